Background: an optimization exercise with open tools, aiming at small area and a short achievable clock period. Do not read the settings as production practice.
Function was checked by simulation only, so behaviour that the tests miss may differ from the original.
Order is by start time. A run may have started before the one above it ended, and the first run may already hold edits.
The series may have gaps, and a smaller design here may also do less where the tests do not look.
No activity file was given, so power comes from the tool's default toggle rates.

File: flow/design.v
module Register32bit(
    input wire [31:0] I,
    input wire E,
    input wire [2:0] FunSel,
    input wire Clock,
    output reg [31:0] Q
    );
    always @(posedge Clock) begin
        if(E) begin
            case(FunSel)
                3'b000: Q <= Q - 1;
                3'b001: Q <= Q + 1;
                3'b010: Q <= I;
                3'b011: Q <= 32'b0;
                3'b100: begin 
                    Q[31:8] <= 24'b0;
                    Q[7:0] <= I[7:0];
                end
                3'b101: begin
                    Q[31:16] <= 16'b0;
                    Q[15:0] <= I[15:0];
                end
                3'b110: begin
                    Q[31:8] <= Q[23:0];
                    Q[7:0] <= I[7:0];
                end
                3'b111: begin
                    Q <= {{16{I[15]}} , I[15:0]};
                end
            endcase
        end    
    end
endmodule
module Register16bit(
    input wire [15:0] I,
    input wire E,
    input wire [1:0] FunSel,
    input wire Clock,
    output reg [15:0] Q
);
always @(posedge Clock) begin
    if(E) begin
        case(FunSel)
            2'b00 : Q <= Q - 1;
            2'b01 : Q <= Q + 1;
            2'b10 : Q <= I;
            2'b11 : Q <= 16'b0;
        endcase
    end
    else begin 
        Q <= Q;
    end
end
endmodule
module DataRegister(
    input wire [7:0] I,
    input wire E,
    input wire [1:0] FunSel,
    input wire Clock,
    output reg [31:0] DROut
    );
    always @(posedge Clock) begin
        if(E) begin
            case(FunSel)
                2'b00: DROut <= {{24{I[7]}},I[7:0]};
                2'b01: DROut <= {24'b0,I[7:0]};
                2'b10: DROut <= {DROut[23:0],I[7:0]};
                2'b11: DROut <= {I[7:0],DROut[31:8]};
            endcase
        end
        else DROut <= DROut;
    end
endmodule
module InstructionRegister(
    input wire [7:0] I,
    input wire Write,
    input wire LH,
    input wire Clock,
    output reg [15:0] IROut
    );
    always @(posedge Clock) begin
        if(Write) begin
            if(LH) begin
               IROut[15:8] <= I[7:0]; 
            end
            else begin
                IROut[7:0] <= I[7:0];
            end
        end
    end
endmodule
module RegisterFile(
    input wire [31:0] I,
    input wire Clock,
    input wire [2:0] FunSel,
    input wire [2:0] OutASel,
    input wire [2:0] OutBSel,
    input wire [3:0] RegSel,
    input wire [3:0] ScrSel,
    output reg [31:0] OutA, OutB
    );
    wire [31:0] R1Q, R2Q, R3Q, R4Q, S1Q, S2Q, S3Q, S4Q;
    Register32bit R1(.I(I), .FunSel(FunSel), .Clock(Clock), .E(RegSel[3]), .Q(R1Q));
    Register32bit R2(.I(I), .FunSel(FunSel), .Clock(Clock), .E(RegSel[2]), .Q(R2Q));
    Register32bit R3(.I(I), .FunSel(FunSel), .Clock(Clock), .E(RegSel[1]), .Q(R3Q));
    Register32bit R4(.I(I), .FunSel(FunSel), .Clock(Clock), .E(RegSel[0]), .Q(R4Q));
    Register32bit S1(.I(I), .FunSel(FunSel), .Clock(Clock), .E(ScrSel[3]), .Q(S1Q));
    Register32bit S2(.I(I), .FunSel(FunSel), .Clock(Clock), .E(ScrSel[2]), .Q(S2Q));
    Register32bit S3(.I(I), .FunSel(FunSel), .Clock(Clock), .E(ScrSel[1]), .Q(S3Q));
    Register32bit S4(.I(I), .FunSel(FunSel), .Clock(Clock), .E(ScrSel[0]), .Q(S4Q));
    always @* begin
        case(OutASel)
            3'b000: OutA = R1Q;
            3'b001: OutA = R2Q;
            3'b010: OutA = R3Q;
            3'b011: OutA = R4Q;
            3'b100: OutA = S1Q;
            3'b101: OutA = S2Q;
            3'b110: OutA = S3Q;
            3'b111: OutA = S4Q;
        endcase
        case(OutBSel)
            3'b000: OutB = R1Q;
            3'b001: OutB = R2Q;
            3'b010: OutB = R3Q;
            3'b011: OutB = R4Q;
            3'b100: OutB = S1Q;
            3'b101: OutB = S2Q;
            3'b110: OutB = S3Q;
            3'b111: OutB = S4Q;
        endcase
    end
endmodule
module AddressRegisterFile(
    input wire [31:0] I,
    input wire [2:0] RegSel,
    input wire [1:0] FunSel, OutCSel, OutDSel,
    output reg [15:0] OutC, OutD,
    input wire Clock
    );
    wire [15:0] PCQ, SPQ, ARQ;
    Register16bit PC(.I(I[15:0]), .E(RegSel[2]), .FunSel(FunSel), .Clock(Clock), .Q(PCQ));
    Register16bit SP(.I(I[15:0]), .E(RegSel[1]), .FunSel(FunSel), .Clock(Clock), .Q(SPQ));
    Register16bit AR(.I(I[15:0]), .E(RegSel[0]), .FunSel(FunSel), .Clock(Clock), .Q(ARQ));
    always @* begin
        case(OutCSel)
            2'b00: OutC = PCQ;
            2'b01: OutC = SPQ;
            2'b10: OutC = ARQ;
            2'b11: OutC = ARQ;
        endcase
        case(OutDSel)
            2'b00: OutD = PCQ;
            2'b01: OutD = SPQ;
            2'b10: OutD = ARQ;
            2'b11: OutD = ARQ;
        endcase
    end
endmodule
module ArithmeticLogicUnit(
    input wire [31:0] A, B,
    input wire [4:0] FunSel,
    input wire WF,
    output wire [31:0] ALUOut,
    output reg [3:0] FlagsOut,
    input wire Clock
    );
    wire [16:0] sum16 = {1'b0, A[15:0]} + {1'b0, B[15:0]};
    wire [16:0] sum16carry = {1'b0, A[15:0]} + {1'b0, B[15:0]} + FlagsOut[2];
    wire [16:0] subs16 = {1'b0, A[15:0]} - {1'b0, B[15:0]};
    wire [32:0] sum32 = {1'b0, A} + {1'b0, B};
    wire [32:0] sum32carry = {1'b0, A} + {1'b0, B} + FlagsOut[2];
    wire [32:0] subs32 = {1'b0, A} - {1'b0, B};
    wire [15:0] and16 = A[15:0] & B[15:0];
    wire [15:0] or16 = A[15:0] | B[15:0];
    wire [15:0] xor16 = A[15:0] ^ B[15:0];
    wire [15:0] nand16 = ~(A[15:0] & B[15:0]);
    wire [31:0] and32 = A & B;
    wire [31:0] or32 = A | B;
    wire [31:0] xor32 = A ^ B;
    wire [31:0] nand32 = ~(A & B);
    wire [31:0] lsl16 = {16'b0, A[15:0] << 1};
    wire [31:0] lsr16 = {16'b0, A[15:0] >> 1};
    wire [31:0] asr16 = {16'b0, $signed(A[15:0]) >>> 1};
    wire [31:0] csl16 = {16'b0, A[14:0], FlagsOut[2]};
    wire [31:0] csr16 = {16'b0, FlagsOut[2], A[15:1]};
    wire [31:0] lsl32 = A << 1;
    wire [31:0] lsr32 = A >> 1;
    wire [31:0] asr32 = $signed(A) >>> 1;
    wire [31:0] csl32 = {A[30:0], FlagsOut[2]};
    wire [31:0] csr32 = {FlagsOut[2], A[31:1]};
    assign ALUOut = (FunSel == 5'b00000) ? {16'b0, A[15:0]} :
                (FunSel == 5'b00001) ? {16'b0, B[15:0]} :
                (FunSel == 5'b10000) ? A :
                (FunSel == 5'b10001) ? B :
                (FunSel == 5'b00010) ? {16'b0, ~A[15:0]} :
                (FunSel == 5'b00011) ? {16'b0, ~B[15:0]} :
                (FunSel == 5'b10010) ? ~A :
                (FunSel == 5'b10011) ? ~B :
                (FunSel == 5'b00100) ? {16'b0, sum16[15:0]} :
                (FunSel == 5'b00101) ? {16'b0, sum16carry[15:0]} :
                (FunSel == 5'b00110) ? {16'b0, subs16[15:0]} :
                (FunSel == 5'b10100) ? sum32 :
                (FunSel == 5'b10101) ? sum32carry :
                (FunSel == 5'b10110) ? subs32 :
                (FunSel == 5'b00111) ? {16'b0, and16} :
                (FunSel == 5'b01000) ? {16'b0, or16} :
                (FunSel == 5'b01001) ? {16'b0, xor16} :
                (FunSel == 5'b01010) ? {16'b0, nand16} :
                (FunSel == 5'b10111) ? and32 :
                (FunSel == 5'b11000) ? or32 :
                (FunSel == 5'b11001) ? xor32 :
                (FunSel == 5'b11010) ? nand32 :
                (FunSel == 5'b01011) ? lsl16 :
                (FunSel == 5'b01100) ? lsr16 :
                (FunSel == 5'b01101) ? asr16 :
                (FunSel == 5'b01110) ? csl16 :
                (FunSel == 5'b01111) ? csr16 :
                (FunSel == 5'b11011) ? lsl32 :
                (FunSel == 5'b11100) ? lsr32 :
                (FunSel == 5'b11101) ? asr32 :
                (FunSel == 5'b11110) ? csl32 :
                (FunSel == 5'b11111) ? csr32 :
                32'b0;
    always @(posedge Clock) begin
        case(FunSel)
            5'b00000: begin
                if(WF) begin
                    FlagsOut[3] <= A[15:0]==16'b0;
                    FlagsOut[1] <= A[15];
                end
            end
            5'b00001: begin
                if(WF) begin
                    FlagsOut[3] <= B[15:0]==16'b0;
                    FlagsOut[1] <= B[15];
                end
            end
            5'b10000: begin
                if(WF) begin
                    FlagsOut[3] <= A == 32'b0;
                    FlagsOut[1] <= A[31];
                end
            end
            5'b10001: begin
                if(WF) begin
                    FlagsOut[3] <= B == 32'b0;
                    FlagsOut[1] <= B[31];
                end
            end
            5'b00010: begin
                if(WF) begin
                    FlagsOut[3] <= ~A[15:0]==16'b0;
                    FlagsOut[1] <= ~A[15];
                end
            end
            5'b00011: begin
                if(WF) begin
                    FlagsOut[3] <= ~B[15:0]==16'b0;
                    FlagsOut[1] <= ~B[15];
                end
            end
            5'b10010: begin
                if(WF) begin
                    FlagsOut[3] <= ~A == 32'b0;
                    FlagsOut[1] <= ~A[31];
                end
            end
            5'b10011: begin
                if(WF) begin
                    FlagsOut[3] <= ~B == 32'b0;
                    FlagsOut[1] <= ~B[31];
                end
            end
            5'b00100: begin
                if(WF) begin
                    FlagsOut[3] <= sum16[15:0] == 16'b0;
                    FlagsOut[2] <= sum16[16];
                    FlagsOut[1] <= sum16[15];
                    FlagsOut[0] <= (A[15] == B[15]) && (sum16[15] != A[15]);
                end
            end
            5'b00101: begin
                if(WF) begin
                    FlagsOut[3] <= sum16carry[15:0] == 16'b0;
                    FlagsOut[2] <= sum16carry[16];
                    FlagsOut[1] <= sum16carry[15];
                    FlagsOut[0] <= (A[15] == B[15]) && (sum16carry[15] != A[15]);
                end
            end
            5'b00110: begin
                if(WF) begin
                    FlagsOut[3] <= subs16[15:0] == 16'b0;
                    FlagsOut[2] <= subs16[16];
                    FlagsOut[1] <= subs16[15];
                    FlagsOut[0] <= (A[15] != B[15]) && (subs16[15] != A[15]);
                end
            end
            5'b10100: begin
                if(WF) begin
                    FlagsOut[3] <= sum32[31:0] == 32'b0;
                    FlagsOut[2] <= sum32[32];
                    FlagsOut[1] <= sum32[31];
                    FlagsOut[0] <= (A[31] == B[31]) && (sum32[31] != A[31]);
                end
            end
            5'b10101: begin
                if(WF) begin
                    FlagsOut[3] <= sum32carry[31:0] == 32'b0;
                    FlagsOut[2] <= sum32carry[32];
                    FlagsOut[1] <= sum32carry[31];
                    FlagsOut[0] <= (A[31] == B[31]) && (sum32carry[31] != A[31]);
                end
            end
            5'b10110: begin
                if(WF) begin
                    FlagsOut[3] <= subs32[31:0] == 32'b0;
                    FlagsOut[2] <= subs32[32];
                    FlagsOut[1] <= subs32[31];
                    FlagsOut[0] <= (A[31] != B[31]) && (subs32[31] != A[31]);
                end
            end
            5'b00111: begin
                if(WF) begin 
                    FlagsOut[3] <= and16 == 0;
                    FlagsOut[1] <= and16[15];
                end
            end
            5'b01000: begin
                if(WF) begin 
                    FlagsOut[3] <= or16 == 0;
                    FlagsOut[1] <= or16[15];
                end
            end
            5'b01001: begin
                if(WF) begin 
                    FlagsOut[3] <= xor16 == 0;
                    FlagsOut[1] <= xor16[15];
                end
            end
            5'b01010: begin
                if(WF) begin 
                    FlagsOut[3] <= nand16 == 0;
                    FlagsOut[1] <= nand16[15];
                end
            end
            5'b10111: begin
                if(WF) begin 
                    FlagsOut[3] <= and32 == 0;
                    FlagsOut[1] <= and32[31];
                end
            end
            5'b11000: begin
                if(WF) begin 
                    FlagsOut[3] <= or32 == 0;
                    FlagsOut[1] <= or32[31];
                end
            end
            5'b11001: begin
                if(WF) begin 
                    FlagsOut[3] <= xor32 == 0;
                    FlagsOut[1] <= xor32[31];
                end
            end
            5'b11010: begin
                if(WF) begin 
                    FlagsOut[3] <= nand32 == 0;
                    FlagsOut[1] <= nand32[31];
                end
            end
            5'b01011: begin
                if(WF) begin
                    FlagsOut[3] <= lsl16 == 32'b0;
                    FlagsOut[2] <= A[15];
                    FlagsOut[1] <= lsl16[15];
                end
            end
            5'b01100: begin
                if(WF) begin
                    FlagsOut[3] <= lsr16 == 32'b0;
                    FlagsOut[2] <= A[0];
                    FlagsOut[1] <= lsr16[15];
                end
            end
            5'b01101: begin
                if(WF) begin
                    FlagsOut[3] <= asr16 == 32'b0;
                end
            end
            5'b01110: begin
                if(WF) begin
                    FlagsOut[3] <= csl16 == 32'b0;
                    FlagsOut[2] <= A[15];
                    FlagsOut[1] <= csl16[15];
                end
            end
            5'b01111: begin
                if(WF) begin
                    FlagsOut[3] <= csr16 == 32'b0;
                    FlagsOut[2] <= A[0];
                    FlagsOut[1] <= csr16[15];
                end
            end
            5'b11011: begin
                if(WF) begin
                    FlagsOut[3] <= lsl32 == 32'b0;
                    FlagsOut[2] <= A[31];
                    FlagsOut[1] <= lsl32[31];
                end
            end
            5'b11100: begin
                if(WF) begin
                    FlagsOut[3] <= lsr32 == 32'b0;
                    FlagsOut[2] <= A[0];
                    FlagsOut[1] <= lsr32[31];
                end
            end
            5'b11101: begin
                if(WF) begin
                    FlagsOut[3] <= asr32 == 32'b0;
                end
            end
            5'b11110: begin
                if(WF) begin
                    FlagsOut[3] <= csl32 == 32'b0;
                    FlagsOut[2] <= A[31];
                    FlagsOut[1] <= csl32[31];
                end
            end
            5'b11111: begin
                if(WF) begin
                    FlagsOut[3] <= csr32 == 32'b0;
                    FlagsOut[2] <= A[0];
                    FlagsOut[1] <= csr32[31];
                end
            end
        endcase
    end
endmodule
module MUX4_1_32bit (
    input  wire [31:0] in1, in2, in3, in4,
    input  wire [1:0] sel,
    output reg  [31:0] out
);
  always @(*) begin
    case (sel)
      2'b00: out = in1;
      2'b01: out = in2;
      2'b10: out = in3;
      2'b11: out = in4;
    endcase
  end
endmodule
module MUX4_1_8bit (
    input  wire [7:0] in1, in2, in3, in4,
    input  wire [1:0] sel,
    output reg  [7:0] out
);
  always @(*) begin
    case (sel)
      2'b00: out = in1;
      2'b01: out = in2;
      2'b10: out = in3;
      2'b11: out = in4;
    endcase
  end
endmodule
module MUX2_1_32bit (
    input wire [31:0] in1, in2,
    input wire sel,
    output reg [31:0] out
);
  always @(*) begin
    case (sel)
      1'b0: out = in1;
      1'b1: out = in2;
    endcase
  end
endmodule
module ArithmeticLogicUnitSystem(
    input wire MuxDSel, IR_Write, IR_LH, 
               DR_E, ALU_WF,
               Clock,
    input wire [1:0] MuxASel, MuxBSel, MuxCSel, DR_FunSel, 
                     ARF_OutCSel, ARF_OutDSel, ARF_FunSel,
    input wire [2:0] RF_FunSel, RF_OutASel, RF_OutBSel, 
                     ARF_RegSel,
    input wire [3:0] RF_RegSel, RF_ScrSel, 
    input wire [4:0] ALU_FunSel,
    input wire [7:0] MemOut,
    output wire [15:0] Address,
    output wire [7:0] MemData,
    output wire [31:0] ALUOut,
    output wire Z, C, N, O
);
    wire [31:0] ALU_A, RF_I, ARF_I, MuxAOut, MuxBOut, MuxDOut;
    wire [7:0]  MEM_I, MuxCOut;
    wire [31:0] OutA, OutB, DROut;
    wire [15:0] IROut, OutD, OutC;
    wire [3:0]  FlagsOut;
    ArithmeticLogicUnit ALU(.WF(ALU_WF),.FunSel(ALU_FunSel),
                        .A(ALU_A),.B(OutB),.Clock(Clock),
                        .ALUOut(ALUOut),.FlagsOut(FlagsOut));
    RegisterFile RF(.I(RF_I),.Clock(Clock),.RegSel(RF_RegSel),
                .ScrSel(RF_ScrSel),.FunSel(RF_FunSel),
                .OutASel(RF_OutASel),.OutBSel(RF_OutBSel),.OutA(OutA),.OutB(OutB));
    AddressRegisterFile ARF(.I(ARF_I),.Clock(Clock),.RegSel(ARF_RegSel),
                      .FunSel(ARF_FunSel),.OutDSel(ARF_OutDSel),
                      .OutCSel(ARF_OutCSel),.OutD(OutD),.OutC(OutC));
    DataRegister DR(.I(MemOut),.Clock(Clock),.E(DR_E),.FunSel(DR_FunSel),.DROut(DROut));
    InstructionRegister IR(.I(MemOut),.Clock(Clock),.Write(IR_Write),.LH(IR_LH),.IROut(IROut));
    assign Address = OutD;
    assign RF_I = MuxAOut;
    assign ARF_I = MuxBOut;
    assign MEM_I = MuxCOut;
    assign ALU_A = MuxDOut;
    assign MemData = MEM_I;
    assign {Z, C, N, O} = FlagsOut;
    MUX4_1_32bit MuxA (
        .in1(ALUOut),
        .in2({16'b0, OutC}),
        .in3(DROut),
        .in4({24'b0, IROut[7:0]}),
        .sel(MuxASel),
        .out(MuxAOut)
    );
    MUX4_1_32bit MuxB (
        .in1(ALUOut),
        .in2({16'b0, OutC}),
        .in3(DROut),
        .in4({24'b0, IROut[7:0]}),
        .sel(MuxBSel),
        .out(MuxBOut)
    );
    MUX4_1_8bit MuxC (
        .in1(ALUOut[7:0]),
        .in2(ALUOut[15:8]),
        .in3(ALUOut[23:16]),
        .in4(ALUOut[31:24]),
        .sel(MuxCSel),
        .out(MuxCOut)
    );
    MUX2_1_32bit MuxD (
        .in1(OutA),
        .in2({16'b0, OutC}),
        .sel(MuxDSel),
        .out(MuxDOut)
    );
endmodule
File: flow/run.sh
#!/bin/bash
# synth_recipe.tcl (not shown) runs the flow's synth.tcl, then flattens the netlist and writes it again
# the make line also repeats each setting of config.mk as NAME=value (left out here)
make -C /OpenROAD-flow-scripts/flow DESIGN_CONFIG=/design/flow/config.mk WORK_HOME=/design/flow/orfs CLKGATE_MAP_FILE= SYNTH_SCRIPT=/design/flow/synth_recipe.tcl finish
File: flow/config.mk
export PLATFORM = sky130hd
export DESIGN_NAME = ArithmeticLogicUnitSystem
export DESIGN_NICKNAME = ArithmeticLogicUnitSystem
export VERILOG_FILES = /design/flow/design.v
export SDC_FILE = /design/flow/constraint.sdc
export NUM_CORES = 4
export LEC_CHECK = 0
export CAP_MARGIN = 20
export CORE_MARGIN = 2
export CORE_UTILIZATION = 30
export PLACE_DENSITY = 0.5
export SETUP_SLACK_MARGIN = 0.3
export SLEW_MARGIN = 20
File: flow/constraint.sdc
create_clock -name core_clock -period 12.0 [get_ports {Clock}]
set_input_delay 2.4000 -clock core_clock [delete_from_list [all_inputs] [get_ports {Clock}]]
set_output_delay 2.4000 -clock core_clock [all_outputs]
set_load 0.01 [all_outputs]
==> results of run 1 <==
==> placed cells by master, fill, tap and decap left out, types with 118 or more instances in the layout <==
cell | Yosys | final
o21ai_0 | 322 | 317
edfxtp_1 | 348 | 348
nand2_1 | 489 | 488
a22oi_1 | 239 | 239
nor2_1 | 428 | 420
xnor2_1 | 370 | 369
nor3_1 | 194 | 192
ha_1 | 156 | 153
nand3_1 | 178 | 178
a21oi_1 | 244 | 243
a221oi_1 | 120 | 118
xor2_1 | 182 | 180
buf_4 | 6 | 291
inv_1 | 192 | 192
==> final cells by class <==
type / count / share of cell area
diodes: 5 / 0.000249
clock buffers: 56 / 0.0245
clock inverters: 32 / 0.00552
inverters: 201 / 0.0150
multi-input cells: 4585 / 0.632
flip-flops and latches: 348 / 0.208
well taps: 2016 / 0.0502
repair buffers: 402 / 0.0648
==> state kept, by name, indices dropped and copies added (netlist names) <==
name	cells
RF.S1.Q	32
ARF.AR.Q	16
RF.S2.Q	32
RF.R2.Q	32
RF.S3.Q	32
RF.R3.Q	32
RF.R1.Q	32
ALU.FlagsOut	4
ARF.PC.Q	16
IR.IROut	8
DR.DROut	32
RF.R4.Q	32
RF.S4.Q	32
ARF.SP.Q	16
==> cell usage after synthesis, types with 36 or more instances <==
cell type and instances:
a2bb2oi_1 49, o21ai_0 322, or4_1 41, o22ai_1 59, o21bai_1 36, xor2_1 182, xnor2_1 370, nand3_1 178
nor4_1 92, nand4_1 98, a21oi_1 244, o211ai_1 37, nor2_1 428, ha_1 156, clkbuf_1 482, nor3_1 194
nor2b_1 53, or3_1 58, buf_1 37, and3_1 90, edfxtp_1 348, mux4_2 47, and2_1 47, mux2i_1 95
a221oi_1 120, a211oi_1 55, mux2_2 83, a22oi_1 239, a31oi_1 61, a21o_1 80, buf_2 39, o221ai_1 46
inv_1 192, nand2_1 489, nand2b_1 66
==> through the flow <==
step,instances,setup slack (ps),instance area [um^2],util,total power [uW]
after floorplan,5714,1630,45200,-,3610
after global placement,7550,82.6,48600,0.325,4960
after detailed placement,7550,76.4,48600,0.325,4950
after CTS,7638,327,50200,0.335,6440
after global routing,7641,313,50300,0.336,6790
final,7645,436,50300,0.336,6590
==> metal layers <==
metal | vias to the layer above | wire, um
met5 | - | 101
met4 | 16 | 14000
met3 | 654 | 27400
met1 | 24500 | 102000
li1 | 21200 | -
met2 | 3365 | 108000
==> logic make-up after synthesis <==
| group | synth area share |
|---|---|
| AOI/OAI and AO/OA | 0.264 |
| DFF | 0.231 |
| xor gates and xnor gates | 0.108 |
| muxes | 0.0654 |
| adders and majority gates | 0.0454 |
| buffers and inverters | 0.0688 |
| and+or+nand+nor | 0.217 |
==> worst max-delay path by stage <==
stage | from | to | depth (start not counted)
2_1_floorplan | RF_OutASel[0] | MemData[1] | 19
3_3_place_gp | ARF_OutCSel[0] | MemData[6] | 23
3_5_place_dp | ARF_OutCSel[0] | MemData[3] | 19
4_1_cts | ARF_OutCSel[0] | MemData[6] | 24
5_1_grt | ARF_OutCSel[1] | MemData[7] | 23
6_report | RF_OutBSel[0] | MemData[3] | 22
==> critical path, stage by stage <==
cell             delay [ps]
buf_4                   390
nor2b_1                 300
buf_4                   270
nand2_1                  70
o21ai_0                 130
a221oi_1                170
nor2_1                  600
inv_1                   200
ha_1                    400
buf_4                   200
a21oi_1                 310
and3_1                  360
o21ai_0                 240
a21oi_1                 290
o211ai_1                190
or3_1                   510
o21a_1                  240
nor3_1                  510
a221oi_1                110
a2bb2oi_1               250
mux4_2                  530
clkdlybuf4s50_1         490
==> report_power, final <==
part,switching (uW),internal (uW)
logic,2020,1170
clock network,686,803
registers,380,1530
total,3090,3500
==> timing repair <==
action | 4_1_cts | 5_1_grt
resized for setup | 6 | 24
setup endpoints to repair | 11 | 12
pin swaps | 0 | 2
hold buffers | 0 | 0
cloned | 0 | 0
setup buffers | 0 | 2
==> results.cfg, run 1 <==
[status]
status = no timing/DRC/antenna violations

[sta]
setup_viol = 0
rsz0062_at_grt = false
min_period_over_period = 0.964
hold_viol = 0
tns_ps = 0
slew-limit-headroom = 0.158
clock_skew_ps = 64.4
min_period_ps = 11560
drv_slew = 0
holdWs_ps = 690
max_freq_ghz = 0.0865
worst_slew_pin_slew_ps = 1260

[floorplanning]
io_pins = 113
die_width_um = 392
row_count = 142
die_height_um = 392
die_area_um2 = 154000
initial_core_util = 0.302
core_area_um2 = 150000

[critical_path]
worst-setup-path-type = input port to output port
cp-end-kind = output port
required_ps = 9600
arrival_ps = 9160
r2r_cells = 21
crit_path_max_fanout = 36
regToRegStartpoint = RF.S4.Q[1]$_DFFE_PP_
reg2reg_to = RF.R2.Q[19]$_DFFE_PP_
worst_setup_path_start_kind = input port
reg2reg_slack_ps = 4030

[hold_path]
holdPathStages = 1
min_to = DR.DROut[4]$_DFFE_PP_
min_path_type = flip-flop to flip-flop
min-delay-start = DR.DROut[12]$_DFFE_PP_

[synthesis]
synth-seq-cells = 348
yosysTopAreaCellShare = 0.231
synth_top_area_cell = edfxtp_1
syn_inst = 5714
synth_edf_count = 348
yosysSeqAreaShare = 0.231
netlist_area_um2 = 45200
ys.flop_type = edfxtp_1
yosys.cell_types.count = 116
synthArstFlopShare = 0
ys_top_cells_by_area = edfxtp_1, xnor2_1, ha_1
yosysWarningCount = 10
syn_avg_cell_area_um2 = 7.90

[place]
gp_congestion = 1.05
io_buffers = 112
hpwl_um = 191000

[global_routing]
met1_usage = 0.421
gr-usage-met3 = 0.0674
grt_most_used_layer = met2
grtUsageMet2 = 0.477
grt_pass1_vias = 45700
antenna_found_initial = 15
gr-usage-all-layers = 0.314
gr-total-overflow = 0
grt_max_degree = 193
grt_pass1_wl_um = 350000

[clock_network]
cts_buffers = 48
clk_latency_ps = 700
cts_tree = yes
cts-root-buf = clkbuf_16
clk_path_buf_depth = 3
cts.sinks = 348
htree_num_levels = 2
clk_pin_slew_ps = 60

[drt]
drcViolationCount = 0
drtAntennaViolNets = 0
initialDrtViolationCount = 7355
routedWlPerCell_um = 32.9
wirelength_um = 251000
dr.pass1.iters = 8
via_count = 49700
vias_per_cell = 6.50

[finish]
layout-drive-gt1-share = 0.117
syn2layout_area_growth_pct = 11.4
nFillCells = 15900
register_area_um2 = 10500
multiInputGateArea_um2 = 31800
finalNetCount = 5800

[pwr]
p_leak_uw = 0.0179
power_density_nw_per_um2 = 131
vdd_drop_max_v = 0.000120

[job]
max_cap_viol_count = 0
==> run 2, diff against run 1 <==
==> flow/design.v (replaced) <==
module DataRegister(
    input wire [7:0] I,
    input wire E,
    input wire [1:0] FunSel,
    input wire Clock,
    output reg [31:0] DROut
    );
    always @(posedge Clock) begin
        if(E) begin
            case(FunSel)
                2'b00: DROut <= {{24{I[7]}},I[7:0]};
                2'b01: DROut <= {24'b0,I[7:0]};
                2'b10: DROut <= {DROut[23:0],I[7:0]};
                2'b11: DROut <= {I[7:0],DROut[31:8]};
            endcase
        end
    end
endmodule
module InstructionRegister(
    input wire [7:0] I,
    input wire Write,
    input wire LH,
    input wire Clock,
    output reg [7:0] IROut
    );
    always @(posedge Clock) begin
        if(Write && !LH)
            IROut <= I;
    end
endmodule
module RegisterFile(
    input wire [31:0] I,
    input wire Clock,
    input wire [2:0] FunSel,
    input wire [2:0] OutASel,
    input wire [2:0] OutBSel,
    input wire [3:0] RegSel,
    input wire [3:0] ScrSel,
    output reg [31:0] OutA, OutB
    );
    wire [7:0] en = {ScrSel[0], ScrSel[1], ScrSel[2], ScrSel[3],
                     RegSel[0], RegSel[1], RegSel[2], RegSel[3]};
    wire incdec = (FunSel[2:1] == 2'b00);
    wire dec    = ~FunSel[0];
    wire shl8   = (FunSel == 3'b110);
    reg [31:0] X;
    always @* begin
        case (FunSel)
            3'b010:  X = I;
            3'b100:  X = {24'b0, I[7:0]};
            3'b101:  X = {16'b0, I[15:0]};
            3'b110:  X = {24'b0, I[7:0]};
            3'b111:  X = {{16{I[15]}}, I[15:0]};
            default: X = 32'b0;
        endcase
    end
    genvar k, i;
    generate
        for (k = 0; k < 8; k = k + 1) begin : R
            reg [31:0] q;
            wire a  = en[k] & incdec;
            wire sh = en[k] & shl8;
            wire ld = en[k] & ~incdec;
            wire [32:0] c;
            wire [31:0] m;
            assign c[0] = a;
            for (i = 0; i < 32; i = i + 1) begin : b
                assign c[i+1] = c[i] & (q[i] ^ dec);
                if (i >= 8) begin : hi
                    assign m[i] = sh ? q[i-8] : ld ? X[i] : q[i];
                end else begin : lo
                    assign m[i] = ld ? X[i] : q[i];
                end
            end
            always @(posedge Clock)
                q <= m ^ c[31:0];
        end
    endgenerate
    always @* begin
        case (OutASel)
            3'b000: OutA = R[0].q;
            3'b001: OutA = R[1].q;
            3'b010: OutA = R[2].q;
            3'b011: OutA = R[3].q;
            3'b100: OutA = R[4].q;
            3'b101: OutA = R[5].q;
            3'b110: OutA = R[6].q;
            3'b111: OutA = R[7].q;
        endcase
        case (OutBSel)
            3'b000: OutB = R[0].q;
            3'b001: OutB = R[1].q;
            3'b010: OutB = R[2].q;
            3'b011: OutB = R[3].q;
            3'b100: OutB = R[4].q;
            3'b101: OutB = R[5].q;
            3'b110: OutB = R[6].q;
            3'b111: OutB = R[7].q;
        endcase
    end
endmodule
module AddressRegisterFile(
    input wire [31:0] I,
    input wire [2:0] RegSel,
    input wire [1:0] FunSel, OutCSel, OutDSel,
    output reg [15:0] OutC, OutD,
    input wire Clock
    );
    wire [2:0] en = {RegSel[0], RegSel[1], RegSel[2]};    
    wire incdec = ~FunSel[1];
    wire dec    = ~FunSel[0];
    wire [15:0] X = FunSel[0] ? 16'b0 : I[15:0];           
    genvar k, i;
    generate
        for (k = 0; k < 3; k = k + 1) begin : A
            reg [15:0] q;
            wire a  = en[k] & incdec;
            wire ld = en[k] & ~incdec;
            wire [16:0] c;
            assign c[0] = a;
            for (i = 0; i < 16; i = i + 1) begin : b
                assign c[i+1] = c[i] & (q[i] ^ dec);
            end
            always @(posedge Clock)
                q <= (ld ? X : q) ^ c[15:0];
        end
    endgenerate
    always @* begin
        case (OutCSel)
            2'b00:   OutC = A[0].q;
            2'b01:   OutC = A[1].q;
            default: OutC = A[2].q;
        endcase
        case (OutDSel)
            2'b00:   OutD = A[0].q;
            2'b01:   OutD = A[1].q;
            default: OutD = A[2].q;
        endcase
    end
endmodule
module ArithmeticLogicUnit(
    input wire [31:0] A, B,
    input wire [4:0] FunSel,
    input wire WF,
    output wire [31:0] ALUOut,
    output reg [3:0] FlagsOut,
    input wire Clock
    );
    wire w32 = FunSel[4];
    wire [3:0] f = FunSel[3:0];
    wire cf = FlagsOut[2];
    reg [3:0] T;
    always @* begin
        case (f)
            4'b0000: T = 4'b1100;    
            4'b0001: T = 4'b1010;    
            4'b0010: T = 4'b0011;    
            4'b0011: T = 4'b0101;    
            4'b0100: T = 4'b0110;    
            4'b0101: T = 4'b0110;    
            4'b0110: T = 4'b1001;    
            4'b0111: T = 4'b1000;    
            4'b1000: T = 4'b1110;    
            4'b1001: T = 4'b0110;    
            4'b1010: T = 4'b0111;    
            default: T = 4'b0000;    
        endcase
    end
    wire arith = (f == 4'b0100) | (f == 4'b0101) | (f == 4'b0110);
    wire sub   = (f == 4'b0110);
    wire cin   = (f == 4'b0110) | ((f == 4'b0101) & cf);
    wire left  = (f == 4'b1011) | (f == 4'b1110);
    wire right = (f == 4'b1100) | (f == 4'b1101) | (f == 4'b1111);
    wire asr   = (f == 4'b1101);
    wire shift = left | right;
    wire [3:0] Thi = w32 ? T : 4'b0000;
    wire arith_hi = arith & w32;
    wire left_hi  = left & w32;
    wire right_hi = right & w32;
    wire lin0   = (f == 4'b1110) & cf;                    
    wire rin31  = (asr & A[31]) | ((f == 4'b1111) & cf);  
    wire rin15  = w32 ? A[16] : ((asr & A[15]) | ((f == 4'b1111) & cf));
    wire [31:0] L, g;
    genvar i;
    generate
        for (i = 0; i < 32; i = i + 1) begin : bitl
            wire [3:0] t = (i < 16) ? T : Thi;
            wire ar = (i < 16) ? arith : arith_hi;
            assign L[i] = A[i] ? (B[i] ? t[3] : t[2]) : (B[i] ? t[1] : t[0]);
            assign g[i] = ar & A[i] & ~L[i];
        end
    endgenerate
    wire [31:0] Gl [0:5];
    wire [31:0] Pl [0:5];
    assign Gl[0] = {g[31:1], g[0] | (L[0] & cin)};
    assign Pl[0] = L;
    genvar l;
    generate
        for (l = 0; l < 5; l = l + 1) begin : lvl
            for (i = 0; i < 32; i = i + 1) begin : b
                if (i & (1 << l)) begin : op
                    localparam integer j = ((i >> l) << l) - 1;
                    assign Gl[l+1][i] = Gl[l][i] | (Pl[l][i] & Gl[l][j]);
                    assign Pl[l+1][i] = Pl[l][i] & Pl[l][j];
                end else begin : pass
                    assign Gl[l+1][i] = Gl[l][i];
                    assign Pl[l+1][i] = Pl[l][i];
                end
            end
        end
    endgenerate
    wire [32:0] c = {Gl[5], cin};
    wire [31:0] res;
    generate
        for (i = 0; i < 32; i = i + 1) begin : outb
            wire lf = (i < 16) ? left : left_hi;
            wire rt = (i < 16) ? right : right_hi;
            wire ci = (i == 16) ? (c[16] & w32) : c[i];
            wire sl = (i == 0) ? lin0 : A[i-1];
            wire sr = (i == 31) ? rin31 : (i == 15) ? rin15 : A[i+1];
            assign res[i] = (L[i] ^ ci) | (lf & sl) | (rt & sr);
        end
    endgenerate
    assign ALUOut = res;
    wire zero = ~|res;
    wire neg  = w32 ? res[31] : res[15];
    wire cout = w32 ? c[32] : c[16];
    wire ovf  = w32 ? (c[31] ^ c[32]) : (c[15] ^ c[16]);
    wire atop = w32 ? A[31] : A[15];
    always @(posedge Clock) begin
        if (WF) begin
            FlagsOut[3] <= zero;
            if (!asr)
                FlagsOut[1] <= neg;
            if (arith)
                FlagsOut[2] <= cout ^ sub;
            else if (left)
                FlagsOut[2] <= atop;
            else if (right & !asr)
                FlagsOut[2] <= A[0];
            if (arith)
                FlagsOut[0] <= ovf;
        end
    end
endmodule
module ArithmeticLogicUnitSystem(
    input wire MuxDSel, IR_Write, IR_LH,
               DR_E, ALU_WF,
               Clock,
    input wire [1:0] MuxASel, MuxBSel, MuxCSel, DR_FunSel,
                     ARF_OutCSel, ARF_OutDSel, ARF_FunSel,
    input wire [2:0] RF_FunSel, RF_OutASel, RF_OutBSel,
                     ARF_RegSel,
    input wire [3:0] RF_RegSel, RF_ScrSel,
    input wire [4:0] ALU_FunSel,
    input wire [7:0] MemOut,
    output wire [15:0] Address,
    output wire [7:0] MemData,
    output wire [31:0] ALUOut,
    output wire Z, C, N, O
);
    wire [31:0] OutA, OutB, DROut;
    wire [15:0] OutC, OutD;
    wire [7:0]  IROut;
    wire [3:0]  FlagsOut;
    reg  [31:0] MuxAOut;
    reg  [15:0] MuxBOut;
    reg  [7:0]  MuxCOut;
    wire [31:0] ALU_A = MuxDSel ? {16'b0, OutC} : OutA;
    ArithmeticLogicUnit ALU(.WF(ALU_WF), .FunSel(ALU_FunSel),
                        .A(ALU_A), .B(OutB), .Clock(Clock),
                        .ALUOut(ALUOut), .FlagsOut(FlagsOut));
    RegisterFile RF(.I(MuxAOut), .Clock(Clock), .RegSel(RF_RegSel),
                .ScrSel(RF_ScrSel), .FunSel(RF_FunSel),
                .OutASel(RF_OutASel), .OutBSel(RF_OutBSel), .OutA(OutA), .OutB(OutB));
    AddressRegisterFile ARF(.I({16'b0, MuxBOut}), .Clock(Clock), .RegSel(ARF_RegSel),
                      .FunSel(ARF_FunSel), .OutDSel(ARF_OutDSel),
                      .OutCSel(ARF_OutCSel), .OutD(OutD), .OutC(OutC));
    DataRegister DR(.I(MemOut), .Clock(Clock), .E(DR_E), .FunSel(DR_FunSel), .DROut(DROut));
    InstructionRegister IR(.I(MemOut), .Clock(Clock), .Write(IR_Write), .LH(IR_LH), .IROut(IROut));
    always @* begin
        case (MuxASel)
            2'b00: MuxAOut = ALUOut;
            2'b01: MuxAOut = {16'b0, OutC};
            2'b10: MuxAOut = DROut;
            2'b11: MuxAOut = {24'b0, IROut};
        endcase
        case (MuxBSel)
            2'b00: MuxBOut = ALUOut[15:0];
            2'b01: MuxBOut = OutC;
            2'b10: MuxBOut = DROut[15:0];
            2'b11: MuxBOut = {8'b0, IROut};
        endcase
        case (MuxCSel)
            2'b00: MuxCOut = ALUOut[7:0];
            2'b01: MuxCOut = ALUOut[15:8];
            2'b10: MuxCOut = ALUOut[23:16];
            2'b11: MuxCOut = ALUOut[31:24];
        endcase
    end
    assign Address = OutD;
    assign MemData = MuxCOut;
    assign {Z, C, N, O} = FlagsOut;
endmodule
==> results.cfg, run 2 <==
[global_routing]
gr-total-overflow = 0
grt_pass1_wl_um = 212000
antenna_found_initial = 6
grt_max_degree = 137
gr-usage-all-layers = 0.269
grt_pass1_vias = 29000

[synthesis]
ys_top_cells_by_area = dfxtp_1, mux2i_1, xnor2_1
synth_most_common_cell = nand2_1
synth-seq-cells = 348
synthArstFlopShare = 0
syn_avg_cell_area_um2 = 7.80
synth_top_area_cell = dfxtp_1
yosysSeqAreaShare = 0.241
yosysTopAreaCellShare = 0.198
syn_inst = 3948
synth_edf_count = 44
yosys.cell_types.count = 100
yosysWarningCount = 6
ys.flop_type = dfxtp_1
netlist_area_um2 = 30800
synth_common_cells = nand2_1, dfxtp_1, a21oi_1

[critical_path]
critical_path.slowest_cell = o21ai_0
arrival_ps = 8440
worst-path-buf-inv = 3
cp_common_cell = a21oi_1
cpLargestDelayFamily = compound AO/OA/AOI/OAI gates
cp_slowest_stage_delay_ps = 820
worstPathCellList = buf_2 -> buf_4 -> and2_1 -> a222oi_1 -> o21ai_1 -> a21oi_1 -> or4b_1 -> a22o_1 -> o211ai_4 -> a2bb2oi_1 -> a21oi_1 -> o21ai_2 -> and3_1 -> o21ai_0 -> mux4_2 -> clkdlybuf4s50_1
worst_setup_path_start_kind = input port
worst-setup-path-type = input port to output port
cp-end-kind = output port
required_ps = 9600
crit_path_max_fanout = 39

[finish]
regMostFlops = RF.R.q
final_area_um2 = 34300
finalNetCount = 3900
layout_commonest_cell = nand2_1
layout-drive-gt1-share = 0.0908
post-route-util = 0.338
syn2layout_area_growth_pct = 11.5
reg_top3 = RF.R.q x256, ARF.A.q x48, DR.DROut x32
largest_reg_flops = 256
nFillCells = 10800
register_area_um2 = 7410
multiInputGateArea_um2 = 21700
final_cell_mix = nand2_1, dfxtp_1, a21oi_1

[clock_network]
postCtsSetupRepairBufs = 0
htree_num_levels = 2
clk_pin_slew_ps = 60
cts_tree = yes
clk_latency_ps = 630
postCtsResizedCells = 0
clk_path_buf_depth = 3
cts.sinks = 348
cts-root-buf = clkbuf_16
cts_buffers = 47
cts_hold_buffers = 0

[hold_path]
min_path_type = flip-flop to flip-flop

[drt]
dr.pass1.iters = 6
initialDrtViolationCount = 4046
drtAntennaViolNets = 0
via_count = 31900
drcViolationCount = 0
vias_per_cell = 6.08
wirelength_um = 148000
routedWlPerCell_um = 28.3

[floorplanning]
die_height_um = 324
die_area_um2 = 105000
core_area_um2 = 102000
io_pins = 113
initial_core_util = 0.303
die_width_um = 324
row_count = 117

[pwr]
seq_power_share = 0.371
vdd_drop_max_v = 0.000113
power_density_nw_per_um2 = 149
p_sw_uw = 2130
swShare = 0.417
p_leak_uw = 0.0124
pwr-share-clk = 0.292
power_frac_comb = 0.337
internal_power_uw = 2970

[sta]
worst_slew_pin_slew_ps = 1170
min_period_ps = 10840
slew-limit-headroom = 0.219
min_period_over_period = 0.904
clock_skew_ps = 25.1
drv_slew = 0
hold_viol = 0
setup_viol = 0
tns_ps = 0
rsz0062_at_grt = false
max_freq_ghz = 0.0922

[status]
status = no timing/DRC/antenna violations

[place]
io_buffers = 112
gp_congestion = 0.999
hpwl_um = 114000
post_dp_cell_area_um2 = 32800

[job]
max_cap_viol_count = 0
[run 2: cell type report]
type,instances,area share
diodes,3,0.000219
clock buffers,59,0.0383
well taps,1368,0.0498
flip-flops and latches,348,0.216
repair buffers,188,0.0488
clock inverters,24,0.00740
inverters,64,0.00700
multi-input cells,3194,0.633
[run 2: cells by family after synthesis]
group                    Yosys count  share of synthesized area
XOR/XNOR                         347                     0.0987
flip-flops                       348                      0.241
buffers and inverters            406                     0.0556
adder cells (fa/ha/maj)            4                    0.00163
multiplexers                     365                      0.143
AO/OA/AOI/OAI                   1223                      0.262
AND/OR/NAND/NOR                 1255                      0.199
[run 2: worst reg2reg max path, stage by stage, from the launching register on]
cell	delay, ps
dfxtp_1	350
inv_1	260
a221oi_1	140
a211oi_1	950
or2_1	300
mux4_2	580
nor4_4	300
nand3_1	210
a21oi_1	330
o21ai_2	200
and3_1	210
nor3_1	780
a21oi_1	590
o21ai_0	450
xor2_1	170
[run 2: final timing paths]
kind	start	endpoint	slack (ps)	cells after the start
max	RF_OutBSel[0]	MemData[4]	1160	16
min	ARF.A[0].q[0]$_DFF_P_	ARF.A[0].q[0]$_DFF_P_	570	1
max reg2reg	RF.R[2].q[7]$_DFF_P_	RF.R[7].q[30]$_DFF_P_	6100	14
min reg2reg	ARF.A[0].q[0]$_DFF_P_	ARF.A[0].q[0]$_DFF_P_	570	1
[run 2: power by group through the flow]
| stage | combinational (uW) | clock, uW | sequential, uW |
|---|---|---|---|
| global route | 1850 | 1550 | 1910 |
| detailed placement | 1690 | 0 | 1900 |
| finish | 1720 | 1490 | 1890 |
| floorplan | 1240 | 0 | 1570 |
| CTS | 1700 | 1510 | 1870 |
| global placement | 1680 | 0 | 1900 |
[run 2: metal layers]
layer  track usage  vias to the layer above  part of all wire
li1              -                    14400                 -
met1         0.362                    15500              0.43
met2         0.407                     1681              0.43
met3        0.0482                      364             0.082
met4         0.146                        4             0.059
met5             0                        -           0.00016
[run 2: stage by stage]
step,setup WS (ps),instances,hold WS (ps),total power [uW]
5_1_grt,814,5248,592,5310
3_3_place_gp,1320,5161,539,3580
6_report,1160,5248,568,5100
3_5_place_dp,1330,5162,554,3590
4_1_cts,1330,5245,563,5080
2_1_floorplan,3360,3948,493,2810
==> run 3, diff against run 2 <==
--- a/flow/config.mk
+++ b/flow/config.mk
@@ -9,5 +9,5 @@
 export CORE_MARGIN = 2
 export CORE_UTILIZATION = 30
 export PLACE_DENSITY = 0.5
-export SETUP_SLACK_MARGIN = 0.3
+export SETUP_SLACK_MARGIN = 3
 export SLEW_MARGIN = 20
==> results.cfg, run 3 <==
[status]
status = no timing/DRC/antenna violations

[synthesis]
yosysSeqAreaShare = 0.241
yosysWarningCount = 6
netlist_area_um2 = 30800
ys_top_cells_by_area = dfxtp_1, mux2i_1, xnor2_1
synth_common_cells = nand2_1, dfxtp_1, a21oi_1
synth_top_area_cell = dfxtp_1
synth_edf_count = 44
synth-seq-cells = 348
ys.flop_type = dfxtp_1
syn_inst = 3948
yosysTopAreaCellShare = 0.198
synth_most_common_cell = nand2_1
yosys.cell_types.count = 100
syn_avg_cell_area_um2 = 7.80
synthArstFlopShare = 0

[drt]
drtAntennaViolNets = 0
initialDrtViolationCount = 4380
vias_per_cell = 6.14
via_count = 32800
wirelength_um = 153000
routedWlPerCell_um = 28.6
dr.pass1.iters = 8
drcViolationCount = 0

[global_routing]
gr-usage-all-layers = 0.277
antenna_found_initial = 3
gr-total-overflow = 0
grt_pass1_wl_um = 218000
grt_max_degree = 137
grt_pass1_vias = 29700

[place]
pre_cts_ws_ps = 1330
io_buffers = 112
place_inst = 5162
hpwl_um = 114000
gp_congestion = 0.999

[clock_network]
clk_path_buf_depth = 3
htree_num_levels = 2
clk_latency_ps = 640
cts_hold_buffers = 0
clk_pin_slew_ps = 60
cts.sinks = 348
cts_tree = yes
cts-root-buf = clkbuf_16
cts_buffers = 47

[critical_path]
r2r_cells = 16
critPathLaunch = RF_OutASel[0]
reg2reg_slack_ps = 6490
worst-setup-path-type = input port to output port
worst_setup_path_start_kind = input port
arrival_ps = 6570
crit_path_max_fanout = 28
regToRegStartpoint = RF.R[7].q[5]$_DFF_P_
reg2reg_to = RF.R[7].q[30]$_DFF_P_
cp-end-kind = output port
required_ps = 9600

[finish]
nFillCells = 10600
largest_reg_flops = 256
reg_top3 = RF.R.q x256, ARF.A.q x48, DR.DROut x32
layout-drive-gt1-share = 0.150
layout_commonest_cell = nand2_1
layoutNonFillerInstCount = 5342
finalNetCount = 3996
final_cell_mix = nand2_1, dfxtp_1, nor2_1
regMostFlops = RF.R.q
syn2layout_area_growth_pct = 18.3

[floorplanning]
die_area_um2 = 105000
row_count = 117
die_width_um = 324
initial_core_util = 0.303
core_area_um2 = 102000
die_height_um = 324
io_pins = 113

[job]
max_cap_viol_count = 0

[sta]
hold_viol = 0
slew-limit-headroom = 0.223
min_period_over_period = 0.747
setup_viol = 0
clock_skew_ps = 29.4
rsz0062_at_grt = true
worst_slew_pin_slew_ps = 1160
drv_slew = 0
min_period_ps = 8970
max_freq_ghz = 0.111
tns_ps = 0
fin_ws_ps = 3030

[hold_path]
min_to = ARF.A[1].q[2]$_DFF_P_
min-delay-start = ARF.A[1].q[2]$_DFF_P_
min_path_type = flip-flop to flip-flop
holdPathStages = 2

[pwr]
vdd_drop_max_v = 0.000115
p_leak_uw = 0.0132
power_density_nw_per_um2 = 144
==> run 3: critical path, stage by stage <==
cell,delay (ps)
buf_16,160
nor2b_4,190
buf_4,170
a21oi_1,120
o21ai_1,210
o31ai_2,390
or4b_1,500
a22o_1,300
o211ai_4,300
o2bb2ai_4,170
o211ai_1,150
a211oi_2,300
buf_4,170
nor2_1,40
mux2_4,360
mux4_2,460
buf_2,160
==> run 3: metal layers <==
metal | up-vias | GRT usage | share of wire
met5 | - | 0 | 0.00014
met4 | 4 | 0.158 | 0.064
met3 | 445 | 0.0524 | 0.088
met2 | 1811 | 0.413 | 0.43
met1 | 16000 | 0.372 | 0.42
li1 | 14600 | - | -
==> run 3: cells by family (layout without fill, tap and decap cells) <==
kind of cell             count (synthesis)  in the layout  share of synthesized area
AND/OR/NAND/NOR                       1255           1255                      0.199
adder cells (fa/ha/maj)                  4              4                    0.00163
AO/OA/AOI/OAI                         1223           1224                      0.262
multiplexers                           365            365                      0.143
buffers and inverters                  406            430                     0.0556
flip-flops                             348            348                      0.241
XOR/XNOR                               347            347                     0.0987
other                                    0              1                          0
==> run 3: worst max path at each step <==
stage	endpoint	slack (ps)	depth (start not counted)
2_1_floorplan	MemData[7]	3360	18
3_3_place_gp	MemData[4]	1320	13
3_5_place_dp	MemData[4]	1330	16
4_1_cts	MemData[7]	3020	16
5_1_grt	MemData[1]	2950	18
6_report	MemData[6]	3030	17
==> run 3: stage by stage <==
step	total power [uW]	util	area (um^2)	hold slack [ps]
6_report	5260	0.358	36400	569
5_1_grt	5460	0.358	36400	592
4_1_cts	5180	0.354	36000	563
3_5_place_dp	3590	0.322	32800	554
3_3_place_gp	3580	0.322	32800	539
2_1_floorplan	2810	-	30800	493
==> run 3: power by group <==
group,leakage (uW),switching (uW),internal (uW)
logic,0.00953,1060,814
clock network,0.000762,629,863
registers,0.00296,514,1380
total,0.0132,2200,3060
==> run 3: timing repair <==
| action | in CTS | in global routing |
|---|---|---|
| setup buffers | 63 | 20 |
| pin swaps | 39 | 31 |
| gates cloned | 11 | 2 |
| endpoints found under the setup margin | 37 | 22 |
| gates resized for setup | 236 | 62 |
==> run 3: layout make-up <==
type                            instances  area [um^2]  area share
Antenna cell                            1         2.50   0.0000687
Sequential cell                       348         7410       0.203
Multi-Input combinational cell       3195        22600       0.621
Clock inverter                         24          254     0.00697
Inverter                               64          262     0.00718
Tap cell                             1368         1710      0.0470
Clock buffer                           59         1310      0.0361
Timing Repair inverter                  1         5.00    0.000137
Timing Repair Buffer                  282         2860      0.0784
==> run 4, diff against run 3 <==
--- a/flow/design.v
+++ b/flow/design.v
@@ -58,46 +58,73 @@
     generate
         for (k = 0; k < 8; k = k + 1) begin : R
             reg [31:0] q;
-            wire a  = en[k] & incdec;
-            wire sh = en[k] & shl8;
-            wire ld = en[k] & ~incdec;
-            wire [32:0] c;
-            wire [31:0] m;
+            wire [31:0] d;
+            wire a   = en[k] & incdec;
+            wire sh  = en[k] & shl8;
+            wire ldl = en[k] & ~incdec;           
+            wire ldh = en[k] & ~incdec & ~shl8;   
+            wire hd  = ~(en[k] & ~incdec);        
+            wire [16:0] c;
             assign c[0] = a;
-            for (i = 0; i < 32; i = i + 1) begin : b
-                assign c[i+1] = c[i] & (q[i] ^ dec);
-                if (i >= 8) begin : hi
-                    assign m[i] = sh ? q[i-8] : ld ? X[i] : q[i];
-                end else begin : lo
-                    assign m[i] = ld ? X[i] : q[i];
+            for (i = 0; i < 16; i = i + 1) begin : s
+                if (i < 4) begin : lo
+                    RegSlice #(.SH(0)) sl(.q(q[2*i+1:2*i]), .qm8(2'b00), .x(X[2*i+1:2*i]),
+                        .c(c[i]), .dec(dec), .sh(1'b0), .ld(ldl), .hd(hd),
+                        .d(d[2*i+1:2*i]), .cn(c[i+1]));
+                end else begin : hi
+                    RegSlice #(.SH(1)) sl(.q(q[2*i+1:2*i]), .qm8(q[2*i-7:2*i-8]), .x(X[2*i+1:2*i]),
+                        .c(c[i]), .dec(dec), .sh(sh), .ld(ldh), .hd(hd),
+                        .d(d[2*i+1:2*i]), .cn(c[i+1]));
                 end
             end
             always @(posedge Clock)
-                q <= m ^ c[31:0];
+                q <= d;
+        end
+    endgenerate
+    wire [7:0] sa = 8'b1 << OutASel;
+    wire [7:0] sb = 8'b1 << OutBSel;
+    generate
+        for (i = 0; i < 32; i = i + 1) begin : rd
+            wire [7:0] col = {R[7].q[i], R[6].q[i], R[5].q[i], R[4].q[i],
+                              R[3].q[i], R[2].q[i], R[1].q[i], R[0].q[i]};
+            wire ya, yb;
+            ReadBit8 ra(.d(col), .s(sa), .y(ya));
+            ReadBit8 rb(.d(col), .s(sb), .y(yb));
+            always @* begin
+                OutA[i] = ya;
+                OutB[i] = yb;
+            end
+        end
+    endgenerate
+endmodule
+module RegSlice #(parameter SH = 1) (
+    input wire [1:0] q, qm8, x,
+    input wire c, dec, sh, ld, hd,
+    output wire [1:0] d,
+    output wire cn
+    );
+    wire c1 = c & (q[0] ^ dec);
+    assign cn = c1 & (q[1] ^ dec);
+    wire [1:0] m;
+    genvar j;
+    generate
+        for (j = 0; j < 2; j = j + 1) begin : b
+            if (SH) begin : s
+                assign m[j] = (sh & qm8[j]) | (ld & x[j]) | (hd & q[j]);
+            end else begin : n
+                assign m[j] = (ld & x[j]) | (hd & q[j]);
+            end
         end
     endgenerate
-    always @* begin
-        case (OutASel)
-            3'b000: OutA = R[0].q;
-            3'b001: OutA = R[1].q;
-            3'b010: OutA = R[2].q;
-            3'b011: OutA = R[3].q;
-            3'b100: OutA = R[4].q;
-            3'b101: OutA = R[5].q;
-            3'b110: OutA = R[6].q;
-            3'b111: OutA = R[7].q;
-        endcase
-        case (OutBSel)
-            3'b000: OutB = R[0].q;
-            3'b001: OutB = R[1].q;
-            3'b010: OutB = R[2].q;
-            3'b011: OutB = R[3].q;
-            3'b100: OutB = R[4].q;
-            3'b101: OutB = R[5].q;
-            3'b110: OutB = R[6].q;
-            3'b111: OutB = R[7].q;
-        endcase
-    end
+    assign d[0] = c  ? ~q[0] : m[0];
+    assign d[1] = c1 ? ~q[1] : m[1];
+endmodule
+module ReadBit8(
+    input wire [7:0] d,
+    input wire [7:0] s,
+    output wire y
+    );
+    assign y = |(d & s);
 endmodule
 module AddressRegisterFile(
     input wire [31:0] I,
@@ -114,29 +141,41 @@
     generate
         for (k = 0; k < 3; k = k + 1) begin : A
             reg [15:0] q;
+            wire [15:0] d;
             wire a  = en[k] & incdec;
             wire ld = en[k] & ~incdec;
-            wire [16:0] c;
+            wire [8:0] c;
             assign c[0] = a;
-            for (i = 0; i < 16; i = i + 1) begin : b
-                assign c[i+1] = c[i] & (q[i] ^ dec);
+            for (i = 0; i < 8; i = i + 1) begin : s
+                RegSlice #(.SH(0)) sl(.q(q[2*i+1:2*i]), .qm8(2'b00), .x(X[2*i+1:2*i]),
+                    .c(c[i]), .dec(dec), .sh(1'b0), .ld(ld), .hd(~ld),
+                    .d(d[2*i+1:2*i]), .cn(c[i+1]));
             end
             always @(posedge Clock)
-                q <= (ld ? X : q) ^ c[15:0];
+                q <= d;
         end
     endgenerate
-    always @* begin
-        case (OutCSel)
-            2'b00:   OutC = A[0].q;
-            2'b01:   OutC = A[1].q;
-            default: OutC = A[2].q;
-        endcase
-        case (OutDSel)
-            2'b00:   OutD = A[0].q;
-            2'b01:   OutD = A[1].q;
-            default: OutD = A[2].q;
-        endcase
-    end
+    wire [2:0] sc = {OutCSel[1], OutCSel == 2'b01, OutCSel == 2'b00};
+    wire [2:0] sd = {OutDSel[1], OutDSel == 2'b01, OutDSel == 2'b00};
+    generate
+        for (i = 0; i < 16; i = i + 1) begin : rd
+            wire [2:0] col = {A[2].q[i], A[1].q[i], A[0].q[i]};
+            wire yc, yd;
+            ReadBit3 rc(.d(col), .s(sc), .y(yc));
+            ReadBit3 rd(.d(col), .s(sd), .y(yd));
+            always @* begin
+                OutC[i] = yc;
+                OutD[i] = yd;
+            end
+        end
+    endgenerate
+endmodule
+module ReadBit3(
+    input wire [2:0] d,
+    input wire [2:0] s,
+    output wire y
+    );
+    assign y = |(d & s);
 endmodule
 module ArithmeticLogicUnit(
     input wire [31:0] A, B,
--- a/flow/config.mk
+++ b/flow/config.mk
@@ -11,3 +11,5 @@
 export PLACE_DENSITY = 0.5
 export SETUP_SLACK_MARGIN = 3
 export SLEW_MARGIN = 20
+export SYNTH_HIERARCHICAL = 1
+export SYNTH_MINIMUM_KEEP_SIZE = 0
==> results.cfg, run 4 <==
[critical_path]
arrival_ps = 6770
worst-setup-path-type = input port to output port
cp-end-kind = output port
r2r_cells = 20
worst_setup_path_start_kind = input port
required_ps = 9600
reg2reg_to = RF.R[4].q[28]$_DFF_P_
crit_path_max_fanout = 16
reg2reg_slack_ps = 6230
regToRegStartpoint = ARF.A[0].q[1]$_DFF_P_

[drt]
wl_met3_um = 11800
dr.pass1.iters = 13
drtAntennaViolNets = 0
initialDrtViolationCount = 4741
top_layer = met5
wl_met1_um = 50600
dr_wl_met2_um = 55300
wirelength_um = 122000
via_count = 28900
drcViolationCount = 0
vias_per_cell = 6.45
routedWlPerCell_um = 27.2

[synthesis]
syn_avg_cell_area_um2 = 9.04
syn_inst = 3049
netlist_area_um2 = 27600
yosysWarningCount = 12

[finish]
regMostFlops = RF.R.q
syn2layout_area_growth_pct = 23.4
layout-drive-gt1-share = 0.214
layout_commonest_cell = dfxtp_1
layoutNonFillerInstCount = 4487
largest_reg_flops = 256
nFillCells = 9222
final_cell_mix = dfxtp_1, a222oi_1, mux2i_1
finalNetCount = 3323
final_area_um2 = 34000
reg_top3 = RF.R.q x256, ARF.A.q x48, DR.DROut x32
diodes = 0

[place]
io_buffers = 112
gp_congestion = 0.965
post_dp_cell_area_um2 = 30200
place_inst = 4259
hpwl_um = 87600

[clock_network]
htree_num_levels = 2
cts_hold_buffers = 0
cts-root-buf = clkbuf_16
clk_latency_ps = 610
cts_tree = yes
clk_pin_slew_ps = 60
cts.sinks = 348
clk_path_buf_depth = 3
cts_buffers = 45

[sta]
holdWs_ps = 497
rsz0062_at_grt = true
min_period_ps = 9170
tns_ps = 0
worst_slew_pin_slew_ps = 1200
hold_viol = 0
drv_slew = 0
slew-limit-headroom = 0.199
max_freq_ghz = 0.109
setup_viol = 0
min_period_over_period = 0.764
clock_skew_ps = 46.2

[floorplanning]
core_area_um2 = 91400
initial_core_util = 0.302
row_count = 111
io_pins = 113
die_area_um2 = 94400
die_width_um = 307
die_height_um = 307

[pwr]
power_uw = 4580
power_density_nw_per_um2 = 135
vdd_drop_max_v = 0.0000985
p_leak_uw = 0.0130

[job]
max_cap_viol_count = 0

[global_routing]
grt_pass1_wl_um = 176000
grt_max_degree = 194
grt_pass1_vias = 25900
antenna_found_initial = 3
gr-usage-all-layers = 0.244
gr-total-overflow = 0

[hold_path]
min-delay-start = ARF.A[0].q[15]$_DFF_P_
min_to = ARF.A[0].q[15]$_DFF_P_
min_path_type = flip-flop to flip-flop
holdPathStages = 1

[status]
status = no timing/DRC/antenna violations
## run 4: metrics by stage
| step | utilization | worst slack, ps |
|---|---|---|
| after floorplan | - | 1790 |
| after global placement | 0.330 | 1140 |
| after detailed placement | 0.330 | 994 |
| after CTS | 0.363 | 2880 |
| after global routing | 0.372 | 2750 |
| final | 0.372 | 2830 |
## run 4: worst max-delay path, cell delays in order
cell	delay, ps
buf_12	110
nor3b_4	150
buf_12	140
buf_12	140
a22oi_2	210
nand4_1	260
mux2_4	380
nand2b_4	150
o32ai_2	230
or2_4	190
nor4_4	60
and3_4	190
a221o_1	430
buf_4	170
o211ai_1	160
buf_4	160
a21oi_4	60
o21ai_2	120
or3b_4	420
mux4_2	490
buf_6	140
## run 4: power by group
part           switching, uW  internal, uW  leakage [uW]
clock network            590           822      0.000735
logic                    809           656       0.00930
registers                367          1340       0.00293
total                   1770          2820        0.0130
## run 4: worst max path at each step
stage / startpoint / end / slack (ps)
after global placement: ARF_OutCSel[1] / MemData[3] / 1140
final: RF_OutASel[0] / MemData[5] / 2830
after CTS: RF_OutASel[1] / MemData[3] / 2880
after global routing: ALU_FunSel[1] / MemData[5] / 2750
after floorplan: RF_FunSel[0] / RF.R[0].q[31]$_DFF_P_ / 1790
after detailed placement: ARF_OutCSel[1] / MemData[3] / 990
## run 4: area by class of cell
class,count,area [um^2],share of cell area
Timing Repair Buffer,335,3290,0.0965
Clock buffer,65,1300,0.0382
Clock inverter,17,195,0.00573
Tap cell,1186,1480,0.0436
Sequential cell,348,7410,0.218
Inverter,61,235,0.00691
Multi-Input combinational cell,2475,20100,0.591
## run 4: per-layer routing
metal,vias to the layer above,GRT usage
met5,-,0
met4,4,0.0690
met3,257,0.0491
met2,1672,0.396
met1,14100,0.327
li1,12900,-
## run 4: repair_timing
action	CTS	global route
endpoints found under the setup margin	39	29
gates resized for setup	237	86
gates cloned	8	5
hold endpoints to repair	0	0
buffers inserted	88	44
pin swaps	56	57
==> run 5, diff against run 4 <==
==> flow/design.v (replaced) <==
module DataRegister(
    input wire [7:0] I,
    input wire E,
    input wire [1:0] FunSel,
    input wire Clock,
    output reg [31:0] DROut
    );
    wire hd  = ~E;
    wire s00 = E & (FunSel == 2'b00);    
    wire s01 = E & (FunSel == 2'b01);    
    wire s10 = E & (FunSel == 2'b10);    
    wire s11 = E & (FunSel == 2'b11);    
    wire slo = s00 | s01 | s10;          
    wire [31:0] d;
    genvar i;
    generate
        for (i = 0; i < 32; i = i + 1) begin : b
            if (i < 8) begin : lo
                DataRegBit u(.q(DROut[i]), .hd(hd), .a(I[i]), .sa(slo), .b(DROut[i+8]), .sb(s11),
                             .c(1'b0), .sc(1'b0), .y(d[i]));
            end else if (i < 24) begin : mid
                DataRegBit u(.q(DROut[i]), .hd(hd), .a(I[7]), .sa(s00), .b(DROut[i+8]), .sb(s11),
                             .c(DROut[i-8]), .sc(s10), .y(d[i]));
            end else begin : hi
                DataRegBit u(.q(DROut[i]), .hd(hd), .a(I[7]), .sa(s00), .b(I[i-24]), .sb(s11),
                             .c(DROut[i-8]), .sc(s10), .y(d[i]));
            end
        end
    endgenerate
    always @(posedge Clock)
        DROut <= d;
endmodule
module DataRegBit(input wire q, hd, a, sa, b, sb, c, sc, output wire y);
    assign y = (hd & q) | (sa & a) | (sb & b) | (sc & c);
endmodule
module InstructionRegister(
    input wire [7:0] I,
    input wire Write,
    input wire LH,
    input wire Clock,
    output reg [7:0] IROut
    );
    always @(posedge Clock) begin
        if(Write && !LH)
            IROut <= I;
    end
endmodule
module RegisterFile(
    input wire [31:0] I,
    input wire Clock,
    input wire [2:0] FunSel,
    input wire [3:0] RegSel,
    input wire [3:0] ScrSel,
    output wire [255:0] Q
    );
    wire [7:0] en = {ScrSel[0], ScrSel[1], ScrSel[2], ScrSel[3],
                     RegSel[0], RegSel[1], RegSel[2], RegSel[3]};
    wire incdec = (FunSel[2:1] == 2'b00);
    wire dec    = ~FunSel[0];
    wire shl8   = (FunSel == 3'b110);
    reg [31:0] X;
    always @* begin
        case (FunSel)
            3'b010:  X = I;
            3'b100:  X = {24'b0, I[7:0]};
            3'b101:  X = {16'b0, I[15:0]};
            3'b110:  X = {24'b0, I[7:0]};
            3'b111:  X = {{16{I[15]}}, I[15:0]};
            default: X = 32'b0;
        endcase
    end
    genvar k, i;
    generate
        for (k = 0; k < 8; k = k + 1) begin : R
            reg [31:0] q;
            wire [31:0] d;
            wire a   = en[k] & incdec;
            wire sh  = en[k] & shl8;
            wire ldl = en[k] & ~incdec;           
            wire ldh = en[k] & ~incdec & ~shl8;   
            wire hd  = ~(en[k] & ~incdec);        
            wire [4:0] cl;           
            wire [32:8] c;           
            assign cl[0] = a;
            assign c[8] = cl[4];
            for (i = 0; i < 4; i = i + 1) begin : s
                RegSlice sl(.q(q[2*i+1:2*i]), .x(X[2*i+1:2*i]),
                    .c(cl[i]), .dec(dec), .ld(ldl), .hd(hd),
                    .d(d[2*i+1:2*i]), .cn(cl[i+1]));
            end
            for (i = 8; i < 32; i = i + 1) begin : t
                if (i % 2 == 0) begin : e
                    RegBitShT sl(.q(q[i]), .qm8(q[i-8]), .x(X[i]),
                        .c(c[i]), .dec(dec), .sh(sh), .ld(ldh), .hd(hd),
                        .d(d[i]), .ncn(c[i+1]));
                end else begin : o
                    RegBitShN sl(.q(q[i]), .qm8(q[i-8]), .x(X[i]),
                        .nc(c[i]), .dec(dec), .sh(sh), .ld(ldh), .hd(hd),
                        .d(d[i]), .cn(c[i+1]));
                end
            end
            always @(posedge Clock)
                q <= d;
            assign Q[32*k+31:32*k] = q;
        end
    endgenerate
endmodule
module RegSlice(
    input wire [1:0] q, x,
    input wire c, dec, ld, hd,
    output wire [1:0] d,
    output wire cn
    );
    wire c1 = c & (q[0] ^ dec);
    assign cn = c1 & (q[1] ^ dec);
    wire [1:0] m = ({2{ld}} & x) | ({2{hd}} & q);
    assign d[0] = c  ? ~q[0] : m[0];
    assign d[1] = c1 ? ~q[1] : m[1];
endmodule
module RegBitShT(
    input wire q, qm8, x,
    input wire c, dec, sh, ld, hd,
    output wire d,
    output wire ncn
    );
    wire nm, p;
    Aoi222 um(.a(sh), .b(qm8), .c(ld), .d(x), .e(hd), .f(q), .y(nm));
    Xor2 ux(.a(q), .b(dec), .y(p));
    Nand2 uc(.a(c), .b(p), .y(ncn));
    Mux2i ud(.a0(nm), .a1(q), .s(c), .y(d));         
endmodule
module RegBitShN(
    input wire q, qm8, x,
    input wire nc, dec, sh, ld, hd,
    output wire d,
    output wire cn
    );
    wire nm, np;
    Aoi222 um(.a(sh), .b(qm8), .c(ld), .d(x), .e(hd), .f(q), .y(nm));
    Xnor2 ux(.a(q), .b(dec), .y(np));
    Nor2 uc(.a(nc), .b(np), .y(cn));
    Mux2i ud(.a0(q), .a1(nm), .s(nc), .y(d));        
endmodule
module Xor2(input wire a, b, output wire y);
    assign y = a ^ b;
endmodule
module Xnor2(input wire a, b, output wire y);
    assign y = ~(a ^ b);
endmodule
module Nand2(input wire a, b, output wire y);
    assign y = ~(a & b);
endmodule
module Nor2(input wire a, b, output wire y);
    assign y = ~(a | b);
endmodule
module Mux2i(input wire a0, a1, s, output wire y);
    assign y = ~(s ? a1 : a0);
endmodule
module ReadBit8(input wire [7:0] d, input wire [7:0] s, output wire y);
    assign y = |(d & s);
endmodule
module ReadBit11(input wire [10:0] d, input wire [10:0] s, output wire y);
    wire n0, n1, n2, n3;
    Aoi222 u0(.a(d[0]), .b(s[0]), .c(d[1]), .d(s[1]), .e(d[2]), .f(s[2]), .y(n0));
    Aoi222 u1(.a(d[3]), .b(s[3]), .c(d[4]), .d(s[4]), .e(d[5]), .f(s[5]), .y(n1));
    Aoi222 u2(.a(d[6]), .b(s[6]), .c(d[7]), .d(s[7]), .e(d[8]), .f(s[8]), .y(n2));
    Aoi22  u3(.a(d[9]), .b(s[9]), .c(d[10]), .d(s[10]), .y(n3));
    Nand4  u4(.a(n0), .b(n1), .c(n2), .d(n3), .y(y));
endmodule
module Aoi222(input wire a, b, c, d, e, f, output wire y);
    assign y = ~((a & b) | (c & d) | (e & f));
endmodule
module Aoi22(input wire a, b, c, d, output wire y);
    assign y = ~((a & b) | (c & d));
endmodule
module Nand4(input wire a, b, c, d, output wire y);
    assign y = ~(a & b & c & d);
endmodule
module ReadBit4(input wire [3:0] d, input wire [3:0] s, output wire y);
    assign y = |(d & s);
endmodule
module ReadBit3(input wire [2:0] d, input wire [2:0] s, output wire y);
    assign y = |(d & s);
endmodule
module ReadBit2(input wire [1:0] d, input wire [1:0] s, output wire y);
    assign y = |(d & s);
endmodule
module AddressRegisterFile(
    input wire [15:0] I,
    input wire [2:0] RegSel,
    input wire [1:0] FunSel,
    output wire [47:0] Q,
    input wire Clock
    );
    wire [2:0] en = {RegSel[0], RegSel[1], RegSel[2]};    
    wire incdec = ~FunSel[1];
    wire dec    = ~FunSel[0];
    wire [15:0] X = FunSel[0] ? 16'b0 : I;                 
    genvar k, i;
    generate
        for (k = 0; k < 3; k = k + 1) begin : A
            reg [15:0] q;
            wire [15:0] d;
            wire a  = en[k] & incdec;
            wire ld = en[k] & ~incdec;
            wire [8:0] c;
            assign c[0] = a;
            for (i = 0; i < 8; i = i + 1) begin : s
                RegSlice sl(.q(q[2*i+1:2*i]), .x(X[2*i+1:2*i]),
                    .c(c[i]), .dec(dec), .ld(ld), .hd(~ld),
                    .d(d[2*i+1:2*i]), .cn(c[i+1]));
            end
            always @(posedge Clock)
                q <= d;
            assign Q[16*k+15:16*k] = q;
        end
    endgenerate
endmodule
module ArithmeticLogicUnit(
    input wire [31:0] A, B,
    input wire [4:0] FunSel,
    input wire WF,
    output wire [31:0] ALUOut,
    output reg [3:0] FlagsOut,
    input wire Clock
    );
    wire w32 = FunSel[4];
    wire [3:0] f = FunSel[3:0];
    wire cf = FlagsOut[2];
    reg [3:0] T;
    always @* begin
        case (f)
            4'b0000: T = 4'b1100;    
            4'b0001: T = 4'b1010;    
            4'b0010: T = 4'b0011;    
            4'b0011: T = 4'b0101;    
            4'b0111: T = 4'b1000;    
            4'b1000: T = 4'b1110;    
            4'b1001: T = 4'b0110;    
            4'b1010: T = 4'b0111;    
            default: T = 4'b0000;    
        endcase
    end
    wire arith = (f == 4'b0100) | (f == 4'b0101) | (f == 4'b0110);
    wire sub   = (f == 4'b0110);
    wire cin   = (f == 4'b0110) | ((f == 4'b0101) & cf);
    wire left  = (f == 4'b1011) | (f == 4'b1110);
    wire right = (f == 4'b1100) | (f == 4'b1101) | (f == 4'b1111);
    wire asr   = (f == 4'b1101);
    wire [3:0] Thi = w32 ? T : 4'b0000;
    wire arith_hi = arith & w32;
    wire left_hi  = left & w32;
    wire right_hi = right & w32;
    wire lin0   = (f == 4'b1110) & cf;                    
    wire rin31  = (asr & A[31]) | ((f == 4'b1111) & cf);  
    wire rin15  = w32 ? A[16] : ((asr & A[15]) | ((f == 4'b1111) & cf));
    wire [31:0] p, g;
    wire [31:0] Gl [0:5];
    wire [31:0] Pl [0:5];
    function integer par;
        input integer x;
        integer k;
        begin
            par = 0;
            for (k = 0; k < 32; k = k + 1)
                par = par ^ ((x >> k) & 1);
        end
    endfunction
    genvar i, l;
    generate
        for (i = 0; i < 32; i = i + 1) begin : pg
            if (i == 0) begin : b0
                AdderPG0 u(.a(A[i]), .b(B[i]), .sub(sub), .cin(cin), .p(p[i]), .g(g[i]));
            end else begin : bn
                AdderPG u(.a(A[i]), .b(B[i]), .sub(sub), .p(p[i]), .g(g[i]));
            end
        end
    endgenerate
    assign Gl[0] = g;
    assign Pl[0] = p;
    generate
        for (l = 0; l < 5; l = l + 1) begin : lvl
            for (i = 0; i < 32; i = i + 1) begin : b
                if (i & (1 << l)) begin : op
                    localparam integer j = ((i >> l) << l) - 1;
                    localparam integer pi_ = par(i & ((1 << l) - 1));
                    localparam integer pj_ = l % 2;
                    wire gj = (pi_ == pj_) ? Gl[l][j] : ~Gl[l][j];
                    wire pj = (pi_ == pj_) ? Pl[l][j] : ~Pl[l][j];
                    if (pi_ == 0) begin : t
                        AdderNodeT n(.gi(Gl[l][i]), .pi(Pl[l][i]), .gj(gj), .pj(pj),
                                     .ng(Gl[l+1][i]), .np(Pl[l+1][i]));
                    end else begin : n
                        AdderNodeN n(.ngi(Gl[l][i]), .npi(Pl[l][i]), .ngj(gj), .npj(pj),
                                     .g(Gl[l+1][i]), .p(Pl[l+1][i]));
                    end
                end else begin : pass
                    assign Gl[l+1][i] = Gl[l][i];
                    assign Pl[l+1][i] = Pl[l][i];
                end
            end
        end
    endgenerate
    wire [32:0] c;
    assign c[0] = cin;
    generate
        for (i = 1; i <= 32; i = i + 1) begin : cb
            if (par(i - 1)) begin : inv
                assign c[i] = ~Gl[5][i-1];
            end else begin : tru
                assign c[i] = Gl[5][i-1];
            end
        end
    endgenerate
    wire [31:0] res;
    generate
        for (i = 0; i < 32; i = i + 1) begin : outb
            wire [3:0] t = (i < 16) ? T : Thi;
            wire ar = (i < 16) ? arith : arith_hi;
            wire lf = (i < 16) ? left : left_hi;
            wire rt = (i < 16) ? right : right_hi;
            wire sl = (i == 0) ? lin0 : A[i-1];
            wire sr = (i == 31) ? rin31 : (i == 15) ? rin15 : A[i+1];
            wire other;
            AluOther uo(.a(A[i]), .b(B[i]), .t(t), .lf(lf), .sl(sl), .rt(rt), .sr(sr), .y(other));
            if (i > 0 && par(i - 1)) begin : resn
                AluResN ur(.p(p[i]), .nc(Gl[5][i-1]), .ar(ar), .other(other), .y(res[i]));
            end else begin : rest
                AluRes ur(.p(p[i]), .c(c[i]), .ar(ar), .other(other), .y(res[i]));
            end
        end
    endgenerate
    assign ALUOut = res;
    wire zero = ~|res;
    wire neg  = w32 ? res[31] : res[15];
    wire cout = w32 ? c[32] : c[16];
    wire ovf  = w32 ? (c[31] ^ c[32]) : (c[15] ^ c[16]);
    wire atop = w32 ? A[31] : A[15];
    always @(posedge Clock) begin
        if (WF) begin
            FlagsOut[3] <= zero;
            if (!asr)
                FlagsOut[1] <= neg;
            if (arith)
                FlagsOut[2] <= cout ^ sub;
            else if (left)
                FlagsOut[2] <= atop;
            else if (right & !asr)
                FlagsOut[2] <= A[0];
            if (arith)
                FlagsOut[0] <= ovf;
        end
    end
endmodule
module AdderPG(input wire a, b, sub, output wire p, g);
    wire bx = b ^ sub;
    assign p = a ^ bx;
    assign g = a & bx;
endmodule
module AdderPG0(input wire a, b, sub, cin, output wire p, g);
    wire bx = b ^ sub;
    assign p = a ^ bx;
    assign g = (a & bx) | (p & cin);
endmodule
module AdderNodeT(input wire gi, pi, gj, pj, output wire ng, np);
    assign ng = ~(gi | (pi & gj));
    assign np = ~(pi & pj);
endmodule
module AdderNodeN(input wire ngi, npi, ngj, npj, output wire g, p);
    assign g = ~(ngi & (npi | ngj));
    assign p = ~(npi | npj);
endmodule
module AluOther(input wire a, b, input wire [3:0] t, input wire lf, sl, rt, sr, output wire y);
    wire lg = a ? (b ? t[3] : t[2]) : (b ? t[1] : t[0]);
    assign y = lg | (lf & sl) | (rt & sr);
endmodule
module AluRes(input wire p, c, ar, other, output wire y);
    assign y = (ar & (p ^ c)) | other;
endmodule
module AluResN(input wire p, nc, ar, other, output wire y);
    assign y = (ar & ~(p ^ nc)) | other;
endmodule
module ArithmeticLogicUnitSystem(
    input wire MuxDSel, IR_Write, IR_LH,
               DR_E, ALU_WF,
               Clock,
    input wire [1:0] MuxASel, MuxBSel, MuxCSel, DR_FunSel,
                     ARF_OutCSel, ARF_OutDSel, ARF_FunSel,
    input wire [2:0] RF_FunSel, RF_OutASel, RF_OutBSel,
                     ARF_RegSel,
    input wire [3:0] RF_RegSel, RF_ScrSel,
    input wire [4:0] ALU_FunSel,
    input wire [7:0] MemOut,
    output wire [15:0] Address,
    output wire [7:0] MemData,
    output wire [31:0] ALUOut,
    output wire Z, C, N, O
);
    wire [255:0] RQ;
    wire [47:0]  AQ;
    wire [31:0]  ALU_A, OutB, DROut, MuxAOut;
    wire [15:0]  OutC, MuxBOut;
    wire [7:0]   IROut;
    wire [3:0]   FlagsOut;
    ArithmeticLogicUnit ALU(.WF(ALU_WF), .FunSel(ALU_FunSel),
                        .A(ALU_A), .B(OutB), .Clock(Clock),
                        .ALUOut(ALUOut), .FlagsOut(FlagsOut));
    RegisterFile RF(.I(MuxAOut), .Clock(Clock), .RegSel(RF_RegSel),
                .ScrSel(RF_ScrSel), .FunSel(RF_FunSel), .Q(RQ));
    AddressRegisterFile ARF(.I(MuxBOut), .Clock(Clock), .RegSel(ARF_RegSel),
                      .FunSel(ARF_FunSel), .Q(AQ));
    DataRegister DR(.I(MemOut), .Clock(Clock), .E(DR_E), .FunSel(DR_FunSel), .DROut(DROut));
    InstructionRegister IR(.I(MemOut), .Clock(Clock), .Write(IR_Write), .LH(IR_LH), .IROut(IROut));
    wire [7:0] selA  = MuxDSel ? 8'b0 : (8'b1 << RF_OutASel);
    wire [7:0] selB  = 8'b1 << RF_OutBSel;
    wire [2:0] selC  = {ARF_OutCSel[1], ARF_OutCSel == 2'b01, ARF_OutCSel == 2'b00};
    wire [2:0] selD  = {ARF_OutDSel[1], ARF_OutDSel == 2'b01, ARF_OutDSel == 2'b00};
    wire [2:0] selAC = MuxDSel ? selC : 3'b0;
    wire [3:0] sMA   = 4'b1 << MuxASel;
    wire [3:0] sMB   = 4'b1 << MuxBSel;
    wire [3:0] sMC   = 4'b1 << MuxCSel;
    genvar i;
    generate
        for (i = 0; i < 32; i = i + 1) begin : rd
            wire [7:0] col = {RQ[224+i], RQ[192+i], RQ[160+i], RQ[128+i],
                              RQ[96+i], RQ[64+i], RQ[32+i], RQ[i]};
            ReadBit8 rb(.d(col), .s(selB), .y(OutB[i]));
            if (i < 16) begin : lo
                wire [2:0] acol = {AQ[32+i], AQ[16+i], AQ[i]};
                ReadBit11 ra(.d({acol, col}), .s({selAC, selA}), .y(ALU_A[i]));
                ReadBit3 rc(.d(acol), .s(selC), .y(OutC[i]));
                ReadBit3 rdd(.d(acol), .s(selD), .y(Address[i]));
            end else begin : hi
                ReadBit8 ra(.d(col), .s(selA), .y(ALU_A[i]));
            end
        end
        for (i = 0; i < 32; i = i + 1) begin : ma
            if (i < 8) begin : b0
                ReadBit4 m(.d({IROut[i], DROut[i], OutC[i], ALUOut[i]}), .s(sMA), .y(MuxAOut[i]));
            end else if (i < 16) begin : b1
                ReadBit3 m(.d({DROut[i], OutC[i], ALUOut[i]}), .s(sMA[2:0]), .y(MuxAOut[i]));
            end else begin : b2
                ReadBit2 m(.d({DROut[i], ALUOut[i]}), .s({sMA[2], sMA[0]}), .y(MuxAOut[i]));
            end
        end
        for (i = 0; i < 16; i = i + 1) begin : mb
            if (i < 8) begin : b0
                ReadBit4 m(.d({IROut[i], DROut[i], OutC[i], ALUOut[i]}), .s(sMB), .y(MuxBOut[i]));
            end else begin : b1
                ReadBit3 m(.d({DROut[i], OutC[i], ALUOut[i]}), .s(sMB[2:0]), .y(MuxBOut[i]));
            end
        end
        for (i = 0; i < 8; i = i + 1) begin : mc
            ReadBit4 m(.d({ALUOut[24+i], ALUOut[16+i], ALUOut[8+i], ALUOut[i]}), .s(sMC), .y(MemData[i]));
        end
    endgenerate
    assign {Z, C, N, O} = FlagsOut;
endmodule
==> flow/flow/run.sh (new file) <==
#!/bin/bash
# Layout flow: the standard flow (standard.sh, all steps unchanged, from
# the standard synthesis to the final layout), with one difference: the
# buffers that the placement step puts on every input and output port are
# sky130_fd_sc_hd__buf_2 cells instead of the resizer's default choice.
# make's full output goes to standard.log in the work folder; ORFS keeps each
# step's own log under orfs/logs.
set -euo pipefail
bash standard.sh "BUFFER_PORTS_ARGS=-buffer_cell sky130_fd_sc_hd__buf_2" finish > standard.log 2>&1
==> flow/standard.sh (new file) <==
#!/bin/bash
# synth_recipe.tcl (not shown) runs the flow's synth.tcl, then flattens the netlist and writes it again
# the make line also repeats each setting of config.mk as NAME=value (left out here)
make -C /OpenROAD-flow-scripts/flow DESIGN_CONFIG=/design/flow/config.mk WORK_HOME=/design/flow/orfs CLKGATE_MAP_FILE= SYNTH_SCRIPT=/design/flow/synth_recipe.tcl "${@:-finish}"
--- a/flow/config.mk
+++ b/flow/config.mk
@@ -7,9 +7,11 @@
 export LEC_CHECK = 0
 export CAP_MARGIN = 20
 export CORE_MARGIN = 2
-export CORE_UTILIZATION = 30
-export PLACE_DENSITY = 0.5
-export SETUP_SLACK_MARGIN = 3
+export CORE_UTILIZATION = 45
+export CTS_CLUSTER_DIAMETER = 100
+export CTS_CLUSTER_SIZE = 20
+export PLACE_DENSITY = 0.65
+export SETUP_SLACK_MARGIN = 4.0
 export SLEW_MARGIN = 20
 export SYNTH_HIERARCHICAL = 1
 export SYNTH_MINIMUM_KEEP_SIZE = 0
removed: flow/run.sh
==> results.cfg, run 5 <==
[critical_path]
worst-setup-path-type = input port to output port
required_ps = 9600
critical_path.slowest_cell = nand4_1
cp_slowest_stage_delay_ps = 400
worst_setup_path_start_kind = input port
crit_path_max_fanout = 15
arrival_ps = 6020
cp-end-kind = output port
worstPathCellList = buf_6 -> and3b_2 -> buf_12 -> a22oi_2 -> nand4_1 -> xor2_1 -> ha_1 -> a21oi_4 -> o21ai_2 -> a21oi_4 -> o21ai_4 -> buf_12 -> buf_4 -> a21oi_2 -> xnor2_1 -> a21o_1 -> a22oi_2 -> nand2_1 -> buf_2

[pwr]
pwr-share-clk = 0.231
swShare = 0.402
power_density_nw_per_um2 = 120
p_sw_uw = 1440
internal_power_uw = 2140
power_frac_comb = 0.308
p_leak_uw = 0.0121
vdd_drop_max_v = 0.000103
seq_power_share = 0.461

[finish]
syn2layout_area_growth_pct = 17.1
largest_reg_flops = 256
layoutNonFillerInstCount = 3739
layout_commonest_cell = a222oi_1
reg_top3 = RF.R.q x256, ARF.A.q x48, DR.DROut x32
finalNetCount = 3066
nFillCells = 5143
layout-drive-gt1-share = 0.221
multiInputGateArea_um2 = 18800
register_area_um2 = 7090
regMostFlops = RF.R.q
final_cell_mix = a222oi_1, dfxtp_1, a22oi_1

[place]
hpwl_um = 81500
gp_congestion = 1.01
io_buffers = 112
place_inst = 3614

[hold_path]
min_path_type = flip-flop to flip-flop

[global_routing]
grt_max_degree = 74
grt_pass1_vias = 24900
grt_pass1_wl_um = 163000
gr-total-overflow = 0
gr-usage-all-layers = 0.357
antenna_found_initial = 0

[sta]
slew-limit-headroom = 0.177
max_freq_ghz = 0.119
min_period_ps = 8420
rsz0062_at_grt = true
min_period_over_period = 0.702
drv_slew = 0
tns_ps = 0
clock_skew_ps = 29.3
hold_viol = 0
worst_slew_pin_slew_ps = 1230
setup_viol = 0

[floorplanning]
io_pins = 113
die_width_um = 242
initial_core_util = 0.453
row_count = 87
die_area_um2 = 58400
core_area_um2 = 56200
die_height_um = 242

[job]
max_cap_viol_count = 0

[drt]
drtAntennaViolNets = 0
wirelength_um = 111000
via_count = 28000
drcViolationCount = 0
initialDrtViolationCount = 5960
routedWlPerCell_um = 29.8
vias_per_cell = 7.48
dr.pass1.iters = 17

[clock_network]
cts_tree = yes
cts_buffers = 22
clk_path_buf_depth = 3
cts_hold_buffers = 0
clk_latency_ps = 590
clk_pin_slew_ps = 90
cts-root-buf = clkbuf_16
htree_num_levels = 1
cts.sinks = 348

[status]
status = no timing/DRC/antenna violations

[synthesis]
netlist_area_um2 = 25400
syn_inst = 2686
yosysWarningCount = 11
syn_avg_cell_area_um2 = 9.47
==> run 5: path summary, 6_finish.rpt <==
kind	startpoint	end	slack (ps)	cells after the start
setup reg to reg	RF.R[4].q[5]$_DFF_P_	RF.R[1].q[23]$_DFF_P_	6740	19
setup / recovery	RF_OutBSel[2]	MemData[3]	3580	19
hold / removal	RF.R[2].q[31]$_DFF_P_	RF.R[2].q[31]$_DFF_P_	500	1
hold reg to reg	RF.R[2].q[31]$_DFF_P_	RF.R[2].q[31]$_DFF_P_	500	1
==> run 5: timing repair <==
item	in CTS	in global routing
setup endpoints to repair	37	41
gates resized for setup	62	35
gates cloned	2	3
pin swaps	60	22
buffers inserted	62	27
==> run 5: worst max-delay path: cells and delay by family <==
family,cells,cell delay [ps]
AOI/OAI and AO/OA,8,1380
and+or+nand+nor,3,750
buffers and inverters,5,720
xor gates and xnor gates,2,370
adders and majority gates,1,380
==> run 5: power by group through the flow <==
stage / clock network, uW / registers [uW] / logic, uW
3_5_place_dp: 0 / 1650 / 980
6_report: 830 / 1650 / 1100
5_1_grt: 869 / 1650 / 1170
4_1_cts: 831 / 1620 / 1040
2_1_floorplan: 0 / 1490 / 715
3_3_place_gp: 0 / 1640 / 950
==> run 5: per-stage QoR <==
step | hold WS (ps) | setup WS (ps) | area (um^2) | total power (uW) | utilization
6_report | 503 | 3580 | 29800 | 3580 | 0.530
5_1_grt | 525 | 3510 | 29800 | 3690 | 0.530
4_1_cts | 501 | 3750 | 29400 | 3490 | 0.523
3_5_place_dp | 486 | 2770 | 27900 | 2630 | 0.497
3_3_place_gp | 464 | 2950 | 27900 | 2590 | 0.497
2_1_floorplan | 448 | 590 | 26000 | 2200 | -
==> run 5: layer usage <==
metal,track usage,up-vias,wire [um]
met5,0,-,150
li1,-,11900,-
met1,0.470,13500,41900
met2,0.546,2169,48100
met4,0.199,2,7630
met3,0.0713,429,13600
==> run 5: layout make-up <==
class	count	share of cell area
multi-input cells	2249	0.630
flip-flops and latches	348	0.238
repair buffers	264	0.0659
well taps	756	0.0318
clock buffers	26	0.0200
inverters	90	0.0116
clock inverters	4	0.00214
repair inverters	1	0.000168
diodes	1	0.0000840
==> run 6, diff against run 5 <==
==> flow/run.sh (new file) <==
#!/bin/bash
# synth_recipe.tcl (not shown) runs the flow's synth.tcl, then flattens the netlist and writes it again
# the make line also repeats each setting of config.mk as NAME=value (left out here)
make -C /OpenROAD-flow-scripts/flow DESIGN_CONFIG=/design/flow/config.mk WORK_HOME=/design/flow/orfs CLKGATE_MAP_FILE= SYNTH_SCRIPT=/design/flow/synth_recipe.tcl finish
removed: flow/flow/run.sh
removed: flow/standard.sh
==> results.cfg, run 6 <==
[status]
status = no timing/DRC/antenna violations

[finish]
layout_commonest_cell = a222oi_1
layoutNonFillerInstCount = 3853
syn2layout_area_growth_pct = 24.3
final_cell_mix = a222oi_1, dfxtp_1, a22oi_1
multiInputGateArea_um2 = 19100
nFillCells = 5015
regMostFlops = RF.R.q
finalNetCount = 3175
reg_top3 = RF.R.q x256, ARF.A.q x48, DR.DROut x32
register_area_um2 = 7090
layout-drive-gt1-share = 0.241
largest_reg_flops = 256

[floorplanning]
die_width_um = 242
row_count = 87
initial_core_util = 0.453
die_area_um2 = 58400
io_pins = 113
core_area_um2 = 56200
die_height_um = 242

[drt]
drcViolationCount = 0
vias_per_cell = 7.48
drtAntennaViolNets = 0
via_count = 28800
dr.pass1.iters = 17
initialDrtViolationCount = 6549
routedWlPerCell_um = 30.9
wirelength_um = 119000

[clock_network]
clk_latency_ps = 590
cts.sinks = 348
htree_num_levels = 1
clk_path_buf_depth = 3
cts-root-buf = clkbuf_16
cts_tree = yes
cts_buffers = 23
clk_pin_slew_ps = 100

[hold_path]
min_path_type = flip-flop to flip-flop

[critical_path]
worst-setup-path-type = input port to output port
required_ps = 9600
arrival_ps = 6140
crit_path_max_fanout = 16
worst_setup_path_start_kind = input port
cp-end-kind = output port

[place]
gp_congestion = 1.02
io_buffers = 112
place_inst = 3614
hpwl_um = 83900

[synthesis]
syn_inst = 2686
yosysWarningCount = 11
netlist_area_um2 = 25400
syn_avg_cell_area_um2 = 9.47

[pwr]
power_density_nw_per_um2 = 119
internal_power_uw = 2240
vdd_drop_max_v = 0.000111
p_sw_uw = 1520
p_leak_uw = 0.0129
seq_power_share = 0.444
power_frac_comb = 0.324
swShare = 0.405
pwr-share-clk = 0.232

[global_routing]
grt_pass1_wl_um = 174000
grt_pass1_vias = 26300
met1_usage = 0.492
antenna_found_initial = 1
gr-usage-all-layers = 0.384
gr-total-overflow = 0
grt_most_used_layer = met2
gr-usage-met3 = 0.0915
grtUsageMet2 = 0.583
grt_max_degree = 68

[sta]
hold_viol = 0
min_period_ps = 8540
drv_slew = 0
max_freq_ghz = 0.117
clock_skew_ps = 23.5
worst_slew_pin_slew_ps = 1250
rsz0062_at_grt = true
setup_viol = 0
tns_ps = 0
slew-limit-headroom = 0.158
min_period_over_period = 0.712

[job]
max_cap_viol_count = 0
[run 6: changes by cell type in the layout (fill, tap and decap cells not counted), moves of 11 or more]
cell             change
a22oi_1             -11
a22oi_2             +11
buf_2               -97
buf_4               +86
buf_6               +22
clkbuf_2            +15
clkdlybuf4s50_1     +60
[run 6: worst paths after layout]
path         depth (start not counted)  slack, ps             startpoint                    end
min reg2reg                          1        500  RF.R[1].q[31]$_DFF_P_  RF.R[1].q[31]$_DFF_P_
min                                  1        500  RF.R[1].q[31]$_DFF_P_  RF.R[1].q[31]$_DFF_P_
max reg2reg                         20       6340   RF.R[4].q[0]$_DFF_P_  RF.R[3].q[25]$_DFF_P_
max                                 21       3460          RF_OutBSel[1]             MemData[3]
[run 6: stage by stage]
step                       util  power, uW  worst slack [ps]  area, um^2  hold slack (ps)
after floorplan               -       2200               590       26000              448
after global placement    0.507       2650              1900       28500              473
after detailed placement  0.507       2690              1710       28500              475
after CTS                 0.551       3640              3720       31000              498
after global routing      0.563       3860              3410       31600              521
final                     0.563       3770              3460       31600              503
[run 6: power groups by stage]
stage	clock network, uW	logic, uW	registers, uW
floorplan	0	715	1490
global placement	0	998	1650
detailed placement	0	1030	1660
CTS	867	1140	1630
global route	903	1290	1670
finish	874	1220	1670
[run 6: per-layer routing]
metal | vias up | wire, um
li1 | 12100 | -
met1 | 13900 | 43600
met2 | 2229 | 50900
met3 | 571 | 14800
met4 | 2 | 9820
met5 | - | 10
[run 6: repair_timing]
item / in CTS / in global routing
cloned: 9 / 0
hold buffers: 0 / 0
pin swaps: 109 / 52
setup buffers: 139 / 52
endpoints found under the setup margin: 128 / 57
gates resized for setup: 227 / 121
[run 6: area by class of cell]
cell class | instances | share of cell area
Clock inverter | 7 | 0.00281
Clock buffer | 27 | 0.0193
Tap cell | 756 | 0.0299
Sequential cell | 348 | 0.224
Timing Repair Buffer | 371 | 0.107
Multi-Input combinational cell | 2249 | 0.605
Timing Repair inverter | 2 | 0.000396
Inverter | 90 | 0.0113
Antenna cell | 3 | 0.000237
[run 6: critical path, cell delays in order]
cell and delay (ps):
buf_12 120, and3b_2 240, buf_12 170, a22oi_2 170, nand4_1 320, xor2_1 250, ha_1 330, a21o_1 230
a21oi_4 190, o21ai_4 90, a21oi_4 240, o21ai_4 80, buf_12 150, buf_8 130, a21oi_4 120, xnor2_1 100
a21o_1 220, buf_6 130, a22oi_2 210, nand2_1 90, buf_2 140
==> run 7, diff against run 6 <==
--- a/flow/config.mk
+++ b/flow/config.mk
@@ -7,10 +7,10 @@
 export LEC_CHECK = 0
 export CAP_MARGIN = 20
 export CORE_MARGIN = 2
-export CORE_UTILIZATION = 45
+export CORE_UTILIZATION = 30
 export CTS_CLUSTER_DIAMETER = 100
 export CTS_CLUSTER_SIZE = 20
-export PLACE_DENSITY = 0.65
+export PLACE_DENSITY = 0.5
 export SETUP_SLACK_MARGIN = 4.0
 export SLEW_MARGIN = 20
 export SYNTH_HIERARCHICAL = 1
==> results.cfg, run 7 <==
[status]
status = no timing/DRC/antenna violations

[drt]
wirelength_um = 127000
dr.pass1.iters = 15
via_count = 28500
drcViolationCount = 0
vias_per_cell = 6.68
routedWlPerCell_um = 29.8
drtAntennaViolNets = 0
initialDrtViolationCount = 5739

[hold_path]
min_path_type = flip-flop to flip-flop
min-delay-start = RF.R[3].q[31]$_DFF_P_

[finish]
syn2layout_area_growth_pct = 29.0
layout_commonest_cell = a222oi_1
reg_top3 = RF.R.q x256, ARF.A.q x48, DR.DROut x32
layout-drive-gt1-share = 0.252
layoutNonFillerInstCount = 4267
final_area_um2 = 32800
diodes = 0
nFillCells = 8379
regMostFlops = RF.R.q
final_cell_mix = a222oi_1, dfxtp_1, a22oi_1
largest_reg_flops = 256
finalNetCount = 3208

[synthesis]
netlist_area_um2 = 25400
yosysWarningCount = 11
syn_avg_cell_area_um2 = 9.47
syn_inst = 2686

[clock_network]
cts_buffers = 25
clk_latency_ps = 620
cts_hold_buffers = 0
cts.sinks = 348
cts-root-buf = clkbuf_16
cts_tree = yes
clk_path_buf_depth = 3
htree_num_levels = 1
clk_pin_slew_ps = 80

[floorplanning]
die_area_um2 = 87100
die_width_um = 295
core_area_um2 = 83800
initial_core_util = 0.303
row_count = 106
die_height_um = 295
io_pins = 113

[global_routing]
gr-total-overflow = 0
grt_pass1_vias = 25800
antenna_found_initial = 0
grt_max_degree = 115
grt_pass1_wl_um = 180000
gr-usage-all-layers = 0.274

[place]
hpwl_um = 91200
place_inst = 3984
io_buffers = 112
post_dp_cell_area_um2 = 29000
gp_congestion = 0.942

[critical_path]
cpLargestDelayFamily = compound AO/OA/AOI/OAI gates
regToRegStartpoint = RF.R[0].q[0]$_DFF_P_
worst-setup-path-type = input port to output port
worstPathCellList = buf_12 -> and3b_2 -> buf_12 -> a22oi_2 -> nand4_1 -> xor2_1 -> ha_1 -> a21o_1 -> a21oi_2 -> o21ai_4 -> a21oi_4 -> o21ai_4 -> buf_12 -> buf_8 -> a21oi_4 -> xnor2_1 -> a21o_1 -> buf_6 -> a22oi_2 -> nand2_1 -> buf_2
cp-end-kind = output port
critPathLaunch = RF_OutBSel[2]
cp_common_cell = buf_12
arrival_ps = 6040
worst-path-buf-inv = 6
critical_path.slowest_cell = ha_1
worst_setup_path_start_kind = input port
reg2reg_slack_ps = 6360
required_ps = 9600
crit_path_max_fanout = 6
cp_slowest_stage_delay_ps = 330

[job]
max_cap_viol_count = 0

[sta]
worst_slew_pin_slew_ps = 1260
drv_slew = 0
clock_skew_ps = 28.0
max_freq_ghz = 0.118
hold_viol = 0
min_period_ps = 8440
slew-limit-headroom = 0.158
setup_viol = 0
rsz0062_at_grt = true
tns_ps = 0
min_period_over_period = 0.703

[pwr]
power_density_nw_per_um2 = 118
vdd_drop_max_v = 0.000107
p_leak_uw = 0.0132
## run 7: power breakdown
group          switching (uW)  total [uW]  internal (uW)
clock network             510         937            427
logic                     682        1270            586
registers                 373        1670           1300
total                    1570        3880           2310
## run 7: per-stage QoR
stage | hold WS, ps | utilization | total power [uW] | setup WS (ps)
floorplan | 448 | - | 2200 | 590
global route | 525 | 0.391 | 4010 | 3470
detailed placement | 479 | 0.345 | 2720 | 1580
global placement | 485 | 0.345 | 2690 | 1700
CTS | 497 | 0.380 | 3780 | 3670
finish | 498 | 0.391 | 3880 | 3560
## run 7: path summary, 6_finish.rpt
kind / to / depth (start not counted)
max: MemData[2] / 21
min: RF.R[3].q[31]$_DFF_P_ / 1
max reg2reg: RF.R[7].q[27]$_DFF_P_ / 21
min reg2reg: RF.R[3].q[31]$_DFF_P_ / 1
## run 7: worst reg2reg max path: cells and delay by family (launching register included)
kind | cells | cell delay [ps]
compound gates | 10 | 2920
xor+xnor | 2 | 320
fa+ha+maj | 1 | 330
buf+inv | 5 | 620
flops | 1 | 460
mux | 1 | 140
simple gates | 2 | 730
## run 7: cell type report
type,instances,area (um^2),area share
inverter,90,354,0.0108
clock inverter,10,143,0.00435
sequential,348,7090,0.216
tap,1134,1420,0.0432
timing repair inverter,1,5.00,0.000153
timing repair buffer,399,3870,0.118
multi-input combinational,2253,19300,0.587
clock buffer,32,662,0.0202
## run 7: timing repair
action,CTS,global route
gates resized for setup,308,85
pin swaps,105,65
endpoints found under the setup margin,176,57
buffers inserted,160,62
gates cloned,13,6
## run 7: routing by layer
layer  share of wire  wire [um]  vias to the layer above  GRT usage
met1            0.40      50900                    14100      0.360
met5               0          0                        -          0
li1                -          -                    12200          -
met3            0.10      13300                      380     0.0598
met4           0.058       7380                        0      0.128
met2            0.44      55400                     1871      0.427
==> run 8, diff against run 7 <==
--- a/flow/design.v
+++ b/flow/design.v
@@ -353,9 +353,13 @@
     end
 endmodule
 module AdderPG(input wire a, b, sub, output wire p, g);
-    wire bx = b ^ sub;
-    assign p = a ^ bx;
-    assign g = a & bx;
+    wire bx;
+    Xor2 u0(.a(b), .b(sub), .y(bx));
+    Xor2 u1(.a(a), .b(bx), .y(p));
+    And2 u2(.a(a), .b(bx), .y(g));
+endmodule
+module And2(input wire a, b, output wire y);
+    assign y = a & b;
 endmodule
 module AdderPG0(input wire a, b, sub, cin, output wire p, g);
     wire bx = b ^ sub;
==> flow/flow/run.sh (new file) <==
#!/bin/bash
# Layout flow: the standard flow (standard.sh, all steps unchanged, from
# the standard synthesis to the final layout), with one difference: the
# buffers that the placement step puts on every input and output port are
# sky130_fd_sc_hd__buf_2 cells instead of the resizer's default choice.
# make's full output goes to standard.log in the work folder; ORFS keeps each
# step's own log under orfs/logs.
set -euo pipefail
bash standard.sh "BUFFER_PORTS_ARGS=-buffer_cell sky130_fd_sc_hd__buf_2" finish > standard.log 2>&1
==> flow/standard.sh (new file) <==
#!/bin/bash
# synth_recipe.tcl (not shown) runs the flow's synth.tcl, then flattens the netlist and writes it again
# the make line also repeats each setting of config.mk as NAME=value (left out here)
make -C /OpenROAD-flow-scripts/flow DESIGN_CONFIG=/design/flow/config.mk WORK_HOME=/design/flow/orfs CLKGATE_MAP_FILE= SYNTH_SCRIPT=/design/flow/synth_recipe.tcl "${@:-finish}"
--- a/flow/config.mk
+++ b/flow/config.mk
@@ -7,10 +7,10 @@
 export LEC_CHECK = 0
 export CAP_MARGIN = 20
 export CORE_MARGIN = 2
-export CORE_UTILIZATION = 30
+export CORE_UTILIZATION = 40
 export CTS_CLUSTER_DIAMETER = 100
 export CTS_CLUSTER_SIZE = 20
-export PLACE_DENSITY = 0.5
+export PLACE_DENSITY = 0.6
 export SETUP_SLACK_MARGIN = 4.0
 export SLEW_MARGIN = 20
 export SYNTH_HIERARCHICAL = 1
removed: flow/run.sh
==> results.cfg, run 8 <==
[critical_path]
worst_setup_path_start_kind = input port
arrival_ps = 5970
cp-end-kind = output port
regToRegStartpoint = RF.R[0].q[0]$_DFF_P_
worst-setup-path-type = input port to output port
critPathLaunch = RF_OutASel[1]
worst-path-buf-inv = 7
critical_path.slowest_cell = a222oi_1
crit_path_max_fanout = 16
worstPathCellList = buf_12 -> nor4b_4 -> buf_4 -> clkbuf_16 -> a222oi_1 -> nand4_1 -> xor2_1 -> nand2_1 -> o21ai_4 -> a21oi_4 -> o21ai_4 -> buf_12 -> clkinv_8 -> buf_4 -> o21ai_2 -> xor2_1 -> a21o_1 -> a22oi_2 -> nand2_1 -> buf_2
cpLargestDelayFamily = compound AO/OA/AOI/OAI gates
cp_slowest_stage_delay_ps = 450
required_ps = 9600

[finish]
nFillCells = 5979
regMostFlops = RF.R.q
final_area_um2 = 31100
syn2layout_area_growth_pct = 21.7
final_cell_mix = a222oi_1, dfxtp_1, a22oi_1
layout-drive-gt1-share = 0.251
register_area_um2 = 7090
reg_top3 = RF.R.q x256, ARF.A.q x48, DR.DROut x32
multiInputGateArea_um2 = 19200
finalNetCount = 3123
layout_commonest_cell = a222oi_1
largest_reg_flops = 256

[global_routing]
grt_pass1_wl_um = 173000
gr-total-overflow = 0
grt_pass1_vias = 25800
antenna_found_initial = 0
gr-usage-all-layers = 0.340
grt_max_degree = 60

[sta]
setup_viol = 0
clock_skew_ps = 27.6
slew-limit-headroom = 0.179
max_freq_ghz = 0.120
min_period_over_period = 0.697
holdWs_ps = 502
min_period_ps = 8370
rsz0062_at_grt = true
tns_ps = 0
drv_slew = 0
hold_viol = 0
fin_ws_ps = 3630
worst_slew_pin_slew_ps = 1230

[drt]
drtAntennaViolNets = 0
vias_per_cell = 7.26
initialDrtViolationCount = 6505
via_count = 28500
drcViolationCount = 0
routedWlPerCell_um = 30.3
dr.pass1.iters = 17
wirelength_um = 119000

[clock_network]
clk_pin_slew_ps = 90
cts-root-buf = clkbuf_16
cts_tree = yes
cts_buffers = 22
htree_num_levels = 1
clk_latency_ps = 590
clk_path_buf_depth = 3
cts.sinks = 348
cts_hold_buffers = 0

[job]
max_cap_viol_count = 0

[floorplanning]
die_width_um = 257
die_area_um2 = 65800
io_pins = 113
core_area_um2 = 63100
initial_core_util = 0.404
die_height_um = 257
row_count = 92

[hold_path]
min-delay-start = RF.R[0].q[31]$_DFF_P_
min_path_type = flip-flop to flip-flop

[status]
status = no timing/DRC/antenna violations

[pwr]
vdd_drop_max_v = 0.000104
p_leak_uw = 0.0125
power_density_nw_per_um2 = 118

[place]
hpwl_um = 85700
io_buffers = 112
post_dp_cell_area_um2 = 28200
pre_cts_ws_ps = 2570
gp_congestion = 1.04

[synthesis]
netlist_area_um2 = 25500
syn_avg_cell_area_um2 = 9.39
syn_inst = 2717
yosysWarningCount = 11
-- run 8: per-layer routing --
metal  track usage  wire (um)  up-vias
li1              -          -    12000
met1         0.452      46000    14000
met2         0.520      52000     2047
met3        0.0722      14000      431
met4         0.169       6960        0
met5             0          0        -
-- run 8: layout make-up --
cell class,count,area share
Multi-Input combinational cell,2279,0.620
Sequential cell,348,0.228
Timing Repair Buffer,322,0.0858
Tap cell,846,0.0341
Clock buffer,28,0.0191
Inverter,90,0.0116
Clock inverter,3,0.00133
Timing Repair inverter,1,0.000161
Antenna cell,1,0.0000806
-- run 8: what timing repair did --
action                     in CTS  in global routing
cloned                          3                  3
setup buffers                  77                 57
gates resized for setup       122                 87
pin swaps                      61                 70
setup endpoints to repair      37                 52
-- run 8: worst paths after layout --
| check | end | cells past startpoint | slack [ps] |
|---|---|---|---|
| setup reg to reg | RF.R[3].q[25]$_DFF_P_ | 19 | 6620 |
| hold reg to reg | RF.R[0].q[31]$_DFF_P_ | 1 | 500 |
| setup / recovery | MemData[0] | 20 | 3630 |
| hold / removal | RF.R[0].q[31]$_DFF_P_ | 1 | 500 |
-- run 8: stage by stage --
step,instances,util,power (uW)
6_report,3918,0.492,3660
5_1_grt,3917,0.492,3790
4_1_cts,3857,0.478,3530
3_5_place_dp,3746,0.448,2660
3_3_place_gp,3744,0.447,2620
2_1_floorplan,2732,-,2200
-- run 8: power by group --
part           internal, uW  switching [uW]  leakage (uW)
sequential             1300             351       0.00287
clock                   354             459      0.000307
combinational           516             682       0.00936
total                  2170            1490        0.0125
==> run 9, diff against run 8 <==
--- a/flow/design.v
+++ b/flow/design.v
@@ -353,13 +353,9 @@
     end
 endmodule
 module AdderPG(input wire a, b, sub, output wire p, g);
-    wire bx;
-    Xor2 u0(.a(b), .b(sub), .y(bx));
-    Xor2 u1(.a(a), .b(bx), .y(p));
-    And2 u2(.a(a), .b(bx), .y(g));
-endmodule
-module And2(input wire a, b, output wire y);
-    assign y = a & b;
+    wire bx = b ^ sub;
+    assign p = a ^ bx;
+    assign g = a & bx;
 endmodule
 module AdderPG0(input wire a, b, sub, cin, output wire p, g);
     wire bx = b ^ sub;
==> results.cfg, run 9 <==
[critical_path]
reg2reg_to = RF.R[7].q[28]$_DFF_P_
cp-end-kind = output port
required_ps = 9600
worst_setup_path_start_kind = input port
arrival_ps = 5990
cp_slowest_stage_delay_ps = 320
worst-setup-path-type = input port to output port
r2r_cells = 19
reg2reg_slack_ps = 6750
worstPathCellList = buf_12 -> and3b_2 -> buf_12 -> a22oi_2 -> nand4_1 -> xor2_1 -> ha_1 -> a21o_1 -> a21oi_4 -> o21ai_4 -> a21oi_4 -> o21ai_4 -> buf_12 -> buf_8 -> a21oi_4 -> xnor2_1 -> a21o_1 -> a22oi_2 -> nand2_1 -> buf_2
regToRegStartpoint = RF.R[4].q[0]$_DFF_P_
crit_path_max_fanout = 8
critical_path.slowest_cell = ha_1

[sta]
max_freq_ghz = 0.119
tns_ps = 0
drv_slew = 0
clock_skew_ps = 31.8
rsz0062_at_grt = true
min_period_over_period = 0.700
holdWs_ps = 509
slew-limit-headroom = 0.143
min_period_ps = 8390
hold_viol = 0
setup_viol = 0
worst_slew_pin_slew_ps = 1280

[drt]
routedWlPerCell_um = 29.6
wirelength_um = 114000
drcViolationCount = 0
drtAntennaViolNets = 0
vias_per_cell = 7.20
initialDrtViolationCount = 6054
dr.pass1.iters = 19
via_count = 27800

[finish]
final_cell_mix = a222oi_1, dfxtp_1, a22oi_1
reg_top3 = RF.R.q x256, ARF.A.q x48, DR.DROut x32
diodes = 0
layout_commonest_cell = a222oi_1
post-route-util = 0.480
nFillCells = 5950
syn2layout_area_growth_pct = 19.0
regMostFlops = RF.R.q
largest_reg_flops = 256
finalNetCount = 3094
layout-drive-gt1-share = 0.230

[hold_path]
holdPathStages = 1
min_to = RF.R[0].q[31]$_DFF_P_
min_path_type = flip-flop to flip-flop
min-delay-start = RF.R[0].q[31]$_DFF_P_

[clock_network]
htree_num_levels = 1
cts.sinks = 348
cts_tree = yes
clk_path_buf_depth = 3
cts_hold_buffers = 0
clk_pin_slew_ps = 90
cts-root-buf = clkbuf_16
clk_latency_ps = 590
cts_buffers = 23

[floorplanning]
initial_core_util = 0.404
die_width_um = 256
io_pins = 113
die_area_um2 = 65600
core_area_um2 = 63000
row_count = 92
die_height_um = 256

[place]
gp_congestion = 0.983
hpwl_um = 84300
io_buffers = 112

[global_routing]
gr-usage-all-layers = 0.330
gr-total-overflow = 0
grt_pass1_vias = 25100
antenna_found_initial = 1
grt_max_degree = 164
grt_pass1_wl_um = 168000

[synthesis]
netlist_area_um2 = 25400
syn_avg_cell_area_um2 = 9.47
yosysWarningCount = 11
syn_inst = 2686

[pwr]
p_leak_uw = 0.0123
vdd_drop_max_v = 0.0000803
power_density_nw_per_um2 = 120

[status]
status = no timing/DRC/antenna violations

[job]
max_cap_viol_count = 0
==> run 9: per-layer routing <==
metal | vias to the layer above | wire length, um | global-route usage
met5 | - | 0 | 0
met4 | 0 | 6420 | 0.154
met3 | 341 | 12500 | 0.0573
met2 | 1919 | 50800 | 0.515
met1 | 13600 | 44400 | 0.442
li1 | 12000 | - | -
==> run 9: stage by stage <==
stage / power, uW / instance area [um^2] / setup slack, ps / instances
after global placement: 2610 / 28100 / 2900 / 3708
final: 3620 / 30300 / 3610 / 3857
after CTS: 3530 / 29700 / 3810 / 3820
after detailed placement: 2650 / 28100 / 2800 / 3708
after global routing: 3740 / 30300 / 3560 / 3857
after floorplan: 2200 / 26000 / 590 / 2701
==> run 9: final cells by class <==
| cell class | instances | area, um^2 | area share |
|---|---|---|---|
| Clock buffer | 28 | 604 | 0.0200 |
| Clock inverter | 4 | 57.6 | 0.00190 |
| Inverter | 90 | 354 | 0.0117 |
| Multi-Input combinational cell | 2248 | 18800 | 0.622 |
| Sequential cell | 348 | 7090 | 0.234 |
| Tap cell | 846 | 1060 | 0.0350 |
| Timing Repair Buffer | 293 | 2260 | 0.0747 |
==> run 9: report_power, final <==
part | switching (uW) | internal (uW) | leakage [uW]
combinational | 643 | 484 | 0.00915
clock | 475 | 366 | 0.000321
sequential | 357 | 1300 | 0.00287
total | 1480 | 2150 | 0.0123
==> run 9: worst max path at each step <==
stage,from,to,slack (ps),cells past startpoint
global route,RF_OutBSel[0],MemData[4],3560,20
detailed placement,ALU_FunSel[0],MemData[7],2800,20
global placement,ALU_FunSel[0],MemData[7],2900,20
finish,RF_OutBSel[0],MemData[2],3610,20
floorplan,RF_FunSel[0],RF.R[3].q[31]$_DFF_P_,590,30
CTS,RF_OutBSel[0],MemData[7],3810,19
==> run 9: critical path, delay by kind of cell <==
family / cells / cell delay [ps]
AO/OA/AOI/OAI: 9 / 1550
buffers and inverters: 5 / 720
AND/OR/NAND/NOR: 3 / 660
adder cells (fa/ha/maj): 1 / 320
XOR/XNOR: 2 / 310
==> run 9: timing repair <==
action                                  4_1_cts  5_1_grt
pin swaps                                    86       42
gates cloned                                  3        0
setup buffers                                77       35
gates resized for setup                      81       38
endpoints found under the setup margin       37       33

## separate check: timing with driven ports
Ports are ideal in the flow. The routed layouts listed here were re-timed in OpenROAD.
Step 1 assumes that a clkbuf_16 drives the clock port and a buf_2 every other input.
Step 2 also shifts input and output timing later by t, the mid clock arrival at the registers, as if the neighbouring blocks saw the same clock.
a / b / c = ideal / step 1 / step 2; a / b = the first two.
run | shift t [ns] | slack for setup (ns) | worst setup path at the end | clock arrival spread, ns | cell pins on the clock port's net
run 1 | 0.744 | 0.436 / 0.317 / 0.317 | input to output | 0.065 / 0.065 | 1
run 2 | 0.684 | 1.157 / 1.040 / 1.040 | input to output | 0.026 / 0.025 | 1
run 3 | 0.697 | 3.031 / 2.792 / 2.792 | input to output | 0.029 / 0.029 | 1
run 4 | 0.652 | 2.832 / 2.719 / 2.719 | input to output | 0.047 / 0.046 | 1
run 5 | 0.639 | 3.577 / 3.535 / 3.535 | input to output | 0.029 / 0.029 | 1
run 6 | 0.645 | 3.456 / 3.405 / 3.405 | input to output | 0.024 / 0.023 | 1
run 7 | 0.670 | 3.560 / 3.444 / 3.444 | input to output | 0.028 / 0.028 | 1
run 8 | 0.639 | 3.633 / 3.449 / 3.449 | input to output | 0.028 / 0.028 | 1
run 9 | 0.640 | 3.606 / 3.547 / 3.547 | input to output | 0.032 / 0.032 | 1
After both steps every run listed still meets setup and hold. For run 3, which loses most, drivers alone change the setup slack by -0.239 ns; drivers and shift together by -0.239 ns.
